Context: an optimization exercise on an open-source flow, tuned for small area. The choices shown serve that exercise and are no tape-out recipe. Function was checked by simulation only, so behaviour that the tests miss may differ from the original. Runs are listed by start time; runs that overlapped did not see each other's results, and the first one shown may already differ from the original design. Not every run is shown, and edits may drop behaviour that the tests do not exercise. Power and IR drop assume default switching activity.

==> design/flow/design.v <==
`timescale 1ns / 1ps
`default_nettype none
module blk_mem_gen_inputMem(
	input	wire		clka,
	input	wire [7:0]	dina,
	input	wire [5:0]	addra,
	input	wire		wea,
	input	wire		clkb,
	input	wire [5:0]	addrb,
	output	reg  [7:0]	doutb
);
	reg [7:0] mem [0:63];
	reg [7:0] coreOut;
	always @(posedge clka) begin
		if(wea) mem[addra] <= dina;
		coreOut <= mem[addrb];
		doutb <= coreOut;
	end
endmodule
module blk_mem_gen_outputMem(
	input	wire		clka,
	input	wire [7:0]	dina,
	input	wire [5:0]	addra,
	input	wire [0:0]	wea,
	input	wire		clkb,
	input	wire [5:0]	addrb,
	output	reg  [7:0]	doutb
);
	reg [7:0] mem [0:63];
	always @(posedge clka) begin
		if(wea[0]) mem[addra] <= dina;
		doutb <= mem[addrb];
	end
endmodule
module blk_mem_gen_paramReg(
	input	wire		clka,
	input	wire [31:0]	dina,
	input	wire [7:0]	addra,
	input	wire		wea,
	output	reg  [31:0]	douta,
	input	wire		clkb,
	input	wire [31:0]	dinb,
	input	wire [7:0]	addrb,
	input	wire		web,
	output	reg  [31:0]	doutb
);
	reg [31:0] mem [0:15];
	always @(posedge clka) begin
		if(wea) mem[addra[3:0]] <= dina;
		if(web) mem[addrb[3:0]] <= dinb;
		douta <= wea ? dina : mem[addra[3:0]];
		doutb <= web ? dinb : mem[addrb[3:0]];
	end
endmodule
module fifo36Wrapper(
	input 	wire 			writeClk,
	input 	wire [35:0] writeData,
	input 	wire 			writeEnable,
	output 	wire 			full,
	input 	wire 			readClk,
	output 	wire [35:0] readData,
	input 	wire 			readEnable,
	output 	wire 			empty,
	input 	wire 			reset
);
	reg [35:0] mem [0:3];
	reg [1:0] wrPtr;
	reg [1:0] rdPtr;
	reg [2:0] count;
	wire doWrite = writeEnable && (count != 3'd4);
	wire doRead = readEnable && (count != 3'd0);
	assign full = (count == 3'd4);
	assign empty = (count == 3'd0);
	assign readData = mem[rdPtr];
	always @(posedge writeClk) begin
		if(reset) begin
			wrPtr <= 0;
			rdPtr <= 0;
			count <= 0;
		end
		else begin
			if(doWrite) begin
				mem[wrPtr] <= writeData;
				wrPtr <= wrPtr + 1'b1;
			end
			if(doRead) rdPtr <= rdPtr + 1'b1;
			count <= count + {2'b0, doWrite} - {2'b0, doRead};
		end
	end
endmodule
`timescale 1ns / 1ps
`default_nettype none
module ethernetController #(
	parameter INMEM_USER_BYTE_WIDTH = 1,
	parameter OUTMEM_USER_BYTE_WIDTH = 1,
	parameter INMEM_USER_ADDRESS_WIDTH = 6,
	parameter OUTMEM_USER_ADDRESS_WIDTH = 6,
	parameter INMEM_USER_REGISTER = 1,
	parameter MAC_ADDRESS = 48'hAAAAAAAAAAAA
)(
   input		wire clk,																	 
   input  	wire reset,																					 
   input		wire 		[7:0] 	rx_ll_data_in,														 
   input		wire 					rx_ll_sof_in,														 
   input		wire 					rx_ll_eof_in,														 
   input		wire 					rx_ll_src_rdy_in,													 
	output	reg 					rx_ll_dst_rdy_out,												 
   output 	wire 		[7:0] 	tx_ll_data_out,													 
   output 	reg					tx_ll_sof_out,														 
   output 	reg					tx_ll_eof_out,														 
	output 	reg					tx_ll_src_rdy_out,												 
   input  	wire 					tx_ll_dst_rdy_in,													 
	output	reg	[6:0]			sysACE_MPADD,														 
	input		wire 	[15:0]		sysACE_MPDATA_in,													 
	output	wire 	[15:0]		sysACE_MPDATA_out,													 
	output	wire 					sysACE_MPDATA_t,													 
	output	wire 					sysACE_MPCE,														 
	output	reg					sysACE_MPWE,														 
	output	reg					sysACE_MPOE,														 
	output	reg					userLogicReset,													 
	output 	wire 					userRunValue,														 
	input 	wire 					userRunClear,														 
	input 	wire 														register32CmdReq,				 
	output	wire 														register32CmdAck,				 
	input		wire 		[31:0] 										register32WriteData,			 
	input 	wire 		[7:0] 										register32Address,			 
	input 	wire 														register32WriteEn,			 
	output 	reg														register32ReadDataValid,	 
	output 	wire 		[31:0] 										register32ReadData,			 
	input 	wire 														inputMemoryReadReq,			 
	output	wire 														inputMemoryReadAck,			 
	input		wire [(INMEM_USER_ADDRESS_WIDTH - 1):0] 		inputMemoryReadAdd,			 
	output 	wire 														inputMemoryReadDataValid,	 
	output	wire [((INMEM_USER_BYTE_WIDTH * 8) - 1):0] 	inputMemoryReadData,			 
	input 	wire 														outputMemoryWriteReq,		 
	output 	wire 														outputMemoryWriteAck,		 
	input		wire [(OUTMEM_USER_ADDRESS_WIDTH - 1):0] 		outputMemoryWriteAdd,		 
	input		wire [((OUTMEM_USER_BYTE_WIDTH * 8) - 1):0] 	outputMemoryWriteData,		 
	input 	wire [(OUTMEM_USER_BYTE_WIDTH - 1):0]			outputMemoryWriteByteMask	 
);
	function integer logb2;
		input integer val;
		begin
			val = val >> 1;
			for(logb2 = 0; val > 0; logb2 = logb2+1)	begin
				val = val >> 1;
			end
		end
	endfunction
	localparam OUTMEM_LOG_USER_BYTE_WIDTH = logb2(OUTMEM_USER_BYTE_WIDTH);
	localparam INMEM_CONTROLLER_ADDR_WIDTH = INMEM_USER_ADDRESS_WIDTH + logb2(INMEM_USER_BYTE_WIDTH);
	localparam OUTMEM_CONTROLLER_ADDR_WIDTH = OUTMEM_USER_ADDRESS_WIDTH + logb2(OUTMEM_USER_BYTE_WIDTH);
	localparam	IDLE = 0;								 
	localparam	RECEIVING_REQ = 1;					 
	localparam	PROCESS_REQ = 2;						 
	localparam	RECEIVE_OUTPUT_MEM_READ = 3;		 
	localparam	PROCESS_OUTPUT_MEM_READ = 4;		 
	localparam	RECEIVE_INPUT_MEM_WRITE = 5;		 
	localparam	PROCESS_INPUT_MEM_WRITE = 6;		 
	localparam	SEND_INPUT_MEM_WRITE_ACK = 7;	 
	localparam	RECEIVE_REG32_READ = 8;			 
	localparam	RECEIVE_REG32_WRITE = 9;			 
	localparam	REG32_TRANSACTION = 10;			 
	localparam	SEND_REG32_ACK = 11;				 
	localparam	RECEIVE_CONFIG_CF = 12;			 
	localparam	SEND_CONFIG_CF_ACK = 13;			 
	localparam	SEND_SA_COMMAND = 14;				 
	localparam	RECEIVE_SA_REG_WRITE = 15;		 
	localparam	SEND_SA_REG_WRITE_ACK = 16;		 
	localparam	RECEIVE_SA_REG_READ = 17;			 
	localparam	SEND_SA_REG_READ = 18;				 
	localparam	SEND_SA_REG_READ_DATA = 19;		 
	localparam	SEND_RESET_ACK = 20;				 
	localparam	RECEIVE_ERROR = 21;					 
	localparam	RECEIVE_EMPTY_PACKET = 22;		 
	localparam	RECEIVE_ERROR_PACKET_LENGTH = 0;				 
	localparam	RECEIVE_ERROR_COMMAND = 1;						 
	localparam	RECEIVE_ERROR_READ_LENGTH = 2;					 
	localparam	RECEIVE_ERROR_READ_RUNNING = 3;					 
	localparam	RECEIVE_ERROR_WRITE_LENGTH = 4;					 
	localparam	RECEIVE_ERROR_WRITE_RUNNING = 5;				 
	localparam	RECEIVE_ERROR_WRITE_AND_EXECUTE_RUNNING = 6; 
	localparam	RECEIVE_ERROR_WRITE_AND_EXECUTE_LENGTH = 7;	 
	localparam	RECEIVE_ERROR_REG32_READ_LENGTH = 8;			 
	localparam	RECEIVE_ERROR_REG32_READ_RUNNING = 9;			 
	localparam	RECEIVE_ERROR_REG32_WRITE_LENGTH = 10;		 
	localparam	RECEIVE_ERROR_REG32_WRITE_RUNNING = 11;		 
	localparam	RECEIVE_ERROR_SYSACE_CONFIG_LENGTH = 12;		 
	localparam	RECEIVE_ERROR_SYSACE_CONFIG_RUNNING = 13;	 
	localparam	RECEIVE_ERROR_SYSACE_CONFIG_ADDRESS = 14;	 
	localparam	RECEIVE_ERROR_SA_REG_WRITE_LENGTH = 15;		 
	localparam	RECEIVE_ERROR_SA_REG_WRITE_RUNNING = 16;		 
	localparam	RECEIVE_ERROR_SA_REG_WRITE_ADDRESS = 17;		 
	localparam	RECEIVE_ERROR_SA_REG_READ_LENGTH = 18;		 
	localparam	RECEIVE_ERROR_SA_REG_READ_RUNNING = 19;		 
	localparam	RECEIVE_ERROR_SA_REG_READ_ADDRESS = 20;		 
	localparam	RECEIVE_ERROR_RESET_LENGTH = 21;				 
	localparam	PROCESS_READ_SEND_HEADER = 1;		 
	localparam	PROCESS_READ_SEND_DATA = 2;			 
	localparam	PROCESS_SEND_TERM_HEADER = 3;		 
	localparam	INIT_WAIT_FOR_DONE = 4;				 
	localparam	WAIT_FOR_DONE = 5;						 
	localparam CONFIGFROMCF = 0;
	localparam WRITE_SA_REG = 2;
	localparam READ_SA_REG = 3;
	localparam	MAX_PACKET_LENGTH = 1486;				 
	reg [4:0] rx_state;
	reg [3:0] rx_header_counter;
	reg [2:0] rx_command_counter;
	reg [6:0] rx_error_status;							 
	reg [39:0] rx_header_buffer_dest_add;			 
	reg [47:0] rx_header_buffer_src_add;
	reg [15:0] rx_header_buffer_len;
	reg [31:0] rx_mem_address;
	reg [31:0] rx_mem_length;
	reg [7:0] rx_reg_address;
	reg [31:0] rx_reg_value;
	reg [15:0] rx_SA_reg_value;
	reg [31:0] rx_mem_start_address;
	reg [31:0] rx_mem_start_length;
	reg [2:0] tx_state;
	reg [4:0] tx_header_counter;
	reg [31:0] tx_curr_mem_address;	 
	reg [31:0] tx_curr_bytes_left;		 
	reg [15:0] tx_read_len;				 
	reg [(OUTMEM_USER_ADDRESS_WIDTH - 1):0] tx_max_output_address;	
	reg resetMaxOutputAddress;
	reg tx_readback_after_execute;
	reg [47:0] tx_header_buffer_dest_add;
	reg [47:0] tx_header_buffer_src_add;
	reg [15:0] tx_header_buffer_len;
	reg [71:0] tx_packet_payload;
	reg [47:0] tx_save_dest_add;
	reg [(OUTMEM_CONTROLLER_ADDR_WIDTH - 1):0] oldReadAddress;
	wire [(OUTMEM_CONTROLLER_ADDR_WIDTH - 1):0] outputMemReadAddressIn;
	wire [7:0] outputMemReadDataOut;
	reg executeAfterReceive;
	reg userRunRegisterControllerSide;
	reg userRunRegisterUserSide;
	assign userRunValue = userRunRegisterUserSide;
	wire userRunRegisterSet;
	reg softReset;
	reg resetUserClockDomain;
	reg resetControllerClockDomain;
	wire [((INMEM_USER_BYTE_WIDTH * 8) - 1):0] inputMemoryExternalReadData;
	wire [7:0] outputMemoryInternalReadData;
	wire [31:0] register32ExternalReadData;
	reg register32InternalWriteEnable;
	wire [31:0] register32InternalReadData;
	reg [1:0] ethToFifoCommand;
	reg [6:0] ethToFifoAddress;
	reg [15:0] ethToFifoData;
	reg ethToFifoWrite;
	wire toSysACEFifoFull;
	wire [6:0] fifoToEthAddress;
	wire [15:0] fifoToEthData;
	reg fifoToEthRead;
	wire fromSysACEFifoEmpty;		
	always @(posedge clk) begin
		if(resetControllerClockDomain == 1) begin
			rx_state <= IDLE;
			rx_ll_dst_rdy_out <= 0;
			tx_state <= IDLE;
			tx_ll_sof_out <= 1;
			tx_ll_eof_out <= 1;
			tx_ll_src_rdy_out <= 1;
			register32InternalWriteEnable <= 0;
			executeAfterReceive <= 0;
			tx_readback_after_execute <= 0;
			ethToFifoWrite <= 0;
			fifoToEthRead <= 0;
			softReset <= 0;
			resetMaxOutputAddress <= 0;
		end
		else begin
			case(rx_state)
				IDLE: begin
					ethToFifoWrite <= 0;
					fifoToEthRead <= 0;
					softReset <= 0;
					register32InternalWriteEnable <= 0;
					resetMaxOutputAddress <= 0;
					if(rx_ll_src_rdy_in == 0 && rx_ll_sof_in == 0) begin
						rx_state <= RECEIVING_REQ;
						rx_header_buffer_len[7:0] <= rx_ll_data_in;
						rx_header_counter <= 12;
					end
				end
				RECEIVING_REQ: begin
					if(rx_ll_src_rdy_in == 0) begin
						rx_header_buffer_dest_add <= {rx_header_buffer_dest_add[31:0], rx_header_buffer_src_add[47:40]};	 
						rx_header_buffer_src_add <= {rx_header_buffer_src_add[39:0], rx_header_buffer_len[15:8]};
						rx_header_buffer_len <= {rx_header_buffer_len[7:0], rx_ll_data_in};
						rx_header_counter <= rx_header_counter - 1;
						if(rx_header_counter == 0) begin
							if({rx_header_buffer_dest_add[39:0], rx_header_buffer_src_add[47:40]} == MAC_ADDRESS) begin
								if({rx_header_buffer_len[7:0], rx_ll_data_in} >= 1) begin
									rx_state <= PROCESS_REQ;
								end
								else begin
									rx_state <= RECEIVE_ERROR;
									rx_error_status <= RECEIVE_ERROR_PACKET_LENGTH;
									rx_ll_dst_rdy_out <= 1;
								end
							end
							else begin
								rx_state <= RECEIVE_EMPTY_PACKET;
							end
						end
					end
				end
				PROCESS_REQ: begin
					if(rx_ll_src_rdy_in == 0) begin
						if(rx_ll_data_in == 8'h72) begin  
							if(rx_header_buffer_len != 9) begin
								rx_state <= RECEIVE_ERROR;
								rx_error_status <= RECEIVE_ERROR_READ_LENGTH;
								rx_ll_dst_rdy_out <= 1;
							end
							else if(userRunRegisterControllerSide == 1) begin
								rx_state <= RECEIVE_ERROR;
								rx_error_status <= RECEIVE_ERROR_READ_RUNNING;
								rx_ll_dst_rdy_out <= 1;			
							end
							else begin
								rx_state <= RECEIVE_OUTPUT_MEM_READ;
								rx_command_counter <= 7;
							end
						end
						else if(rx_ll_data_in == 8'h77) begin  
							if(userRunRegisterControllerSide == 1) begin
								rx_state <= RECEIVE_ERROR;
								rx_error_status <= RECEIVE_ERROR_WRITE_RUNNING;
								rx_ll_dst_rdy_out <= 1;			
							end
							else begin
								rx_state <= RECEIVE_INPUT_MEM_WRITE;
								rx_command_counter <= 7;
								executeAfterReceive <= 0;
							end
						end
						else if(rx_ll_data_in == 8'h79) begin  
							if(rx_header_buffer_len != 2) begin
								rx_state <= RECEIVE_ERROR;
								rx_error_status <= RECEIVE_ERROR_REG32_READ_LENGTH;
								rx_ll_dst_rdy_out <= 1;
							end
							else begin
								rx_state <= RECEIVE_REG32_READ;
								rx_error_status <= 7'h79;				 
							end
						end
						else if(rx_ll_data_in == 8'h6B) begin  
							if(rx_header_buffer_len != 6) begin
								rx_state <= RECEIVE_ERROR;
								rx_error_status <= RECEIVE_ERROR_REG32_WRITE_LENGTH;
								rx_ll_dst_rdy_out <= 1;
							end
							else if(userRunRegisterControllerSide == 1) begin
								rx_state <= RECEIVE_ERROR;
								rx_error_status <= RECEIVE_ERROR_REG32_WRITE_RUNNING;
								rx_ll_dst_rdy_out <= 1;			
							end
							else begin
								rx_state <= RECEIVE_REG32_WRITE;
								rx_command_counter <= 4;
								rx_error_status <= 7'h6B;				 
							end
						end
						else if(rx_ll_data_in == 8'h67) begin  
							if(userRunRegisterControllerSide == 1) begin
								rx_state <= RECEIVE_ERROR;
								rx_error_status <= RECEIVE_ERROR_WRITE_AND_EXECUTE_RUNNING;
								rx_ll_dst_rdy_out <= 1;
							end
							else begin
								rx_state <= RECEIVE_INPUT_MEM_WRITE;
								rx_command_counter <= 7;
								executeAfterReceive <= 1;
							end
						end
						else if(rx_ll_data_in == 8'h63) begin  
							if(rx_header_buffer_len != 2) begin
								rx_state <= RECEIVE_ERROR;
								rx_error_status <= RECEIVE_ERROR_SYSACE_CONFIG_LENGTH;
								rx_ll_dst_rdy_out <= 1;
							end
							else if(userRunRegisterControllerSide == 1) begin
								rx_state <= RECEIVE_ERROR;
								rx_error_status <= RECEIVE_ERROR_SYSACE_CONFIG_RUNNING;
								rx_ll_dst_rdy_out <= 1;			
							end
							else begin
								rx_state <= RECEIVE_CONFIG_CF;
							end
						end
						else if(rx_ll_data_in == 8'h73) begin  
							if(rx_header_buffer_len != 4) begin
								rx_state <= RECEIVE_ERROR;
								rx_error_status <= RECEIVE_ERROR_SA_REG_WRITE_LENGTH;
								rx_ll_dst_rdy_out <= 1;
							end
							else if(userRunRegisterControllerSide == 1) begin
								rx_state <= RECEIVE_ERROR;
								rx_error_status <= RECEIVE_ERROR_SA_REG_WRITE_RUNNING;
								rx_ll_dst_rdy_out <= 1;			
							end
							else begin
								rx_state <= RECEIVE_SA_REG_WRITE;
								rx_command_counter <= 2;
							end
						end
						else if(rx_ll_data_in == 8'h61) begin  
							if(rx_header_buffer_len != 2) begin
								rx_state <= RECEIVE_ERROR;
								rx_error_status <= RECEIVE_ERROR_SA_REG_READ_LENGTH;
								rx_ll_dst_rdy_out <= 1;
							end
							else if(userRunRegisterControllerSide == 1) begin
								rx_state <= RECEIVE_ERROR;
								rx_error_status <= RECEIVE_ERROR_SA_REG_READ_RUNNING;
								rx_ll_dst_rdy_out <= 1;			
							end
							else begin
								rx_state <= RECEIVE_SA_REG_READ;
							end
						end
						else if(rx_ll_data_in == 8'h6d) begin  
							if(rx_header_buffer_len != 1) begin
								rx_state <= RECEIVE_ERROR;
								rx_error_status <= RECEIVE_ERROR_RESET_LENGTH;
								rx_ll_dst_rdy_out <= 1;
							end
							else begin
								softReset <= 1;
								if(tx_state == IDLE) begin
									tx_ll_sof_out <= 0;
									tx_ll_src_rdy_out <= 0;
									tx_state <= PROCESS_SEND_TERM_HEADER;
									tx_header_counter <= 14;
									tx_header_buffer_dest_add <= rx_header_buffer_src_add;
									tx_header_buffer_src_add <= MAC_ADDRESS;
									tx_header_buffer_len <= 1;
									tx_packet_payload[71:64] <= 8'h6d;
									rx_state <= IDLE;	
								end
								else begin
									rx_ll_dst_rdy_out <= 1;
									rx_state <= SEND_RESET_ACK;
								end
							end
						end
						else begin
							rx_state <= RECEIVE_ERROR;
							rx_error_status <= RECEIVE_ERROR_COMMAND;
							rx_ll_dst_rdy_out <= 1;
						end
					end
				end
				RECEIVE_OUTPUT_MEM_READ: begin	
					if(rx_ll_src_rdy_in == 0) begin
						rx_command_counter <= rx_command_counter - 1;
						rx_mem_address <= {rx_mem_address[23:0], rx_mem_length[31:24]};
						rx_mem_length <= {rx_mem_length[23:0], rx_ll_data_in}; 
						if(rx_command_counter == 0) begin
							if(tx_state == IDLE) begin
								tx_ll_sof_out <= 0;
								tx_ll_src_rdy_out <= 0;
								tx_curr_mem_address <= {rx_mem_address[23:0], rx_mem_length[31:24]};
								tx_curr_bytes_left <= {rx_mem_length[23:0], rx_ll_data_in};
								tx_state <= PROCESS_READ_SEND_HEADER;
								tx_header_counter <= 18;
								tx_header_buffer_dest_add <= rx_header_buffer_src_add;
								tx_header_buffer_src_add <= MAC_ADDRESS;
								tx_readback_after_execute <= 0;
								if({rx_mem_length[23:0], rx_ll_data_in} > (MAX_PACKET_LENGTH - 5)) begin
									tx_header_buffer_len <= MAX_PACKET_LENGTH;
									tx_read_len <= (MAX_PACKET_LENGTH - 5);
									tx_save_dest_add <= rx_header_buffer_src_add;
								end
								else begin
									tx_header_buffer_len <= {rx_mem_length[7:0], rx_ll_data_in} + 5;
									tx_read_len <= {rx_mem_length[7:0], rx_ll_data_in};
								end
								tx_packet_payload[71:64] <= 8'h72;
								tx_packet_payload[63:32] <= {rx_mem_address[23:0], rx_mem_length[31:24]};
								rx_state <= IDLE;
							end
							else begin
								rx_ll_dst_rdy_out <= 1;
								rx_state <= PROCESS_OUTPUT_MEM_READ;
							end
						end
					end
				end
				PROCESS_OUTPUT_MEM_READ: begin
					if(tx_state == IDLE) begin
						tx_ll_sof_out <= 0;
						tx_ll_src_rdy_out <= 0;
						tx_curr_mem_address <= rx_mem_address;
						tx_curr_bytes_left <= rx_mem_length;
						tx_state <= PROCESS_READ_SEND_HEADER;
						tx_header_counter <= 18;
						tx_header_buffer_dest_add <= rx_header_buffer_src_add;
						tx_header_buffer_src_add <= MAC_ADDRESS;
						tx_readback_after_execute <= 0;
						if(rx_mem_length > MAX_PACKET_LENGTH) begin
							tx_header_buffer_len <= MAX_PACKET_LENGTH;
							tx_read_len <= (MAX_PACKET_LENGTH - 5);
							tx_save_dest_add <= rx_header_buffer_src_add;
						end
						else begin
							tx_header_buffer_len <= rx_mem_length[15:0] + 5;
							tx_read_len <= rx_mem_length[15:0];							
						end
						tx_packet_payload[71:64] <= 8'h72;
						tx_packet_payload[63:32] <= rx_mem_address;
						rx_state <= IDLE;
						rx_ll_dst_rdy_out <= 0;
					end
				end
				RECEIVE_INPUT_MEM_WRITE: begin
					if(rx_ll_src_rdy_in == 0) begin
						rx_command_counter <= rx_command_counter - 1;
						rx_mem_address <= {rx_mem_address[23:0], rx_mem_length[31:24]};
						rx_mem_length <= {rx_mem_length[23:0], rx_ll_data_in}; 
						rx_mem_start_address <= {rx_mem_address[23:0], rx_mem_length[31:24]};
						rx_mem_start_length <= {rx_mem_length[23:0], rx_ll_data_in}; 
						if(rx_command_counter == 0) begin
							if({rx_mem_length[7:0], rx_ll_data_in} != rx_header_buffer_len - 9) begin
								rx_state <= RECEIVE_ERROR;
								if(executeAfterReceive == 1) begin
									rx_error_status <= RECEIVE_ERROR_WRITE_AND_EXECUTE_LENGTH;
								end
								else begin
									rx_error_status <= RECEIVE_ERROR_WRITE_LENGTH;
								end
								rx_ll_dst_rdy_out <= 1;
							end
							else begin
								rx_state <= PROCESS_INPUT_MEM_WRITE;
							end
						end
					end				
				end
				PROCESS_INPUT_MEM_WRITE: begin
					if(rx_ll_src_rdy_in == 0) begin
						rx_mem_length <= rx_mem_length - 1;
						rx_mem_address  <= rx_mem_address + 1;
						if(rx_mem_length == 1) begin
							if(tx_state == IDLE) begin
								if(executeAfterReceive == 0)begin
									tx_ll_sof_out <= 0;
									tx_ll_src_rdy_out <= 0;
									tx_state <= PROCESS_SEND_TERM_HEADER;
									tx_header_counter <= 22;
									tx_header_buffer_dest_add <= rx_header_buffer_src_add;
									tx_header_buffer_src_add <= MAC_ADDRESS;
									tx_header_buffer_len <= 9;
									tx_packet_payload[71:64] <= 8'h77;
									tx_packet_payload[63:32] <= rx_mem_start_address;
									tx_packet_payload[31:0] <= rx_mem_start_length;
								end
								else begin
									register32InternalWriteEnable <= 1;
									rx_reg_address <= 8'hFF;
									rx_reg_value <= 32'h00000001;
									tx_state <= INIT_WAIT_FOR_DONE;
									tx_curr_mem_address <= 0;
									resetMaxOutputAddress <= 1;
									tx_header_counter <= 22;
									tx_header_buffer_dest_add <= rx_header_buffer_src_add;
									tx_header_buffer_src_add <= MAC_ADDRESS;
									tx_save_dest_add <= rx_header_buffer_src_add;
									tx_packet_payload[71:64] <= 8'h67;
									tx_packet_payload[63:32] <= 0;
								end																							
								rx_state <= IDLE;
							end
							else begin
								rx_ll_dst_rdy_out <= 1;
								rx_state <= SEND_INPUT_MEM_WRITE_ACK;
							end
						end
					end
				end
				SEND_INPUT_MEM_WRITE_ACK: begin
					if(tx_state == IDLE) begin
						if(executeAfterReceive == 0)begin
							tx_ll_sof_out <= 0;
							tx_ll_src_rdy_out <= 0;
							tx_state <= PROCESS_SEND_TERM_HEADER;
							tx_header_counter <= 22;
							tx_header_buffer_dest_add <= rx_header_buffer_src_add;
							tx_header_buffer_src_add <= MAC_ADDRESS;
							tx_header_buffer_len <= 9;
							tx_packet_payload[71:64] <= 8'h77;
							tx_packet_payload[63:32] <= rx_mem_start_address;
							tx_packet_payload[31:0] <= rx_mem_start_length;
						end
						else begin
							register32InternalWriteEnable <= 1;
							rx_reg_address <= 8'hFF;
							rx_reg_value <= 32'h00000001;
							tx_state <= INIT_WAIT_FOR_DONE;
							tx_curr_mem_address <= 0;
							resetMaxOutputAddress <= 1;
							tx_header_counter <= 22;
							tx_header_buffer_dest_add <= rx_header_buffer_src_add;
							tx_header_buffer_src_add <= MAC_ADDRESS;
							tx_save_dest_add <= rx_header_buffer_src_add;
							tx_packet_payload[71:64] <= 8'h67;
							tx_packet_payload[63:32] <= 0;
						end	
						rx_ll_dst_rdy_out <= 0;						
						rx_state <= IDLE;
					end
				end
				RECEIVE_REG32_READ: begin
					if(rx_ll_src_rdy_in == 0) begin						
						rx_reg_address <= rx_ll_data_in;
						if(userRunRegisterControllerSide == 1 && rx_ll_data_in != 8'hFF) begin
							rx_state <= RECEIVE_ERROR;
							rx_error_status <= RECEIVE_ERROR_REG32_READ_RUNNING;
						end
						else begin
							rx_state <= REG32_TRANSACTION;		
							rx_command_counter <= 1;							
						end
						rx_ll_dst_rdy_out <= 1;
					end								
				end
				RECEIVE_REG32_WRITE: begin
					if(rx_ll_src_rdy_in == 0) begin
						rx_command_counter <= rx_command_counter - 1;
						rx_reg_address <= rx_reg_value[31:24];
						rx_reg_value <= {rx_reg_value[23:0], rx_ll_data_in};
						if(rx_command_counter == 0) begin
							rx_state <= REG32_TRANSACTION;		
							register32InternalWriteEnable <= 1;
							rx_command_counter <= 1;
							rx_ll_dst_rdy_out <= 1;
						end
					end
				end
				REG32_TRANSACTION: begin
					rx_command_counter <= rx_command_counter - 1;
					register32InternalWriteEnable <= 0;
					if(rx_command_counter == 0) begin
						if(tx_state == IDLE) begin
							tx_ll_sof_out <= 0;
							tx_ll_src_rdy_out <= 0;
							tx_state <= PROCESS_SEND_TERM_HEADER;
							tx_header_counter <= 19;
							tx_header_buffer_dest_add <= rx_header_buffer_src_add;
							tx_header_buffer_src_add <= MAC_ADDRESS;
							tx_header_buffer_len <= 6;
							tx_packet_payload[71:64] <= {1'b0, rx_error_status};		 
							tx_packet_payload[63:56] <= rx_reg_address;
							if(rx_reg_address == 8'hFF) begin
								tx_packet_payload[55:24] <= {31'd0, userRunRegisterControllerSide};
							end
							else begin
								tx_packet_payload[55:24] <= register32InternalReadData;
							end
							rx_ll_dst_rdy_out <= 0;
							rx_state <= IDLE;	
						end
						else begin
							rx_state <= SEND_REG32_ACK;
						end
					end
				end
				SEND_REG32_ACK: begin
					if(tx_state == IDLE) begin
						tx_ll_sof_out <= 0;
						tx_ll_src_rdy_out <= 0;
						tx_state <= PROCESS_SEND_TERM_HEADER;
						tx_header_counter <= 19;
						tx_header_buffer_dest_add <= rx_header_buffer_src_add;
						tx_header_buffer_src_add <= MAC_ADDRESS;
						tx_header_buffer_len <= 6;
						tx_packet_payload[71:64] <= {1'b0, rx_error_status};		 
						tx_packet_payload[63:56] <= rx_reg_address;						
						if(rx_reg_address == 8'hFF) begin
							tx_packet_payload[55:24] <= {31'd0, userRunRegisterControllerSide};
						end
						else begin
							tx_packet_payload[55:24] <= register32InternalReadData;
						end
						rx_ll_dst_rdy_out <= 0;
						rx_state <= IDLE;	
					end				
				end
				RECEIVE_CONFIG_CF: begin
					if(rx_ll_src_rdy_in == 0) begin
						if(rx_ll_data_in > 8'd7)begin
							rx_state <= RECEIVE_ERROR;
							rx_error_status <= RECEIVE_ERROR_SYSACE_CONFIG_ADDRESS;
							rx_ll_dst_rdy_out <= 1;
						end
						else begin
							ethToFifoCommand <= CONFIGFROMCF;
							ethToFifoData <= {8'd0, rx_ll_data_in};
							if(tx_state == IDLE && toSysACEFifoFull == 0) begin
								ethToFifoWrite <= 1;
								tx_ll_sof_out <= 0;
								tx_ll_src_rdy_out <= 0;
								tx_state <= PROCESS_SEND_TERM_HEADER;
								tx_header_counter <= 15;
								tx_header_buffer_dest_add <= rx_header_buffer_src_add;
								tx_header_buffer_src_add <= MAC_ADDRESS;
								tx_header_buffer_len <= 2;
								tx_packet_payload[71:64] <= 8'h63;
								tx_packet_payload[63:56] <= rx_ll_data_in;
								rx_state <= IDLE;
							end
							else if(tx_state == IDLE) begin
								tx_ll_sof_out <= 0;
								tx_ll_src_rdy_out <= 0;
								tx_state <= PROCESS_SEND_TERM_HEADER;
								tx_header_counter <= 15;
								tx_header_buffer_dest_add <= rx_header_buffer_src_add;
								tx_header_buffer_src_add <= MAC_ADDRESS;
								tx_header_buffer_len <= 2;
								tx_packet_payload[71:64] <= 8'h63;
								tx_packet_payload[63:56] <= rx_ll_data_in;
								rx_ll_dst_rdy_out <= 1;
								rx_state <= SEND_SA_COMMAND;
							end
							else begin
								rx_ll_dst_rdy_out <= 1;
								rx_state <= SEND_CONFIG_CF_ACK;						
							end
						end
					end								
				end
				SEND_CONFIG_CF_ACK: begin
					if(tx_state == IDLE && toSysACEFifoFull == 0) begin
						ethToFifoWrite <= 1;
						tx_ll_sof_out <= 0;
						tx_ll_src_rdy_out <= 0;
						tx_state <= PROCESS_SEND_TERM_HEADER;
						tx_header_counter <= 15;
						tx_header_buffer_dest_add <= rx_header_buffer_src_add;
						tx_header_buffer_src_add <= MAC_ADDRESS;
						tx_header_buffer_len <= 2;
						tx_packet_payload[71:64] <= 8'h63;
						tx_packet_payload[63:56] <= ethToFifoData[7:0];
						rx_ll_dst_rdy_out <= 0;						
						rx_state <= IDLE;
					end
					else if(tx_state == IDLE) begin
						tx_ll_sof_out <= 0;
						tx_ll_src_rdy_out <= 0;
						tx_state <= PROCESS_SEND_TERM_HEADER;
						tx_header_counter <= 15;
						tx_header_buffer_dest_add <= rx_header_buffer_src_add;
						tx_header_buffer_src_add <= MAC_ADDRESS;
						tx_header_buffer_len <= 2;
						tx_packet_payload[71:64] <= 8'h63;
						tx_packet_payload[63:56] <= ethToFifoData[7:0];
						rx_state <= SEND_SA_COMMAND;
					end					
				end
				SEND_SA_COMMAND: begin
					if(toSysACEFifoFull == 0) begin
						ethToFifoWrite <= 1;
						rx_ll_dst_rdy_out <= 0;
						rx_state <= IDLE;
					end
				end		
				RECEIVE_SA_REG_WRITE: begin
					if(rx_ll_src_rdy_in == 0) begin
						rx_command_counter <= rx_command_counter - 1;
						rx_SA_reg_value <= {rx_SA_reg_value[7:0], rx_ll_data_in};
						if(rx_command_counter == 0) begin
							if(rx_SA_reg_value[15:8] > 8'd47) begin
								rx_state <= RECEIVE_ERROR;
								rx_error_status <= RECEIVE_ERROR_SA_REG_WRITE_ADDRESS;
								rx_ll_dst_rdy_out <= 1;
							end		
							else begin
								ethToFifoCommand <= WRITE_SA_REG;
								ethToFifoAddress <= rx_SA_reg_value[15:8];
								ethToFifoData <= {rx_SA_reg_value[7:0], rx_ll_data_in};
								if(tx_state == IDLE && toSysACEFifoFull == 0) begin
									ethToFifoWrite <= 1;
									tx_ll_sof_out <= 0;
									tx_ll_src_rdy_out <= 0;
									tx_state <= PROCESS_SEND_TERM_HEADER;
									tx_header_counter <= 17;
									tx_header_buffer_dest_add <= rx_header_buffer_src_add;
									tx_header_buffer_src_add <= MAC_ADDRESS;
									tx_header_buffer_len <= 4;
									tx_packet_payload[71:64] <= 8'h73;
									tx_packet_payload[63:40] <= {rx_SA_reg_value, rx_ll_data_in};
									rx_state <= IDLE;
								end
								else if(tx_state == IDLE) begin
									tx_ll_sof_out <= 0;
									tx_ll_src_rdy_out <= 0;
									tx_state <= PROCESS_SEND_TERM_HEADER;
									tx_header_counter <= 17;
									tx_header_buffer_dest_add <= rx_header_buffer_src_add;
									tx_header_buffer_src_add <= MAC_ADDRESS;
									tx_header_buffer_len <= 4;
									tx_packet_payload[71:64] <= 8'h73;
									tx_packet_payload[63:40] <= {rx_SA_reg_value, rx_ll_data_in};
									rx_ll_dst_rdy_out <= 1;
									rx_state <= SEND_SA_COMMAND;
								end
								else begin
									rx_ll_dst_rdy_out <= 1;
									rx_state <= SEND_SA_REG_WRITE_ACK;						
								end
							end
						end								
					end
				end
				SEND_SA_REG_WRITE_ACK: begin
					if(tx_state == IDLE && toSysACEFifoFull == 0) begin
						ethToFifoWrite <= 1;
						tx_ll_sof_out <= 0;
						tx_ll_src_rdy_out <= 0;
						tx_state <= PROCESS_SEND_TERM_HEADER;
						tx_header_counter <= 17;
						tx_header_buffer_dest_add <= rx_header_buffer_src_add;
						tx_header_buffer_src_add <= MAC_ADDRESS;
						tx_header_buffer_len <= 4;
						tx_packet_payload[71:64] <= 8'h73;
						tx_packet_payload[63:40] <= {rx_SA_reg_value, rx_ll_data_in};
						rx_ll_dst_rdy_out <= 0;						
						rx_state <= IDLE;
					end
					else if(tx_state == IDLE) begin
						tx_ll_sof_out <= 0;
						tx_ll_src_rdy_out <= 0;
						tx_state <= PROCESS_SEND_TERM_HEADER;
						tx_header_counter <= 17;
						tx_header_buffer_dest_add <= rx_header_buffer_src_add;
						tx_header_buffer_src_add <= MAC_ADDRESS;
						tx_header_buffer_len <= 4;
						tx_packet_payload[71:64] <= 8'h73;
						tx_packet_payload[63:40] <= {rx_SA_reg_value, rx_ll_data_in};
						rx_state <= SEND_SA_COMMAND;
					end					
				end
				RECEIVE_SA_REG_READ: begin
					if(rx_ll_src_rdy_in == 0) begin
						rx_ll_dst_rdy_out <= 1;
						if(rx_ll_data_in > 8'd47)begin
							rx_state <= RECEIVE_ERROR;
							rx_error_status <= RECEIVE_ERROR_SA_REG_READ_ADDRESS;
						end
						else begin
							ethToFifoCommand <= READ_SA_REG;
							ethToFifoAddress <= rx_ll_data_in[6:0];
							if(toSysACEFifoFull == 0) begin
								ethToFifoWrite <= 1;
								rx_state <= SEND_SA_REG_READ_DATA;
							end
							else begin
								rx_state <= SEND_SA_REG_READ;						
							end
						end
					end								
				end
				SEND_SA_REG_READ: begin
					if(toSysACEFifoFull == 0) begin
						ethToFifoWrite <= 1;
						rx_state <= SEND_SA_REG_READ_DATA;
					end
				end
				SEND_SA_REG_READ_DATA: begin
					ethToFifoWrite <= 0;
					if(tx_state == IDLE && fromSysACEFifoEmpty == 0) begin
						fifoToEthRead <= 1;
						tx_ll_sof_out <= 0;
						tx_ll_src_rdy_out <= 0;
						tx_state <= PROCESS_SEND_TERM_HEADER;
						tx_header_counter <= 17;
						tx_header_buffer_dest_add <= rx_header_buffer_src_add;
						tx_header_buffer_src_add <= MAC_ADDRESS;
						tx_header_buffer_len <= 4;
						tx_packet_payload[71:64] <= 8'h61;
						tx_packet_payload[63:40] <= {1'b0, fifoToEthAddress, fifoToEthData};
						rx_ll_dst_rdy_out <= 0;
						rx_state <= IDLE;
					end
				end
				SEND_RESET_ACK: begin
					if(tx_state == IDLE) begin
						tx_ll_sof_out <= 0;
						tx_ll_src_rdy_out <= 0;
						tx_state <= PROCESS_SEND_TERM_HEADER;
						tx_header_counter <= 14;
						tx_header_buffer_dest_add <= rx_header_buffer_src_add;
						tx_header_buffer_src_add <= MAC_ADDRESS;
						tx_header_buffer_len <= 1;
						tx_packet_payload[71:64] <= 8'h6d;
						rx_ll_dst_rdy_out <= 0;
						rx_state <= IDLE;	
					end				
				end
				RECEIVE_ERROR: begin
					if(tx_state == IDLE) begin
						tx_ll_sof_out <= 0;
						tx_ll_src_rdy_out <= 0;
						tx_state <= PROCESS_SEND_TERM_HEADER;
						tx_header_counter <= 15;
						tx_header_buffer_dest_add <= rx_header_buffer_src_add;
						tx_header_buffer_src_add <= MAC_ADDRESS;
						tx_header_buffer_len <= 2;
						tx_packet_payload[71:64] <= 8'h65;
						tx_packet_payload[63:56] <= {1'b0, rx_error_status};		 
						rx_state <= RECEIVE_EMPTY_PACKET;
						rx_ll_dst_rdy_out <= 0;
					end
				end
				RECEIVE_EMPTY_PACKET: begin
					if(rx_ll_src_rdy_in == 0) begin
						if(rx_ll_eof_in == 0) begin
							rx_state <= IDLE;
						end
					end
				end
				default: begin
					rx_state <= IDLE;
					rx_ll_dst_rdy_out <= 0;
					rx_header_counter <= 12;
				end
			endcase
			case(tx_state)
				IDLE: begin
				end
				PROCESS_READ_SEND_HEADER: begin
					if(tx_ll_dst_rdy_in == 0) begin
						tx_header_counter <= tx_header_counter - 1;
						tx_header_buffer_dest_add <= {tx_header_buffer_dest_add[39:0], tx_header_buffer_src_add[47:40]};
						tx_header_buffer_src_add <= {tx_header_buffer_src_add[39:0], tx_header_buffer_len[15:8]};
						tx_header_buffer_len <= {tx_header_buffer_len[7:0], tx_packet_payload[71:64]};
						tx_packet_payload[71:8] <= tx_packet_payload[63:0];
						if(tx_ll_sof_out == 0) begin
							tx_ll_sof_out <= 1;
						end					
						if(tx_header_counter == 0) begin
							tx_state <= PROCESS_READ_SEND_DATA;
							tx_curr_mem_address <= tx_curr_mem_address + 1;
							oldReadAddress <= tx_curr_mem_address[(OUTMEM_CONTROLLER_ADDR_WIDTH - 1):0];
							if(tx_curr_bytes_left == 1) begin
								tx_ll_eof_out <= 0;
							end
						end
					end
				end
				PROCESS_SEND_TERM_HEADER: begin
					if(tx_ll_dst_rdy_in == 0) begin
						tx_header_counter <= tx_header_counter - 1;
						tx_header_buffer_dest_add <= {tx_header_buffer_dest_add[39:0], tx_header_buffer_src_add[47:40]};
						tx_header_buffer_src_add <= {tx_header_buffer_src_add[39:0], tx_header_buffer_len[15:8]};
						tx_header_buffer_len <= {tx_header_buffer_len[7:0], tx_packet_payload[71:64]};
						tx_packet_payload[71:8] <= tx_packet_payload[63:0];
						if(tx_ll_sof_out == 0) begin
							tx_ll_sof_out <= 1;
						end					
						else if(tx_header_counter == 1) begin
							tx_ll_eof_out <= 0;
						end
						else if(tx_header_counter == 0) begin
							tx_ll_eof_out <= 1;
							tx_ll_src_rdy_out <= 1;
							tx_state <= IDLE;
						end
					end
				end
				PROCESS_READ_SEND_DATA: begin
					if(tx_ll_dst_rdy_in == 0) begin
						tx_read_len <= tx_read_len - 1;
						tx_curr_bytes_left <= tx_curr_bytes_left - 1;
						if(tx_read_len != 1) begin
							tx_curr_mem_address <= tx_curr_mem_address + 1;
							oldReadAddress <= tx_curr_mem_address;
						end
						if(tx_read_len == 2) begin
							tx_ll_eof_out <= 0;
						end
						else if(tx_read_len == 1) begin
							tx_ll_eof_out <= 1;
							if(tx_curr_bytes_left == 1) begin
								tx_ll_src_rdy_out <= 1;
								tx_state <= IDLE;
							end
							else begin
								if(tx_readback_after_execute == 0) begin
									tx_state <= PROCESS_READ_SEND_HEADER;
									tx_header_counter <= 18;
									tx_header_buffer_dest_add <= tx_save_dest_add;
									tx_header_buffer_src_add <= MAC_ADDRESS;
									if(tx_curr_bytes_left - 1 > (MAX_PACKET_LENGTH - 5)) begin
										tx_header_buffer_len <= MAX_PACKET_LENGTH;
										tx_read_len <= (MAX_PACKET_LENGTH - 5);
									end
									else begin
										tx_header_buffer_len <= tx_curr_bytes_left + 4;
										tx_read_len <= tx_curr_bytes_left - 1;
									end
									tx_packet_payload[71:64] <= 8'h72;
									tx_packet_payload[63:32] <= tx_curr_mem_address;
									tx_ll_sof_out <= 0;
								end
								else begin
									tx_state <= PROCESS_READ_SEND_HEADER;
									tx_header_counter <= 22;
									tx_header_buffer_dest_add <= tx_save_dest_add;
									tx_header_buffer_src_add <= MAC_ADDRESS;
									if(tx_curr_bytes_left - 1 > (MAX_PACKET_LENGTH - 9)) begin
										tx_header_buffer_len <= MAX_PACKET_LENGTH;
										tx_read_len <= (MAX_PACKET_LENGTH - 9);
									end
									else begin
										tx_header_buffer_len <= tx_curr_bytes_left + 8;
										tx_read_len <= tx_curr_bytes_left - 1;
									end
									tx_packet_payload[71:64] <= 8'h67;
									tx_packet_payload[63:32] <= tx_curr_mem_address;
									tx_packet_payload[31:0] <= tx_curr_bytes_left - 1;
									tx_ll_sof_out <= 0;
								end
							end
						end
					end
				end
				INIT_WAIT_FOR_DONE: begin
					tx_state <= WAIT_FOR_DONE;
				end
				WAIT_FOR_DONE: begin
					if(softReset == 1)begin
						tx_state <= IDLE;
					end
					if(userRunRegisterControllerSide == 0)begin
						tx_state <= PROCESS_READ_SEND_HEADER;
						tx_readback_after_execute <= 1;
						tx_ll_sof_out <= 0;
						tx_ll_src_rdy_out <= 0;
						tx_curr_bytes_left <= (tx_max_output_address + 1) << OUTMEM_LOG_USER_BYTE_WIDTH;
						if(((tx_max_output_address + 1) << OUTMEM_LOG_USER_BYTE_WIDTH) > (MAX_PACKET_LENGTH - 9)) begin
							tx_header_buffer_len <= MAX_PACKET_LENGTH;
							tx_read_len <= (MAX_PACKET_LENGTH - 9);
						end
						else begin
							tx_header_buffer_len <= ((tx_max_output_address + 1) << OUTMEM_LOG_USER_BYTE_WIDTH) + 9;
							tx_read_len <= (tx_max_output_address + 1) << OUTMEM_LOG_USER_BYTE_WIDTH;
						end		
						tx_packet_payload[31:0] <= (tx_max_output_address + 1) << OUTMEM_LOG_USER_BYTE_WIDTH;
					end
				end
				default: begin
					tx_state <= IDLE;
					tx_ll_sof_out <= 1;
					tx_ll_eof_out <= 1;
					tx_ll_src_rdy_out <= 1;
				end
			endcase
		end
	end
	always @(posedge clk)begin
		if(resetMaxOutputAddress == 1 || reset == 1) begin
			tx_max_output_address <= {OUTMEM_USER_ADDRESS_WIDTH{1'b0}};
		end
		else if(outputMemoryWriteReq == 1 && userRunRegisterUserSide == 1 && (outputMemoryWriteAdd > tx_max_output_address))begin
				tx_max_output_address <= outputMemoryWriteAdd;
		end
	end
	always @(posedge clk) begin
		if(reset) begin
			resetUserClockDomain <= 1;
		end
		else begin
			resetUserClockDomain <= 0;
		end
	end
	always @(posedge clk) begin
		if(reset) begin
			resetControllerClockDomain <= 1;
		end
		else begin
			resetControllerClockDomain <= 0;
		end
	end
	reg userRunClearHistory;
	reg userRunClearToggle;
	reg [1:0] userRunClearToggleControllerSide;
	always @(posedge clk)begin
		if(reset) begin
			userRunClearHistory <= 0;
			userRunClearToggle <= 0;
		end
		else begin
			userRunClearHistory <= userRunClear;
			if(userRunClear == 1 && userRunClearHistory == 0)begin
				userRunClearToggle <= ~userRunClearToggle;
			end
		end
	end
	always @(posedge clk) begin
		if(reset) userRunClearToggleControllerSide <= 2'd0;
		else userRunClearToggleControllerSide <= {userRunClearToggleControllerSide[0], userRunClearToggle};
	end
	always @(posedge clk) begin
		if(softReset == 1 || resetControllerClockDomain == 1) begin
			userRunRegisterControllerSide <= 0;
		end
		else if(userRunClearToggleControllerSide[1] ^ userRunClearToggleControllerSide[0]) begin
			userRunRegisterControllerSide <= 0;
		end
		else if(userRunRegisterSet == 1) begin
			userRunRegisterControllerSide <= 1;
		end
	end
	assign userRunRegisterSet = (register32InternalWriteEnable == 1 && rx_reg_address == 8'hFF) ? rx_reg_value[0] : 0;
	reg userRunRegisterSetHistory;
	reg userRunRegisterSetToggle;
	reg [1:0] userRunRegisterSetToggleUserSide;
	reg softResetHistory;
	reg softResetToggle;
	reg [1:0] softResetToggleUserSide;
	always @(posedge clk)begin
		if(reset) begin
			userRunRegisterSetHistory <= 0;
			userRunRegisterSetToggle <= 0;
			softResetHistory <= 0;
			softResetToggle <= 0;
		end
		else begin
			userRunRegisterSetHistory <= userRunRegisterSet;
			if(userRunRegisterSet == 1 && userRunRegisterSetHistory == 0)begin
				userRunRegisterSetToggle <= ~userRunRegisterSetToggle;
			end
			softResetHistory <= softReset;
			if(softReset == 1 && softResetHistory == 0)begin
				softResetToggle <= ~softResetToggle;
			end
		end
	end
	always @(posedge clk) begin
		if(reset) userRunRegisterSetToggleUserSide <= 2'd0;
		else userRunRegisterSetToggleUserSide <= {userRunRegisterSetToggleUserSide[0], userRunRegisterSetToggle};
		if(reset) softResetToggleUserSide <= 2'd0;
		else softResetToggleUserSide <= {softResetToggleUserSide[0], softResetToggle};
	end
	always @(posedge clk) begin
		if(resetUserClockDomain == 1 || (softResetToggleUserSide[1] ^ softResetToggleUserSide[0])) begin
			userRunRegisterUserSide <= 0;
			userLogicReset <= 1;
		end
		else if(userRunClear) begin
			userRunRegisterUserSide <= 0;
		end
		else if(userRunRegisterSetToggleUserSide[1] ^ userRunRegisterSetToggleUserSide[0]) begin
			userRunRegisterUserSide <= 1;
		end
		else begin
			userLogicReset <= 0;
		end
	end	
	blk_mem_gen_inputMem memInputData(
		.clka(clk),
		.dina(rx_ll_data_in),
		.addra(rx_mem_address[(INMEM_CONTROLLER_ADDR_WIDTH - 1):0]),
		.wea((rx_state == PROCESS_INPUT_MEM_WRITE && rx_ll_src_rdy_in == 0 && userRunRegisterControllerSide == 0) ? 1'b1 : 1'b0),
		.clkb(clk),
		.addrb(inputMemoryReadAdd),
		.doutb(inputMemoryExternalReadData)
	);
	assign inputMemoryReadData = (userRunRegisterUserSide == 1 && inputMemoryReadDataValid == 1) ? 
											inputMemoryExternalReadData : {(INMEM_USER_BYTE_WIDTH * 8){1'b0}};
	assign inputMemoryReadAck = userRunRegisterUserSide;
	reg	[INMEM_USER_REGISTER:0] inputMemoryReadDataValidPipeline;
	always @(posedge clk) begin
		if(reset) inputMemoryReadDataValidPipeline = {(INMEM_USER_REGISTER + 1){1'b0}};
		else begin
			inputMemoryReadDataValidPipeline = inputMemoryReadDataValidPipeline << 1;
			inputMemoryReadDataValidPipeline[0] = (inputMemoryReadReq == 1) && (userRunRegisterUserSide == 1);
		end
	end
	assign inputMemoryReadDataValid = inputMemoryReadDataValidPipeline[INMEM_USER_REGISTER];
	blk_mem_gen_outputMem memOutputData(
		.clka(clk),
		.dina(outputMemoryWriteData),
		.addra(outputMemoryWriteAdd),
		.wea((userRunRegisterUserSide == 1 && outputMemoryWriteReq == 1) ? outputMemoryWriteByteMask : {OUTMEM_USER_BYTE_WIDTH{1'b0}}),
		.clkb(clk),
		.addrb(outputMemReadAddressIn),
		.doutb(outputMemoryInternalReadData)
	);
	assign outputMemReadDataOut = (userRunRegisterControllerSide == 0) ? outputMemoryInternalReadData : 8'd0;
	assign outputMemReadAddressIn = (tx_ll_dst_rdy_in == 0) ? tx_curr_mem_address[(OUTMEM_CONTROLLER_ADDR_WIDTH - 1):0] : oldReadAddress;
	assign outputMemoryWriteAck = userRunRegisterUserSide;
	assign tx_ll_data_out = (tx_state == PROCESS_READ_SEND_DATA)? outputMemReadDataOut: tx_header_buffer_dest_add[47:40];
	blk_mem_gen_paramReg register32File(
		.clka(clk),
		.dina(rx_reg_value),
		.addra(rx_reg_address),
		.wea((userRunRegisterControllerSide == 0) ? register32InternalWriteEnable : 1'b0),
		.douta(register32InternalReadData),
		.clkb(clk),
		.dinb(register32WriteData),
		.addrb(register32Address),
		.web((userRunRegisterUserSide == 1 && register32CmdReq == 1) ? register32WriteEn : 1'b0),
		.doutb(register32ExternalReadData)
	);
	assign register32ReadData = (userRunRegisterUserSide == 1 && register32ReadDataValid ==1) ? register32ExternalReadData : 32'd0;
	assign register32CmdAck = userRunRegisterUserSide;
	always @(posedge clk) begin
		if(reset) register32ReadDataValid <= 0;
		else register32ReadDataValid <= (userRunRegisterUserSide == 1) && (register32CmdReq == 1) && (register32WriteEn == 0);
	end
	reg [15:0] sysACE_MPDATA_In;
	wire [15:0] sysACE_MPDATA_Out;
	assign sysACE_MPDATA_out = sysACE_MPDATA_In;
	assign sysACE_MPDATA_Out = sysACE_MPDATA_in;
	assign sysACE_MPDATA_t = (~sysACE_MPOE && ~sysACE_MPCE);	 
	wire sysACE_clk_o;
	wire sysACEreset;
	assign sysACE_clk_o = clk;
	assign sysACEreset = reset;
	wire toSysACEFifoEmpty;
	wire [1:0] fifoToSysACECommand;
	wire [6:0] fifoToSysACEAddress;
	wire [15:0] fifoToSysACEData;
	reg fifoToSysACERead;
	wire fromSysACEFifoFull;
	reg sysACEToFifoWrite;
	fifo36Wrapper EthToSysACEFifo(
		.writeClk(clk),
		.writeData({ethToFifoCommand, ethToFifoAddress, ethToFifoData}),
		.writeEnable(ethToFifoWrite),
		.full(toSysACEFifoFull),
		.readClk(sysACE_clk_o),
		.readData({fifoToSysACECommand, fifoToSysACEAddress, fifoToSysACEData}),
		.readEnable(fifoToSysACERead),
		.empty(toSysACEFifoEmpty),
		.reset(sysACEreset)
	);
	fifo36Wrapper SysACEToEthFifo(
		.writeClk(sysACE_clk_o),
		.writeData({sysACE_MPADD ,sysACE_MPDATA_Out}),
		.writeEnable(sysACEToFifoWrite),
		.full(fromSysACEFifoFull),
		.readClk(clk),
		.readData({fifoToEthAddress, fifoToEthData}),
		.readEnable(fifoToEthRead),
		.empty(fromSysACEFifoEmpty),
		.reset(sysACEreset)
	);
	localparam	PROCESS_CONFIGFROMCF = 1;		 
	localparam	PROCESS_SA_WRITE = 2;			 
	localparam	PROCESS_SA_READ = 3;				 
	localparam FORCECFRESET = 13'b0000010111111;
	localparam FORCECFUNRESET = 13'b0000000111100;
	reg [2:0] sysACE_state;
	reg [2:0] sysACECounter;
	assign sysACE_MPCE = 0;		 
	always @(posedge sysACE_clk_o) begin
		if(sysACEreset == 1) begin
			sysACE_MPADD <= 0;
			sysACE_MPWE <= 0;		 
			sysACE_MPDATA_In <= 16'd1;
			sysACE_MPOE <= 1;
			sysACE_state <= IDLE;
			fifoToSysACERead <= 0;
			sysACEToFifoWrite <= 0;
		end
		else begin
			case(sysACE_state)
				IDLE: begin
					sysACE_MPWE <= 1;
					sysACE_MPOE <= 1;
					sysACEToFifoWrite	<= 0;
					if(toSysACEFifoEmpty == 0) begin
						fifoToSysACERead <= 1;
						if(fifoToSysACECommand == CONFIGFROMCF) begin
							sysACE_MPADD <= 6'h18;
							sysACE_MPDATA_In <= {fifoToSysACEData[2:0], 13'h00BF};
							sysACE_MPWE <= 0;
							sysACECounter <= 2;
							sysACE_state <= PROCESS_CONFIGFROMCF;
						end
						else if(fifoToSysACECommand == WRITE_SA_REG) begin
							sysACE_MPADD <= fifoToSysACEAddress;
							sysACE_MPDATA_In <= fifoToSysACEData;
							sysACE_MPWE <= 0;
							sysACE_state <= PROCESS_SA_WRITE;
						end
						else if(fifoToSysACECommand == READ_SA_REG) begin
							sysACE_MPADD <= fifoToSysACEAddress;
							sysACE_MPOE <= 0;
							sysACE_state <= PROCESS_SA_READ;
						end
					end
				end
				PROCESS_CONFIGFROMCF: begin
					fifoToSysACERead <= 0;
					sysACECounter <= sysACECounter - 1;
					sysACE_MPWE <= ~sysACE_MPWE;
					if(sysACECounter == 2) begin
						sysACE_MPDATA_In <= {fifoToSysACEData[2:0], 13'h003C};
					end
					if(sysACECounter == 0) begin
						sysACE_state <= IDLE;
					end
				end
				PROCESS_SA_WRITE: begin
					fifoToSysACERead <= 0;
					sysACE_state <= IDLE;
					sysACE_MPWE <= 1;
				end
				PROCESS_SA_READ: begin
					fifoToSysACERead <= 0;
					if(fromSysACEFifoFull == 0) begin
						sysACEToFifoWrite	<= 1;
						sysACE_state <= IDLE;
					end
				end
			endcase
		end
	end
endmodule
==> design/flow/run.sh <==
#!/bin/bash
# synth_recipe.tcl (not shown) runs the flow's synth.tcl, then flattens the netlist and writes it again
# the make line also repeats each setting of config.mk as NAME=value (left out here)
make -C /OpenROAD-flow-scripts/flow DESIGN_CONFIG=/design/flow/config.mk WORK_HOME=/design/flow/orfs CLKGATE_MAP_FILE= SYNTH_SCRIPT=/design/flow/synth_recipe.tcl finish
==> design/flow/config.mk <==
export PLATFORM = sky130hd
export DESIGN_NAME = ethernetController
export DESIGN_NICKNAME = ethernetController
export VERILOG_FILES = /design/flow/design.v
export SDC_FILE = /design/flow/constraint.sdc
export NUM_CORES = 4
export LEC_CHECK = 0
export CAP_MARGIN = 20
export CORE_MARGIN = 2
export CORE_UTILIZATION = 40
export SLEW_MARGIN = 20
==> design/flow/constraint.sdc <==
create_clock -name core_clock -period 8.0 [get_ports {clk}]
set_input_delay 1.6000 -clock core_clock [delete_from_list [all_inputs] [get_ports {clk}]]
set_output_delay 1.6000 -clock core_clock [all_outputs]
set_load 0.01 [all_outputs]
==> results of run 1 <==
cell type report:
| type | count | area (um2) |
|---|---|---|
| diodes | 9 | 22.5 |
| clock buffers | 376 | 7800 |
| clock inverters | 143 | 1650 |
| fillers | 26500 | 165000 |
| inverters | 94 | 365 |
| multi-input cells | 5075 | 44300 |
| flip-flops and latches | 2559 | 75100 |
| well taps | 3978 | 4980 |
| repair buffers | 391 | 3390 |
cells by family (layout without fill, tap and decap cells):
family	count (synthesis)	in the layout	synth area share
muxes	1296	1296	0.180
and+or+nand+nor	2093	2093	0.0817
DFF	2559	2559	0.615
xor gates and xnor gates	165	165	0.0119
AOI/OAI and AO/OA	1459	1459	0.0794
other	1	10	0.0000308
buffers and inverters	788	1004	0.0250
adders and majority gates	61	61	0.00638
layer usage:
layer / GRT usage / up-vias
li1: - / 33400
met1: 0.336 / 41400
met2: 0.395 / 4353
met3: 0.0481 / 989
met4: 0.116 / 20
met5: 0 / -
report_power, final:
| group | leakage, nW | switching, mW | total, mW | internal (mW) |
|---|---|---|---|---|
| combinational | 16.4 | 5.01 | 7.94 | 2.93 |
| clock | 4.56 | 5.72 | 13.3 | 7.54 |
| sequential | 23.0 | 1.12 | 17.0 | 15.8 |
| total | 43.9 | 11.9 | 38.2 | 26.3 |
worst min-delay path by stage:
| stage | end | slack [ps] |
|---|---|---|
| 6_report | memInputData.doutb[4]$_DFF_P_ | 330 |
| 4_1_cts | memInputData.doutb[4]$_DFF_P_ | 330 |
| 5_1_grt | memInputData.doutb[4]$_DFF_P_ | 330 |
| 2_1_floorplan | memInputData.doutb[0]$_DFF_P_ | 310 |
| 3_3_place_gp | memInputData.doutb[2]$_DFF_P_ | 310 |
| 3_5_place_dp | memInputData.doutb[4]$_DFF_P_ | 310 |
worst max-delay path: cells and delay by family (launching register included):
kind                   cells  cell delay, ps
DFF                        1             780
buffers and inverters      2             700
and+or+nand+nor            4            2560
AOI/OAI and AO/OA          4             940
cell usage after synthesis, types with 14 or more instances:
master     number  area (um2)
or3_1          29         181
o31ai_1        14         105
xnor2_1       106         928
o311ai_0       16         140
or2_2          16         100
nor2_1        490        1840
and2_1         70         438
a22oi_1       107         803
inv_1          88         330
edfxtp_1     2380       71500
mux4_2        664       15000
nor2b_1        67         419
o21bai_1       15         113
o211ai_1       41         308
buf_1         109         409
clkbuf_1      542        2030
nand4_1        54         338
a211oi_1       70         526
a21o_1         17         128
a22o_1         41         359
a31oi_1        61         382
o32ai_1        16         140
a311oi_1       22         193
o221ai_1       45         394
buf_2          33         165
a221o_1        63         631
nand2b_1       31         194
nor3_1        125         626
and3_1        121         757
nor4_1         46         288
mux2i_1        80         801
o2111ai_1      24         210
nand2_1       732        2750
nand3_1       187         936
o21ai_0       381        1910
mux2_2        552        6220
o22ai_1        65         407
a222oi_1       21         210
nor3b_1        22         165
a221oi_1       27         236
ha_1           59         738
xor2_1         59         517
a21oi_1       303        1520
dfxtp_1       179        3580
stage by stage:
step	worst slack, ps	util	hold WS, ps
2_1_floorplan	656	-	310
3_5_place_dp	2250	0.423	312
4_1_cts	2920	0.454	325
3_3_place_gp	2320	0.423	311
6_report	2700	0.454	326
5_1_grt	2600	0.454	327
state kept, by name, indices dropped and copies added (netlist names), 40 cells and up, named ones only:
| name | cells |
|---|---|
| tx_header_buffer_src_add | 48 |
| EthToSysACEFifo.mem | 100 |
| tx_save_dest_add | 48 |
| memInputData.mem | 512 |
| SysACEToEthFifo.mem | 92 |
| register32File.mem | 512 |
| tx_header_buffer_dest_add | 48 |
| tx_packet_payload | 72 |
| rx_header_buffer_src_add | 48 |
| rx_header_buffer_dest_add | 40 |
| memOutputData.mem | 512 |
==> results.cfg, run 1 <==
[logic_synthesis]
ys_seq_area_frac = 0.615
ys_seq_elements = 2559
synth_nets = 8579
synth-main-ff-cell = edfxtp_1
synth_edf_count = 2380
synthCells = 8422
synthArstFlopShare = 0
syn_area_mm2 = 0.122
synth.distinct_cells = 98
syn_avg_cell_area_um2 = 14.5
synth_warnings = 9

[place]
place_inst = 12100
placed_cell_area_mm2 = 0.128
port_buffers = 176
gp_congestion = 0.985
place_hpwl_mm = 249

[setup_path]
crit_arrival_ps = 5910
r2r-start = rx_state[0]$_SDFFE_PP0P_
end_kind = flip-flop
slowest_delay_ps = 840
cp.required_ps = 8610
path_cells = buf_4, nor2b_1, nand2_1, nor2_1, o21ai_2, buf_4, nor2b_1, o21ai_0, o21ai_0, a221o_1
r2r_slack_ps = 2700
crit_type = reg -> reg
worstPathMaxFanout = 23
cp-start-kind = flip-flop
slowest_stage = nor2_1
regToRegEndpoint = tx_curr_bytes_left[21]$_DFFE_PN_
endpoint = tx_curr_bytes_left[21]$_DFFE_PN_
startpoint = rx_state[0]$_SDFFE_PP0P_
rr_worst_depth = 10

[floorplanning]
fp.coreArea_mm2 = 0.303
initial_utilization = 0.402
die_width_um = 556
fp.dieH_um = 556
row_count = 202
die_area_mm2 = 0.309
ios = 182

[cells_and_area]
final_common_cell = edfxtp_1
area_delta_synth_final_pct = 12.8
final_cell_mix = edfxtp_1, nand2_1, mux4_2
fin_nets = 8566
drive_gt1_frac = 0.233
final_area_mm2 = 0.138
layout.cells.non_filler = 12600

[global_route]
antenna_found_initial = 33
grt_max_degree = 157
overflow = 0
grt_pass1_vias = 78700
grt_usage = 0.251
grt_pass1_wl_mm = 567

[sta]
final_hold_viol_count = 0
drv_slew = 0
slew_headroom = 0.168
rsz0062_at_grt = false
fmax_mhz = 189
fin_crit_sh = 0.663
fin_setup_tns_ps = 0
tightestPinTransition_ps = 1240
fin_skew_ps = 71.7
fin_crit_ps = 5300
finalSetupViolCount = 0

[cts]
worstSkewPairLatency_ps = 920
cts.root.buffer_cell = clkbuf_16
cts_hold_buf = 0
cts-buffers-inserted = 288
cts.clk_slew.worst_paths_ps = 70
post_cts_buffers = 0
htree_levels = 5
cts_resized = 0
clockBufferDepth = 4
clock_sinks = 2559
cts_tree = done

[route]
ant_nets = 0
dr_wl_met3_mm = 36.5
routed_wl_mm = 398
drt_iter0_drc = 10600
avgViaCountPerCell = 6.35
vias = 80100
met1Wirelength_mm = 156
wl_met2_mm = 184
drc = 0
top_layer = met5
wl_per_cell_um = 31.5
dr.pass1.iters = 10

[job]
cap_violations = 0

[power_and_ir_drop]
ir_drop_mv = 0.180
p_per_area_mw_per_mm2 = 277
leakage_nw = 43.9
power_mw = 38.2

[min_path]
worstHoldStart = memInputData.coreOut[4]$_DFF_P_
hold_depth = 0
hp-class = reg -> reg

[outcome]
outcome = timing/DRC/antenna clean
==> inputs of run 2 (changes only) <==
==> design/flow/design.v (replaced) <==
`timescale 1ns / 1ps
`default_nettype none
module blk_mem_gen_inputMem(
	input	wire		clka,
	input	wire [7:0]	dina,
	input	wire [5:0]	addra,
	input	wire		wea,
	input	wire		clkb,
	input	wire [5:0]	addrb,
	output	reg  [7:0]	doutb
);
	reg [7:0] mem [0:63];
	reg [7:0] coreOut;
	always @(posedge clka) begin
		if(wea) mem[addra] <= dina;
		coreOut <= mem[addrb];
		doutb <= coreOut;
	end
endmodule
module blk_mem_gen_outputMem(
	input	wire		clka,
	input	wire [7:0]	dina,
	input	wire [5:0]	addra,
	input	wire [0:0]	wea,
	input	wire		clkb,
	input	wire [5:0]	addrb,
	output	reg  [7:0]	doutb
);
	reg [7:0] mem [0:63];
	always @(posedge clka) begin
		if(wea[0]) mem[addra] <= dina;
		doutb <= mem[addrb];
	end
endmodule
module blk_mem_gen_paramReg(
	input	wire		clka,
	input	wire [31:0]	dina,
	input	wire [7:0]	addra,
	input	wire		wea,
	output	reg  [31:0]	douta,
	input	wire		clkb,
	input	wire [31:0]	dinb,
	input	wire [7:0]	addrb,
	input	wire		web,
	output	reg  [31:0]	doutb
);
	reg [31:0] mem [0:15];
	always @(posedge clka) begin
		if(wea) mem[addra[3:0]] <= dina;
		if(web) mem[addrb[3:0]] <= dinb;
		douta <= wea ? dina : mem[addra[3:0]];
		doutb <= web ? dinb : mem[addrb[3:0]];
	end
endmodule
module fifo36Wrapper(
	input 	wire 			writeClk,
	input 	wire [35:0] writeData,
	input 	wire 			writeEnable,
	output 	wire 			full,
	input 	wire 			readClk,
	output 	wire [35:0] readData,
	input 	wire 			readEnable,
	output 	wire 			empty,
	input 	wire 			reset
);
	reg [35:0] mem [0:3];
	reg [1:0] wrPtr;
	reg [1:0] rdPtr;
	reg [2:0] count;
	wire doWrite = writeEnable && (count != 3'd4);
	wire doRead = readEnable && (count != 3'd0);
	assign full = (count == 3'd4);
	assign empty = (count == 3'd0);
	assign readData = mem[rdPtr];
	always @(posedge writeClk) begin
		if(reset) begin
			wrPtr <= 0;
			rdPtr <= 0;
			count <= 0;
		end
		else begin
			if(doWrite) begin
				mem[wrPtr] <= writeData;
				wrPtr <= wrPtr + 1'b1;
			end
			if(doRead) rdPtr <= rdPtr + 1'b1;
			count <= count + {2'b0, doWrite} - {2'b0, doRead};
		end
	end
endmodule
`timescale 1ns / 1ps
`default_nettype none
module ethernetController #(
	parameter INMEM_USER_BYTE_WIDTH = 1,
	parameter OUTMEM_USER_BYTE_WIDTH = 1,
	parameter INMEM_USER_ADDRESS_WIDTH = 6,
	parameter OUTMEM_USER_ADDRESS_WIDTH = 6,
	parameter INMEM_USER_REGISTER = 1,
	parameter MAC_ADDRESS = 48'hAAAAAAAAAAAA
)(
	input	wire clk,
	input	wire reset,
	input	wire	[7:0]	rx_ll_data_in,
	input	wire			rx_ll_sof_in,
	input	wire			rx_ll_eof_in,
	input	wire			rx_ll_src_rdy_in,
	output	reg				rx_ll_dst_rdy_out,
	output	wire	[7:0]	tx_ll_data_out,
	output	reg				tx_ll_sof_out,
	output	reg				tx_ll_eof_out,
	output	reg				tx_ll_src_rdy_out,
	input	wire			tx_ll_dst_rdy_in,
	output	reg		[6:0]	sysACE_MPADD,
	input	wire	[15:0]	sysACE_MPDATA_in,
	output	wire	[15:0]	sysACE_MPDATA_out,
	output	wire			sysACE_MPDATA_t,
	output	wire			sysACE_MPCE,
	output	reg				sysACE_MPWE,
	output	reg				sysACE_MPOE,
	output	reg				userLogicReset,
	output	wire			userRunValue,
	input	wire			userRunClear,
	input	wire			register32CmdReq,
	output	wire			register32CmdAck,
	input	wire	[31:0]	register32WriteData,
	input	wire	[7:0]	register32Address,
	input	wire			register32WriteEn,
	output	reg				register32ReadDataValid,
	output	wire	[31:0]	register32ReadData,
	input	wire			inputMemoryReadReq,
	output	wire			inputMemoryReadAck,
	input	wire	[(INMEM_USER_ADDRESS_WIDTH - 1):0]		inputMemoryReadAdd,
	output	wire			inputMemoryReadDataValid,
	output	wire	[((INMEM_USER_BYTE_WIDTH * 8) - 1):0]	inputMemoryReadData,
	input	wire			outputMemoryWriteReq,
	output	wire			outputMemoryWriteAck,
	input	wire	[(OUTMEM_USER_ADDRESS_WIDTH - 1):0]		outputMemoryWriteAdd,
	input	wire	[((OUTMEM_USER_BYTE_WIDTH * 8) - 1):0]	outputMemoryWriteData,
	input	wire	[(OUTMEM_USER_BYTE_WIDTH - 1):0]		outputMemoryWriteByteMask
);
	localparam [15:0] MAX_PACKET_LENGTH = 16'd1486;
	localparam [4:0]
		R_IDLE = 5'd0, R_HDR = 5'd1, R_CMD = 5'd2,
		R_RD_ARGS = 5'd3, R_RD_WAIT = 5'd4,
		R_WR_ARGS = 5'd5, R_WR_DATA = 5'd6, R_WR_WAIT = 5'd7,
		R_Y_ARG = 5'd8, R_K_ARGS = 5'd9, R_REG_TX = 5'd10, R_REG_WAIT = 5'd11,
		R_C_ARG = 5'd12, R_C_WAIT = 5'd13,
		R_S_ARGS = 5'd14, R_S_WAIT = 5'd15,
		R_A_ARG = 5'd16, R_A_WAIT = 5'd17,
		R_M_WAIT = 5'd18, R_ERR = 5'd19, R_EMPTY = 5'd20;
	localparam [2:0]
		T_IDLE = 3'd0, T_RSH = 3'd1, T_RSD = 3'd2, T_TERM = 3'd3, T_INIT = 3'd4, T_WAIT = 3'd5;
	localparam [3:0]
		TY_R = 4'd0, TY_G = 4'd1, TY_W = 4'd2, TY_Y = 4'd3, TY_K = 4'd4,
		TY_C = 4'd5, TY_E = 4'd6, TY_S = 4'd7, TY_A = 4'd8, TY_M = 4'd9;
	localparam [1:0] SA_CONFIG = 2'd0, SA_WRITE = 2'd2, SA_READ = 2'd3;
	reg [4:0]	rx_state;
	reg [3:0]	rx_cnt;
	reg			rx_macok;
	reg [63:0]	rx_sl;			 
	wire [47:0]	rx_src = rx_sl[63:16];
	wire [15:0]	rx_len = rx_sl[15:0];
	reg [63:0]	rx_arg;			 
	reg [15:0]	rx_wr_hi;		 
	reg [5:0]	rx_wp;			 
	reg [4:0]	rx_err;
	reg			executeAfterReceive;
	reg			register32InternalWriteEnable;
	reg			softReset;
	reg [1:0]	ethToFifoCommand;
	reg			ethToFifoWrite;
	reg [2:0]	tx_state;
	reg [4:0]	tx_i;
	reg [3:0]	tx_type;
	reg [47:0]	tx_dest;
	reg [47:0]	tx_save_dest;
	reg [31:0]	tx_a;			 
	reg [31:0]	tx_b;			 
	reg [15:0]	tx_read_len;
	reg [5:0]	tx_max_output_address;
	reg			resetControllerClockDomain;
	reg			userRunRegisterControllerSide;
	reg			userRunRegisterUserSide;
	assign userRunValue = userRunRegisterUserSide;
	wire ctrlRun = userRunRegisterControllerSide;
	wire rxv = ~rx_ll_src_rdy_in;
	wire txIdle = (tx_state == T_IDLE);
	wire [15:0] lenMinus9 = rx_len - 16'd9;
	wire [7:0]	regAddrA = rx_arg[39:32];
	wire [31:0]	regDataA = rx_arg[31:0];
	wire [31:0]	register32InternalReadData;
	wire [31:0]	regAckValue = (regAddrA == 8'hFF) ? {31'd0, ctrlRun} : register32InternalReadData;
	wire [6:0]	retAddr;
	wire [15:0]	retData;
	wire		retEmpty;
	wire [31:0] rdDirectLen = {rx_arg[23:0], rx_ll_data_in};
	wire rdDirectSplit = rdDirectLen > (MAX_PACKET_LENGTH - 16'd5);
	wire rdWaitSplit = rx_arg[31:0] > MAX_PACKET_LENGTH;
	wire [31:0] txBytesLeftM1 = tx_b - 32'd1;
	reg txStartTerm, txStartRead, txStartG;
	reg [3:0] txStartType;
	reg [4:0] termLast;
	reg [7:0] cmdChar;
	reg [15:0] lenField;
	wire [7:0] outputMemoryInternalReadData;
	always @(posedge clk) begin
		if(resetControllerClockDomain) begin
			rx_state <= R_IDLE;
			rx_ll_dst_rdy_out <= 0;
			tx_state <= T_IDLE;
			tx_ll_sof_out <= 1;
			tx_ll_eof_out <= 1;
			tx_ll_src_rdy_out <= 1;
			register32InternalWriteEnable <= 0;
			executeAfterReceive <= 0;
			ethToFifoWrite <= 0;
			softReset <= 0;
		end
		else begin
			case(rx_state)
				R_IDLE: begin
					ethToFifoWrite <= 0;
					softReset <= 0;
					register32InternalWriteEnable <= 0;
					if(rxv && !rx_ll_sof_in) begin
						rx_state <= R_HDR;
						rx_macok <= (rx_ll_data_in == MAC_ADDRESS[47:40]);
						rx_cnt <= 12;
					end
				end
				R_HDR: begin
					if(rxv) begin
						rx_sl <= {rx_sl[55:0], rx_ll_data_in};
						rx_cnt <= rx_cnt - 1'b1;
						if(rx_cnt[3] && rx_ll_data_in != MAC_ADDRESS[47:40]) rx_macok <= 0;
						if(rx_cnt == 0) begin
							if(rx_macok) begin
								if({rx_sl[7:0], rx_ll_data_in} != 16'd0) rx_state <= R_CMD;
								else begin
									rx_state <= R_ERR;
									rx_err <= 0;
									rx_ll_dst_rdy_out <= 1;
								end
							end
							else rx_state <= R_EMPTY;
						end
					end
				end
				R_CMD: begin
					if(rxv) begin
						case(rx_ll_data_in)
							8'h72: begin	 
								if(rx_len != 9) begin rx_state <= R_ERR; rx_err <= 2; rx_ll_dst_rdy_out <= 1; end
								else if(ctrlRun) begin rx_state <= R_ERR; rx_err <= 3; rx_ll_dst_rdy_out <= 1; end
								else begin rx_state <= R_RD_ARGS; rx_cnt <= 7; end
							end
							8'h77: begin	 
								if(ctrlRun) begin rx_state <= R_ERR; rx_err <= 5; rx_ll_dst_rdy_out <= 1; end
								else begin rx_state <= R_WR_ARGS; rx_cnt <= 7; executeAfterReceive <= 0; end
							end
							8'h79: begin	 
								if(rx_len != 2) begin rx_state <= R_ERR; rx_err <= 8; rx_ll_dst_rdy_out <= 1; end
								else begin rx_state <= R_Y_ARG; rx_err <= 0; end
							end
							8'h6B: begin	 
								if(rx_len != 6) begin rx_state <= R_ERR; rx_err <= 10; rx_ll_dst_rdy_out <= 1; end
								else if(ctrlRun) begin rx_state <= R_ERR; rx_err <= 11; rx_ll_dst_rdy_out <= 1; end
								else begin rx_state <= R_K_ARGS; rx_cnt <= 4; rx_err <= 1; end
							end
							8'h67: begin	 
								if(ctrlRun) begin rx_state <= R_ERR; rx_err <= 6; rx_ll_dst_rdy_out <= 1; end
								else begin rx_state <= R_WR_ARGS; rx_cnt <= 7; executeAfterReceive <= 1; end
							end
							8'h63: begin	 
								if(rx_len != 2) begin rx_state <= R_ERR; rx_err <= 12; rx_ll_dst_rdy_out <= 1; end
								else if(ctrlRun) begin rx_state <= R_ERR; rx_err <= 13; rx_ll_dst_rdy_out <= 1; end
								else rx_state <= R_C_ARG;
							end
							8'h73: begin	 
								if(rx_len != 4) begin rx_state <= R_ERR; rx_err <= 15; rx_ll_dst_rdy_out <= 1; end
								else if(ctrlRun) begin rx_state <= R_ERR; rx_err <= 16; rx_ll_dst_rdy_out <= 1; end
								else begin rx_state <= R_S_ARGS; rx_cnt <= 2; end
							end
							8'h61: begin	 
								if(rx_len != 2) begin rx_state <= R_ERR; rx_err <= 18; rx_ll_dst_rdy_out <= 1; end
								else if(ctrlRun) begin rx_state <= R_ERR; rx_err <= 19; rx_ll_dst_rdy_out <= 1; end
								else rx_state <= R_A_ARG;
							end
							8'h6D: begin	 
								if(rx_len != 1) begin rx_state <= R_ERR; rx_err <= 21; rx_ll_dst_rdy_out <= 1; end
								else begin
									softReset <= 1;
									if(txIdle) rx_state <= R_IDLE;
									else begin rx_ll_dst_rdy_out <= 1; rx_state <= R_M_WAIT; end
								end
							end
							default: begin rx_state <= R_ERR; rx_err <= 1; rx_ll_dst_rdy_out <= 1; end
						endcase
					end
				end
				R_RD_ARGS: begin
					if(rxv) begin
						rx_cnt <= rx_cnt - 1'b1;
						rx_arg <= {rx_arg[55:0], rx_ll_data_in};
						if(rx_cnt == 0) begin
							if(txIdle) rx_state <= R_IDLE;
							else begin rx_ll_dst_rdy_out <= 1; rx_state <= R_RD_WAIT; end
						end
					end
				end
				R_RD_WAIT: begin
					if(txIdle) begin rx_state <= R_IDLE; rx_ll_dst_rdy_out <= 0; end
				end
				R_WR_ARGS: begin
					if(rxv) begin
						rx_cnt <= rx_cnt - 1'b1;
						rx_arg <= {rx_arg[55:0], rx_ll_data_in};
						rx_wr_hi <= rx_arg[23:8];
						rx_wp <= rx_arg[29:24];
						if(rx_cnt == 0) begin
							if({rx_arg[7:0], rx_ll_data_in} != lenMinus9) begin
								rx_state <= R_ERR;
								rx_err <= executeAfterReceive ? 5'd7 : 5'd4;
								rx_ll_dst_rdy_out <= 1;
							end
							else rx_state <= R_WR_DATA;
						end
					end
				end
				R_WR_DATA: begin
					if(rxv) begin
						rx_arg[31:0] <= rx_arg[31:0] - 1'b1;
						rx_wp <= rx_wp + 1'b1;
						if(rx_arg[31:0] == 32'd1) begin
							if(txIdle) begin
								if(executeAfterReceive) begin
									register32InternalWriteEnable <= 1;
									rx_arg[39:0] <= {8'hFF, 32'd1};
								end
								rx_state <= R_IDLE;
							end
							else begin rx_ll_dst_rdy_out <= 1; rx_state <= R_WR_WAIT; end
						end
					end
				end
				R_WR_WAIT: begin
					if(txIdle) begin
						if(executeAfterReceive) begin
							register32InternalWriteEnable <= 1;
							rx_arg[39:0] <= {8'hFF, 32'd1};
						end
						rx_ll_dst_rdy_out <= 0;
						rx_state <= R_IDLE;
					end
				end
				R_Y_ARG: begin
					if(rxv) begin
						rx_arg[39:32] <= rx_ll_data_in;
						if(ctrlRun && rx_ll_data_in != 8'hFF) begin rx_state <= R_ERR; rx_err <= 9; end
						else begin rx_state <= R_REG_TX; rx_cnt <= 1; end
						rx_ll_dst_rdy_out <= 1;
					end
				end
				R_K_ARGS: begin
					if(rxv) begin
						rx_cnt <= rx_cnt - 1'b1;
						rx_arg <= {rx_arg[55:0], rx_ll_data_in};
						if(rx_cnt == 0) begin
							rx_state <= R_REG_TX;
							register32InternalWriteEnable <= 1;
							rx_cnt <= 1;
							rx_ll_dst_rdy_out <= 1;
						end
					end
				end
				R_REG_TX: begin
					rx_cnt <= rx_cnt - 1'b1;
					register32InternalWriteEnable <= 0;
					if(rx_cnt == 0) begin
						if(txIdle) begin rx_ll_dst_rdy_out <= 0; rx_state <= R_IDLE; end
						else rx_state <= R_REG_WAIT;
					end
				end
				R_REG_WAIT: begin
					if(txIdle) begin rx_ll_dst_rdy_out <= 0; rx_state <= R_IDLE; end
				end
				R_C_ARG: begin
					if(rxv) begin
						if(rx_ll_data_in > 8'd7) begin rx_state <= R_ERR; rx_err <= 14; rx_ll_dst_rdy_out <= 1; end
						else begin
							ethToFifoCommand <= SA_CONFIG;
							rx_arg <= {rx_arg[55:0], rx_ll_data_in};
							if(txIdle) begin ethToFifoWrite <= 1; rx_state <= R_IDLE; end
							else begin rx_ll_dst_rdy_out <= 1; rx_state <= R_C_WAIT; end
						end
					end
				end
				R_C_WAIT: begin
					if(txIdle) begin ethToFifoWrite <= 1; rx_ll_dst_rdy_out <= 0; rx_state <= R_IDLE; end
				end
				R_S_ARGS: begin
					if(rxv) begin
						rx_cnt <= rx_cnt - 1'b1;
						rx_arg <= {rx_arg[55:0], rx_ll_data_in};
						if(rx_cnt == 0) begin
							if(rx_arg[15:8] > 8'd47) begin rx_state <= R_ERR; rx_err <= 17; rx_ll_dst_rdy_out <= 1; end
							else begin
								ethToFifoCommand <= SA_WRITE;
								if(txIdle) begin ethToFifoWrite <= 1; rx_state <= R_IDLE; end
								else begin rx_ll_dst_rdy_out <= 1; rx_state <= R_S_WAIT; end
							end
						end
					end
				end
				R_S_WAIT: begin
					if(txIdle) begin ethToFifoWrite <= 1; rx_ll_dst_rdy_out <= 0; rx_state <= R_IDLE; end
				end
				R_A_ARG: begin
					if(rxv) begin
						rx_ll_dst_rdy_out <= 1;
						if(rx_ll_data_in > 8'd47) begin rx_state <= R_ERR; rx_err <= 20; end
						else begin
							ethToFifoCommand <= SA_READ;
							rx_arg <= {rx_arg[55:0], rx_ll_data_in};
							ethToFifoWrite <= 1;
							rx_state <= R_A_WAIT;
						end
					end
				end
				R_A_WAIT: begin
					ethToFifoWrite <= 0;
					if(txIdle && !retEmpty) begin rx_ll_dst_rdy_out <= 0; rx_state <= R_IDLE; end
				end
				R_M_WAIT: begin
					if(txIdle) begin rx_ll_dst_rdy_out <= 0; rx_state <= R_IDLE; end
				end
				R_ERR: begin
					if(txIdle) begin rx_state <= R_EMPTY; rx_ll_dst_rdy_out <= 0; end
				end
				R_EMPTY: begin
					if(rxv && !rx_ll_eof_in) rx_state <= R_IDLE;
				end
				default: begin
					rx_state <= R_IDLE;
					rx_ll_dst_rdy_out <= 0;
				end
			endcase
			case(tx_state)
				T_RSH: begin
					if(!tx_ll_dst_rdy_in) begin
						tx_i <= tx_i + 1'b1;
						if(!tx_ll_sof_out) tx_ll_sof_out <= 1;
						if(tx_i == ((tx_type == TY_G) ? 5'd22 : 5'd18)) begin
							tx_state <= T_RSD;
							tx_a <= tx_a + 1'b1;
							if(tx_b == 32'd1) tx_ll_eof_out <= 0;
						end
					end
				end
				T_TERM: begin
					if(!tx_ll_dst_rdy_in) begin
						tx_i <= tx_i + 1'b1;
						if(!tx_ll_sof_out) tx_ll_sof_out <= 1;
						else if(tx_i == termLast - 1'b1) tx_ll_eof_out <= 0;
						else if(tx_i == termLast) begin
							tx_ll_eof_out <= 1;
							tx_ll_src_rdy_out <= 1;
							tx_state <= T_IDLE;
						end
					end
				end
				T_RSD: begin
					if(!tx_ll_dst_rdy_in) begin
						tx_read_len <= tx_read_len - 1'b1;
						tx_b <= txBytesLeftM1;
						if(tx_read_len != 16'd1) tx_a <= tx_a + 1'b1;
						if(tx_read_len == 16'd2) tx_ll_eof_out <= 0;
						else if(tx_read_len == 16'd1) begin
							tx_ll_eof_out <= 1;
							if(tx_b == 32'd1) begin
								tx_ll_src_rdy_out <= 1;
								tx_state <= T_IDLE;
							end
							else begin
								tx_state <= T_RSH;
								tx_i <= 0;
								tx_type <= TY_R;
								tx_dest <= tx_save_dest;
								tx_read_len <= (txBytesLeftM1 > (MAX_PACKET_LENGTH - 16'd5)) ? (MAX_PACKET_LENGTH - 16'd5) : txBytesLeftM1[15:0];
								tx_ll_sof_out <= 0;
							end
						end
					end
				end
				T_INIT: tx_state <= T_WAIT;
				T_WAIT: begin
					if(softReset) tx_state <= T_IDLE;
					if(!ctrlRun) begin
						tx_state <= T_RSH;
						tx_ll_sof_out <= 0;
						tx_ll_src_rdy_out <= 0;
						tx_b <= {25'd0, {1'b0, tx_max_output_address} + 7'd1};
						tx_read_len <= {9'd0, {1'b0, tx_max_output_address} + 7'd1};
					end
				end
				T_IDLE: ;
				default: begin
					tx_state <= T_IDLE;
					tx_ll_sof_out <= 1;
					tx_ll_eof_out <= 1;
					tx_ll_src_rdy_out <= 1;
				end
			endcase
			if(txStartTerm || txStartRead) begin
				tx_ll_sof_out <= 0;
				tx_ll_src_rdy_out <= 0;
				tx_i <= 0;
				tx_dest <= rx_src;
				tx_state <= txStartRead ? T_RSH : T_TERM;
				tx_type <= txStartType;
			end
			if(txStartG) begin
				tx_state <= T_INIT;
				tx_i <= 0;
				tx_dest <= rx_src;
				tx_save_dest <= rx_src;
				tx_type <= TY_G;
				tx_a <= 0;
			end
			if(txStartRead) begin
				if(rx_state == R_RD_ARGS) begin
					tx_a <= rx_arg[55:24];
					tx_b <= rdDirectLen;
					tx_read_len <= rdDirectSplit ? (MAX_PACKET_LENGTH - 16'd5) : rdDirectLen[15:0];
					if(rdDirectSplit) tx_save_dest <= rx_src;
				end
				else begin
					tx_a <= rx_arg[63:32];
					tx_b <= rx_arg[31:0];
					tx_read_len <= rdWaitSplit ? (MAX_PACKET_LENGTH - 16'd5) : rx_arg[15:0];
					if(rdWaitSplit) tx_save_dest <= rx_src;
				end
			end
			if(txStartTerm) begin
				case(txStartType)
					TY_W: begin tx_a <= rx_arg[63:32]; tx_b <= {rx_wr_hi, lenMinus9}; end
					TY_Y, TY_K: begin tx_a <= {regAddrA, regAckValue[31:8]}; tx_b[31:24] <= regAckValue[7:0]; end
					TY_C: tx_a[31:24] <= {5'd0, (rx_state == R_C_ARG) ? rx_ll_data_in[2:0] : rx_arg[2:0]};
					TY_S: tx_a[31:8] <= {rx_arg[15:0], rx_ll_data_in};
					TY_A: tx_a[31:8] <= {1'b0, retAddr, retData};
					TY_E: tx_a[31:24] <= {3'd0, rx_err};
					default: ;
				endcase
			end
		end
	end
	always @(*) begin
		txStartTerm = 0;
		txStartRead = 0;
		txStartG = 0;
		txStartType = TY_R;
		if(txIdle) begin
			case(rx_state)
				R_CMD: if(rxv && rx_ll_data_in == 8'h6D && rx_len == 1) begin txStartTerm = 1; txStartType = TY_M; end
				R_M_WAIT: begin txStartTerm = 1; txStartType = TY_M; end
				R_RD_ARGS: if(rxv && rx_cnt == 0) txStartRead = 1;
				R_RD_WAIT: txStartRead = 1;
				R_WR_DATA: if(rxv && rx_arg[31:0] == 32'd1) begin
					if(executeAfterReceive) txStartG = 1;
					else begin txStartTerm = 1; txStartType = TY_W; end
				end
				R_WR_WAIT: begin
					if(executeAfterReceive) txStartG = 1;
					else begin txStartTerm = 1; txStartType = TY_W; end
				end
				R_REG_TX: if(rx_cnt == 0) begin txStartTerm = 1; txStartType = rx_err[0] ? TY_K : TY_Y; end
				R_REG_WAIT: begin txStartTerm = 1; txStartType = rx_err[0] ? TY_K : TY_Y; end
				R_C_ARG: if(rxv && rx_ll_data_in <= 8'd7) begin txStartTerm = 1; txStartType = TY_C; end
				R_C_WAIT: begin txStartTerm = 1; txStartType = TY_C; end
				R_S_ARGS: if(rxv && rx_cnt == 0 && rx_arg[15:8] <= 8'd47) begin txStartTerm = 1; txStartType = TY_S; end
				R_S_WAIT: begin txStartTerm = 1; txStartType = TY_S; end
				R_A_WAIT: if(!retEmpty) begin txStartTerm = 1; txStartType = TY_A; end
				R_ERR: begin txStartTerm = 1; txStartType = TY_E; end
				default: ;
			endcase
		end
	end
	wire [15:0] readLenField = tx_read_len + ((tx_type == TY_G) ? 16'd9 : 16'd5);
	always @(*) begin
		case(tx_type)
			TY_R: begin termLast = 5'd18; cmdChar = 8'h72; lenField = readLenField; end
			TY_G: begin termLast = 5'd22; cmdChar = 8'h67; lenField = readLenField; end
			TY_W: begin termLast = 5'd22; cmdChar = 8'h77; lenField = 16'd9; end
			TY_Y: begin termLast = 5'd19; cmdChar = 8'h79; lenField = 16'd6; end
			TY_K: begin termLast = 5'd19; cmdChar = 8'h6B; lenField = 16'd6; end
			TY_C: begin termLast = 5'd15; cmdChar = 8'h63; lenField = 16'd2; end
			TY_E: begin termLast = 5'd15; cmdChar = 8'h65; lenField = 16'd2; end
			TY_S: begin termLast = 5'd17; cmdChar = 8'h73; lenField = 16'd4; end
			TY_A: begin termLast = 5'd17; cmdChar = 8'h61; lenField = 16'd4; end
			default: begin termLast = 5'd14; cmdChar = 8'h6D; lenField = 16'd1; end
		endcase
	end
	reg [7:0] hdrByte;
	always @(*) begin
		case(tx_i)
			5'd0: hdrByte = tx_dest[47:40];
			5'd1: hdrByte = tx_dest[39:32];
			5'd2: hdrByte = tx_dest[31:24];
			5'd3: hdrByte = tx_dest[23:16];
			5'd4: hdrByte = tx_dest[15:8];
			5'd5: hdrByte = tx_dest[7:0];
			5'd12: hdrByte = lenField[15:8];
			5'd13: hdrByte = lenField[7:0];
			5'd14: hdrByte = cmdChar;
			5'd15: hdrByte = tx_a[31:24];
			5'd16: hdrByte = tx_a[23:16];
			5'd17: hdrByte = tx_a[15:8];
			5'd18: hdrByte = tx_a[7:0];
			5'd19: hdrByte = tx_b[31:24];
			5'd20: hdrByte = tx_b[23:16];
			5'd21: hdrByte = tx_b[15:8];
			5'd22: hdrByte = tx_b[7:0];
			default: hdrByte = MAC_ADDRESS[7:0];
		endcase
	end
	assign tx_ll_data_out = (tx_state == T_RSD) ? (ctrlRun ? 8'd0 : outputMemoryInternalReadData) : hdrByte;
	always @(posedge clk) begin
		if((register32InternalWriteEnable && rx_state == R_IDLE) || reset)
			tx_max_output_address <= 0;
		else if(outputMemoryWriteReq && userRunRegisterUserSide && (outputMemoryWriteAdd > tx_max_output_address))
			tx_max_output_address <= outputMemoryWriteAdd;
	end
	always @(posedge clk) resetControllerClockDomain <= reset;
	reg clrHist, clrP1, clrP2;
	reg setHist, setP1, setP2;
	reg srHist, srP1, srP2;
	wire userRunRegisterSet = register32InternalWriteEnable && (regAddrA == 8'hFF) && regDataA[0];
	always @(posedge clk) begin
		if(reset) begin
			clrHist <= 0; clrP1 <= 0; clrP2 <= 0;
			setHist <= 0; setP1 <= 0; setP2 <= 0;
			srHist <= 0; srP1 <= 0; srP2 <= 0;
		end
		else begin
			clrHist <= userRunClear;
			clrP1 <= userRunClear && !clrHist;
			clrP2 <= clrP1;
			setHist <= userRunRegisterSet;
			setP1 <= userRunRegisterSet && !setHist;
			setP2 <= setP1;
			srHist <= softReset;
			srP1 <= softReset && !srHist;
			srP2 <= srP1;
		end
	end
	always @(posedge clk) begin
		if(softReset || resetControllerClockDomain) userRunRegisterControllerSide <= 0;
		else if(clrP2) userRunRegisterControllerSide <= 0;
		else if(userRunRegisterSet) userRunRegisterControllerSide <= 1;
	end
	always @(posedge clk) begin
		if(resetControllerClockDomain || srP2) begin
			userRunRegisterUserSide <= 0;
			userLogicReset <= 1;
		end
		else if(userRunClear) userRunRegisterUserSide <= 0;
		else if(setP2) userRunRegisterUserSide <= 1;
		else userLogicReset <= 0;
	end
	wire [7:0] inputMemoryExternalReadData;
	blk_mem_gen_inputMem memInputData(
		.clka(clk),
		.dina(rx_ll_data_in),
		.addra(rx_wp),
		.wea(rx_state == R_WR_DATA && rxv && !ctrlRun),
		.clkb(clk),
		.addrb(inputMemoryReadAdd),
		.doutb(inputMemoryExternalReadData)
	);
	reg [1:0] inputMemoryReadDataValidPipeline;
	always @(posedge clk) begin
		if(reset) inputMemoryReadDataValidPipeline <= 2'b00;
		else inputMemoryReadDataValidPipeline <= {inputMemoryReadDataValidPipeline[0], inputMemoryReadReq && userRunRegisterUserSide};
	end
	assign inputMemoryReadDataValid = inputMemoryReadDataValidPipeline[1];
	assign inputMemoryReadData = (userRunRegisterUserSide && inputMemoryReadDataValid) ? inputMemoryExternalReadData : 8'd0;
	assign inputMemoryReadAck = userRunRegisterUserSide;
	wire [5:0] txAddrM1 = tx_a[5:0] - 1'b1;
	blk_mem_gen_outputMem memOutputData(
		.clka(clk),
		.dina(outputMemoryWriteData),
		.addra(outputMemoryWriteAdd),
		.wea(userRunRegisterUserSide && outputMemoryWriteReq && outputMemoryWriteByteMask[0]),
		.clkb(clk),
		.addrb(tx_ll_dst_rdy_in ? txAddrM1 : tx_a[5:0]),
		.doutb(outputMemoryInternalReadData)
	);
	assign outputMemoryWriteAck = userRunRegisterUserSide;
	wire [31:0] register32ExternalReadData;
	blk_mem_gen_paramReg register32File(
		.clka(clk),
		.dina(regDataA),
		.addra(regAddrA),
		.wea(!ctrlRun && register32InternalWriteEnable),
		.douta(register32InternalReadData),
		.clkb(clk),
		.dinb(register32WriteData),
		.addrb(register32Address),
		.web(userRunRegisterUserSide && register32CmdReq && register32WriteEn),
		.doutb(register32ExternalReadData)
	);
	assign register32ReadData = (userRunRegisterUserSide && register32ReadDataValid) ? register32ExternalReadData : 32'd0;
	assign register32CmdAck = userRunRegisterUserSide;
	always @(posedge clk) begin
		if(reset) register32ReadDataValid <= 0;
		else register32ReadDataValid <= userRunRegisterUserSide && register32CmdReq && !register32WriteEn;
	end
	reg [15:0] sysACE_MPDATA_In;
	assign sysACE_MPDATA_out = sysACE_MPDATA_In;
	assign sysACE_MPCE = 0;
	assign sysACE_MPDATA_t = ~sysACE_MPOE;
	reg cmdValid;
	always @(posedge clk) cmdValid <= !reset && ethToFifoWrite;
	wire [1:0] fifoCmd = ethToFifoCommand;
	reg [22:0] ret0, ret1;
	reg [1:0] retCount;
	reg sysACEToFifoWrite;
	wire retPop = (rx_state == R_A_WAIT) && txIdle && !retEmpty;
	assign retEmpty = (retCount == 2'd0);
	assign retAddr = ret0[22:16];
	assign retData = ret0[15:0];
	always @(posedge clk) begin
		if(reset) retCount <= 0;
		else begin
			if(retPop) ret0 <= ret1;
			if(sysACEToFifoWrite) begin
				if(retCount == 2'd0 || (retCount == 2'd1 && retPop)) ret0 <= {sysACE_MPADD, sysACE_MPDATA_in};
				else ret1 <= {sysACE_MPADD, sysACE_MPDATA_in};
			end
			retCount <= retCount + {1'b0, sysACEToFifoWrite} - {1'b0, retPop};
		end
	end
	localparam [1:0] SA_IDLE = 2'd0, SA_PCF = 2'd1, SA_PWR = 2'd2, SA_PRD = 2'd3;
	reg [1:0] sysACE_state;
	reg [1:0] sysACECounter;
	always @(posedge clk) begin
		if(reset) begin
			sysACE_MPADD <= 0;
			sysACE_MPWE <= 0;
			sysACE_MPDATA_In <= 16'd1;
			sysACE_MPOE <= 1;
			sysACE_state <= SA_IDLE;
			sysACEToFifoWrite <= 0;
		end
		else begin
			case(sysACE_state)
				SA_IDLE: begin
					sysACE_MPWE <= 1;
					sysACE_MPOE <= 1;
					sysACEToFifoWrite <= 0;
					if(cmdValid) begin
						if(fifoCmd == SA_CONFIG) begin
							sysACE_MPADD <= 7'h18;
							sysACE_MPDATA_In <= {rx_arg[2:0], 13'h00BF};
							sysACE_MPWE <= 0;
							sysACECounter <= 2;
							sysACE_state <= SA_PCF;
						end
						else if(fifoCmd == SA_WRITE) begin
							sysACE_MPADD <= rx_arg[22:16];
							sysACE_MPDATA_In <= rx_arg[15:0];
							sysACE_MPWE <= 0;
							sysACE_state <= SA_PWR;
						end
						else if(fifoCmd == SA_READ) begin
							sysACE_MPADD <= rx_arg[6:0];
							sysACE_MPOE <= 0;
							sysACE_state <= SA_PRD;
						end
					end
				end
				SA_PCF: begin
					sysACECounter <= sysACECounter - 1'b1;
					sysACE_MPWE <= ~sysACE_MPWE;
					if(sysACECounter == 2) sysACE_MPDATA_In <= {rx_arg[2:0], 13'h003C};
					if(sysACECounter == 0) sysACE_state <= SA_IDLE;
				end
				SA_PWR: begin
					sysACE_state <= SA_IDLE;
					sysACE_MPWE <= 1;
				end
				SA_PRD: begin
					sysACEToFifoWrite <= 1;
					sysACE_state <= SA_IDLE;
				end
			endcase
		end
	end
endmodule
==> run 2 against run 1 <==
Net effect: via count decreased by 21%; setup slack got worse by 1000 ps; still clean on timing, DRC and antenna; hold slack got worse by 1.6 ps; first-iteration DRC count decreased by 24%; clock skew decreased by 7.3 ps; clock-buffer cell count decreased by 81; cell count decreased by 19%; critical endpoint is now tx_ll_data_out[6]; core utilization decreased by 0.071 points; sequential share of layout area decreased by 0.81 points; power decreased by 25%; register-to-register slack improved by 350 ps; clock power decreased by about 20%; highest routed layer unchanged.
==> results.cfg, run 2 <==
[power_and_ir_drop]
pwr-share-clk = 0.371
p_int_mw = 20.6
seqPwrFrac = 0.457
switching_power_mw = 7.93
combPwrFrac = 0.172
switching_share = 0.278
ir_drop_mv = 0.237
p_per_area_mw_per_mm2 = 251
leakage_nw = 36.0

[floorplanning]
fp.dieH_um = 506
die_area_mm2 = 0.256
die_width_um = 506
initial_utilization = 0.401
fp.coreArea_mm2 = 0.251
ios = 182
row_count = 184

[cts]
cts_hold_buf = 0
clock_sinks = 2088
worstSkewPairLatency_ps = 910
cts_resized = 0
cts_tree = done
post_cts_buffers = 0
clockBufferDepth = 3
cts-buffers-inserted = 223
cts.clk_slew.worst_paths_ps = 60
htree_levels = 4
cts.root.buffer_cell = clkbuf_16

[logic_synthesis]
ys_seq_area_frac = 0.607
synthCells = 6610
synth-main-ff-cell = edfxtp_1
synth_most_common_cell = edfxtp_1
synth_warnings = 4
synth_top_area_share = 0.576
syn_area_mm2 = 0.101
synth.distinct_cells = 102
synth_nets = 6751
synth_top_cell_by_area = edfxtp_1
syn_avg_cell_area_um2 = 15.2
synthArstFlopShare = 0
synth_area_leaders = edfxtp_1, mux4_2, mux2_2, dfxtp_1, nand2_1
synth_edf_count = 1931
synthTopCellsByCount = edfxtp_1, mux4_2, mux2_2
ys_seq_elements = 2088

[cells_and_area]
area_delta_synth_final_pct = 13.0
drive_gt1_frac = 0.282
utilization = 0.453
final_common_cell = edfxtp_1
top_regs = memInputData.mem (512), memOutputData.mem (512), register32File.mem (512)
fin_nets = 6756
fillers = 22000
final_cell_mix = edfxtp_1, mux4_2, mux2_2

[global_route]
grt_pass1_vias = 62100
grt_usage = 0.244
overflow = 0
grt_max_degree = 129
antenna_found_initial = 42
grt_pass1_wl_mm = 455

[sta]
fmax_mhz = 158
fin_skew_ps = 64.4
fin_crit_ps = 6340
final_hold_viol_count = 0
worst_slack_ps = 1660
rsz0062_at_grt = false
tightestPinTransition_ps = 1180
slew_headroom = 0.212
fin_crit_sh = 0.792
holdWs_ps = 325
fin_setup_tns_ps = 0
finalSetupViolCount = 0
drv_slew = 0

[place]
port_buffers = 176
gp_congestion = 0.977
place_hpwl_mm = 201
pre_cts_slack_ps = 1900

[route]
dr.pass1.iters = 6
drc = 0
vias = 63000
ant_nets = 0
drt_iter0_drc = 8074
wl_per_cell_um = 31.3
avgViaCountPerCell = 6.19
routed_wl_mm = 318

[setup_path]
worstPathMaxFanout = 21
r2r-start = rx_state[3]$_SDFFE_PP0P_
crit_type = reg -> out
startpoint = tx_type[2]$_SDFFCE_PP0P_
cp-start-kind = flip-flop
end_kind = output pin
crit_arrival_ps = 4740
cp.required_ps = 6400

[outcome]
outcome = timing/DRC/antenna clean

[job]
cap_violations = 0

[min_path]
worstHoldStart = memInputData.coreOut[5]$_DFF_P_
hp-class = reg -> reg
==> run 2: critical path: stages, from the launching register on <==
cell and delay [ps]:
edfxtp_1 670, nor3_2 360, nand2_1 120, ha_1 350, a21oi_1 150, nor2_1 50
nor2_1 440, nor3_1 150, xnor2_1 220, nor2_1 60, nor4_1 560, a21oi_1 190
clkdlybuf4s50_1 540
==> run 2: layer usage <==
layer / global-route usage / up-vias / routed length [um] / part of all wire
met5: 0 / - / 195 / 0.00061
met4: 0.0879 / 28 / 12500 / 0.039
met3: 0.0492 / 601 / 27200 / 0.085
met2: 0.388 / 3027 / 150000 / 0.47
met1: 0.333 / 33000 / 129000 / 0.40
li1: - / 26400 / - / -
==> run 2: final timing paths <==
kind,end,slack (ps),cells past startpoint
setup / recovery,tx_ll_data_out[6],1660,12
setup reg to reg,tx_dest[42]$_DFFE_PP_,3050,10
hold reg to reg,memInputData.doutb[5]$_DFF_P_,320,0
hold / removal,memInputData.doutb[5]$_DFF_P_,320,0
==> run 2: area by class of cell <==
type	count	area (um2)	area share
diodes	15	37.5	0.000330
repair buffers	343	3030	0.0266
inverters	60	228	0.00200
clock buffers	295	6200	0.0545
multi-input cells	3899	37500	0.330
well taps	3348	4190	0.0368
clock inverters	130	1380	0.0122
flip-flops and latches	2088	61100	0.537
==> run 2: cell families after synthesis <==
logic type / count (synthesis) / synth area share
adder cells (fa/ha/maj): 46 / 0.00569
buffers and inverters: 623 / 0.0242
flip-flops: 2088 / 0.607
XOR/XNOR: 153 / 0.0137
other: 1 / 0.0000372
multiplexers: 1334 / 0.222
AO/OA/AOI/OAI: 842 / 0.0550
AND/OR/NAND/NOR: 1523 / 0.0725
==> run 2: power by group through the flow <==
stage	Sequential [mW]	Clock [mW]	Combinational, mW
5_1_grt	13.0	11.2	5.22
6_report	13.0	10.6	4.92
3_5_place_dp	13.3	0	4.87
2_1_floorplan	12.9	0	3.31
4_1_cts	13.0	10.7	4.89
3_3_place_gp	13.3	0	4.81
==> run 2: through the flow <==
stage / std cells / cell area [um2] / power (mW)
2_1_floorplan: 6610 / 101000 / 16.2
3_3_place_gp: 9736 / 106000 / 18.1
3_5_place_dp: 9736 / 106000 / 18.1
4_1_cts: 10200 / 114000 / 28.7
5_1_grt: 10200 / 114000 / 29.4
6_report: 10200 / 114000 / 28.5
==> inputs of run 3 (changes only) <==
--- a/design/flow/design.v
+++ b/design/flow/design.v
@@ -1,92 +1,53 @@
 `timescale 1ns / 1ps
 `default_nettype none
-module blk_mem_gen_inputMem(
-	input	wire		clka,
-	input	wire [7:0]	dina,
-	input	wire [5:0]	addra,
-	input	wire		wea,
-	input	wire		clkb,
-	input	wire [5:0]	addrb,
-	output	reg  [7:0]	doutb
-);
-	reg [7:0] mem [0:63];
-	reg [7:0] coreOut;
-	always @(posedge clka) begin
-		if(wea) mem[addra] <= dina;
-		coreOut <= mem[addrb];
-		doutb <= coreOut;
-	end
+module g_aoi222(input wire a0, input wire s0, input wire a1, input wire s1, input wire a2, input wire s2, output wire y);
+	assign y = ~((a0 & s0) | (a1 & s1) | (a2 & s2));
 endmodule
-module blk_mem_gen_outputMem(
-	input	wire		clka,
-	input	wire [7:0]	dina,
-	input	wire [5:0]	addra,
-	input	wire [0:0]	wea,
-	input	wire		clkb,
-	input	wire [5:0]	addrb,
-	output	reg  [7:0]	doutb
-);
-	reg [7:0] mem [0:63];
-	always @(posedge clka) begin
-		if(wea[0]) mem[addra] <= dina;
-		doutb <= mem[addrb];
-	end
+module g_a22o(input wire a1, input wire a2, input wire b1, input wire b2, output wire y);
+	assign y = (a1 & a2) | (b1 & b2);
 endmodule
-module blk_mem_gen_paramReg(
-	input	wire		clka,
-	input	wire [31:0]	dina,
-	input	wire [7:0]	addra,
-	input	wire		wea,
-	output	reg  [31:0]	douta,
-	input	wire		clkb,
-	input	wire [31:0]	dinb,
-	input	wire [7:0]	addrb,
-	input	wire		web,
-	output	reg  [31:0]	doutb
-);
-	reg [31:0] mem [0:15];
-	always @(posedge clka) begin
-		if(wea) mem[addra[3:0]] <= dina;
-		if(web) mem[addrb[3:0]] <= dinb;
-		douta <= wea ? dina : mem[addra[3:0]];
-		doutb <= web ? dinb : mem[addrb[3:0]];
-	end
+module g_nand2(input wire a, input wire b, output wire y);
+	assign y = ~(a & b);
 endmodule
-module fifo36Wrapper(
-	input 	wire 			writeClk,
-	input 	wire [35:0] writeData,
-	input 	wire 			writeEnable,
-	output 	wire 			full,
-	input 	wire 			readClk,
-	output 	wire [35:0] readData,
-	input 	wire 			readEnable,
-	output 	wire 			empty,
-	input 	wire 			reset
-);
-	reg [35:0] mem [0:3];
-	reg [1:0] wrPtr;
-	reg [1:0] rdPtr;
-	reg [2:0] count;
-	wire doWrite = writeEnable && (count != 3'd4);
-	wire doRead = readEnable && (count != 3'd0);
-	assign full = (count == 3'd4);
-	assign empty = (count == 3'd0);
-	assign readData = mem[rdPtr];
-	always @(posedge writeClk) begin
-		if(reset) begin
-			wrPtr <= 0;
-			rdPtr <= 0;
-			count <= 0;
-		end
-		else begin
-			if(doWrite) begin
-				mem[wrPtr] <= writeData;
-				wrPtr <= wrPtr + 1'b1;
-			end
-			if(doRead) rdPtr <= rdPtr + 1'b1;
-			count <= count + {2'b0, doWrite} - {2'b0, doRead};
-		end
-	end
+module g_nand4(input wire a, input wire b, input wire c, input wire d, output wire y);
+	assign y = ~(a & b & c & d);
+endmodule
+module g_nor3(input wire a, input wire b, input wire c, output wire y);
+	assign y = ~(a | b | c);
+endmodule
+module g_or2(input wire a, input wire b, output wire y);
+	assign y = a | b;
+endmodule
+module sel64(input wire [63:0] d, input wire [63:0] s, output wire y);
+	wire [21:0] l;
+	genvar k;
+	generate for(k = 0; k < 21; k = k + 1) begin : g
+		g_aoi222 u(.a0(d[3*k]), .s0(s[3*k]), .a1(d[3*k+1]), .s1(s[3*k+1]), .a2(d[3*k+2]), .s2(s[3*k+2]), .y(l[k]));
+	end endgenerate
+	g_nand2 u63(.a(d[63]), .b(s[63]), .y(l[21]));
+	wire [5:0] p;
+	g_nand4 n0(.a(l[0]), .b(l[1]), .c(l[2]), .d(l[3]), .y(p[0]));
+	g_nand4 n1(.a(l[4]), .b(l[5]), .c(l[6]), .d(l[7]), .y(p[1]));
+	g_nand4 n2(.a(l[8]), .b(l[9]), .c(l[10]), .d(l[11]), .y(p[2]));
+	g_nand4 n3(.a(l[12]), .b(l[13]), .c(l[14]), .d(l[15]), .y(p[3]));
+	g_nand4 n4(.a(l[16]), .b(l[17]), .c(l[18]), .d(l[19]), .y(p[4]));
+	g_nand2 n5(.a(l[20]), .b(l[21]), .y(p[5]));
+	wire q0, q1;
+	g_nor3 m0(.a(p[0]), .b(p[1]), .c(p[2]), .y(q0));
+	g_nor3 m1(.a(p[3]), .b(p[4]), .c(p[5]), .y(q1));
+	g_nand2 f(.a(q0), .b(q1), .y(y));
+endmodule
+module sel16(input wire [15:0] d, input wire [15:0] s, output wire y);
+	wire [5:0] l;
+	genvar k;
+	generate for(k = 0; k < 5; k = k + 1) begin : g
+		g_aoi222 u(.a0(d[3*k]), .s0(s[3*k]), .a1(d[3*k+1]), .s1(s[3*k+1]), .a2(d[3*k+2]), .s2(s[3*k+2]), .y(l[k]));
+	end endgenerate
+	g_nand2 u15(.a(d[15]), .b(s[15]), .y(l[5]));
+	wire p0, p1;
+	g_nand4 n0(.a(l[0]), .b(l[1]), .c(l[2]), .d(l[3]), .y(p0));
+	g_nand2 n1(.a(l[4]), .b(l[5]), .y(p1));
+	g_or2 f(.a(p0), .b(p1), .y(y));
 endmodule
 `timescale 1ns / 1ps
 `default_nettype none
@@ -188,7 +149,7 @@
 	wire [15:0] lenMinus9 = rx_len - 16'd9;
 	wire [7:0]	regAddrA = rx_arg[39:32];
 	wire [31:0]	regDataA = rx_arg[31:0];
-	wire [31:0]	register32InternalReadData;
+	reg [31:0]	register32InternalReadData;
 	wire [31:0]	regAckValue = (regAddrA == 8'hFF) ? {31'd0, ctrlRun} : register32InternalReadData;
 	wire [6:0]	retAddr;
 	wire [15:0]	retData;
@@ -667,16 +628,34 @@
 		else if(setP2) userRunRegisterUserSide <= 1;
 		else userLogicReset <= 0;
 	end
-	wire [7:0] inputMemoryExternalReadData;
-	blk_mem_gen_inputMem memInputData(
-		.clka(clk),
-		.dina(rx_ll_data_in),
-		.addra(rx_wp),
-		.wea(rx_state == R_WR_DATA && rxv && !ctrlRun),
-		.clkb(clk),
-		.addrb(inputMemoryReadAdd),
-		.doutb(inputMemoryExternalReadData)
-	);
+	integer w;
+	genvar gb, gw;
+	reg [511:0] inMem;
+	reg [7:0] inMemCoreOut;
+	reg [7:0] inputMemoryExternalReadData;
+	wire inMemWe = (rx_state == R_WR_DATA) && rxv && !ctrlRun;
+	wire [63:0] inMemSel = 64'd1 << inputMemoryReadAdd;
+	wire [7:0] inMemRd;
+	generate for(gb = 0; gb < 8; gb = gb + 1) begin : inRd
+		wire [63:0] col;
+		for(gw = 0; gw < 64; gw = gw + 1) begin : c
+			assign col[gw] = inMem[gw*8 + gb];
+		end
+		sel64 u(.d(col), .s(inMemSel), .y(inMemRd[gb]));
+	end endgenerate
+	wire [63:0] inMemWr = {64{inMemWe}} & (64'd1 << rx_wp);
+	wire [63:0] inMemHold = ~inMemWr;
+	wire [511:0] inMemNext;
+	generate for(gw = 0; gw < 64; gw = gw + 1) begin : inWr
+		for(gb = 0; gb < 8; gb = gb + 1) begin : b
+			g_a22o u(.a1(inMem[gw*8 + gb]), .a2(inMemHold[gw]), .b1(rx_ll_data_in[gb]), .b2(inMemWr[gw]), .y(inMemNext[gw*8 + gb]));
+		end
+	end endgenerate
+	always @(posedge clk) begin
+		inMem <= inMemNext;
+		inMemCoreOut <= inMemRd;
+		inputMemoryExternalReadData <= inMemCoreOut;
+	end
 	reg [1:0] inputMemoryReadDataValidPipeline;
 	always @(posedge clk) begin
 		if(reset) inputMemoryReadDataValidPipeline <= 2'b00;
@@ -685,30 +664,60 @@
 	assign inputMemoryReadDataValid = inputMemoryReadDataValidPipeline[1];
 	assign inputMemoryReadData = (userRunRegisterUserSide && inputMemoryReadDataValid) ? inputMemoryExternalReadData : 8'd0;
 	assign inputMemoryReadAck = userRunRegisterUserSide;
+	reg [511:0] outMem;
+	reg [7:0] outMemDout;
+	wire outMemWe = userRunRegisterUserSide && outputMemoryWriteReq && outputMemoryWriteByteMask[0];
 	wire [5:0] txAddrM1 = tx_a[5:0] - 1'b1;
-	blk_mem_gen_outputMem memOutputData(
-		.clka(clk),
-		.dina(outputMemoryWriteData),
-		.addra(outputMemoryWriteAdd),
-		.wea(userRunRegisterUserSide && outputMemoryWriteReq && outputMemoryWriteByteMask[0]),
-		.clkb(clk),
-		.addrb(tx_ll_dst_rdy_in ? txAddrM1 : tx_a[5:0]),
-		.doutb(outputMemoryInternalReadData)
-	);
+	wire [63:0] outMemSel = 64'd1 << (tx_ll_dst_rdy_in ? txAddrM1 : tx_a[5:0]);
+	wire [7:0] outMemRd;
+	generate for(gb = 0; gb < 8; gb = gb + 1) begin : outRd
+		wire [63:0] col;
+		for(gw = 0; gw < 64; gw = gw + 1) begin : c
+			assign col[gw] = outMem[gw*8 + gb];
+		end
+		sel64 u(.d(col), .s(outMemSel), .y(outMemRd[gb]));
+	end endgenerate
+	wire [63:0] outMemWr = {64{outMemWe}} & (64'd1 << outputMemoryWriteAdd);
+	wire [63:0] outMemHold = ~outMemWr;
+	wire [511:0] outMemNext;
+	generate for(gw = 0; gw < 64; gw = gw + 1) begin : outWr
+		for(gb = 0; gb < 8; gb = gb + 1) begin : b
+			g_a22o u(.a1(outMem[gw*8 + gb]), .a2(outMemHold[gw]), .b1(outputMemoryWriteData[gb]), .b2(outMemWr[gw]), .y(outMemNext[gw*8 + gb]));
+		end
+	end endgenerate
+	always @(posedge clk) begin
+		outMem <= outMemNext;
+		outMemDout <= outMemRd;
+	end
+	assign outputMemoryInternalReadData = outMemDout;
 	assign outputMemoryWriteAck = userRunRegisterUserSide;
-	wire [31:0] register32ExternalReadData;
-	blk_mem_gen_paramReg register32File(
-		.clka(clk),
-		.dina(regDataA),
-		.addra(regAddrA),
-		.wea(!ctrlRun && register32InternalWriteEnable),
-		.douta(register32InternalReadData),
-		.clkb(clk),
-		.dinb(register32WriteData),
-		.addrb(register32Address),
-		.web(userRunRegisterUserSide && register32CmdReq && register32WriteEn),
-		.doutb(register32ExternalReadData)
-	);
+	reg [511:0] regMemN;
+	wire [511:0] regMem = ~regMemN;
+	wire [511:0] regMemNext;
+	reg [31:0] register32ExternalReadData;
+	wire regWeA = !ctrlRun && register32InternalWriteEnable;
+	wire regWeB = userRunRegisterUserSide && register32CmdReq && register32WriteEn;
+	wire [15:0] regSelA = 16'd1 << regAddrA[3:0];
+	wire [15:0] regSelB = 16'd1 << register32Address[3:0];
+	wire [15:0] regWrB = {16{regWeB}} & regSelB;
+	wire [15:0] regWrA = {16{regWeA}} & regSelA & ~regWrB;
+	wire [15:0] regHold = ~(regWrA | regWrB);
+	wire [31:0] regRdA, regRdB;
+	generate for(gb = 0; gb < 32; gb = gb + 1) begin : regRd
+		wire [15:0] col;
+		for(gw = 0; gw < 16; gw = gw + 1) begin : c
+			assign col[gw] = regMem[gw*32 + gb];
+			g_aoi222 nx(.a0(regMem[gw*32 + gb]), .s0(regHold[gw]), .a1(regDataA[gb]), .s1(regWrA[gw]),
+				.a2(register32WriteData[gb]), .s2(regWrB[gw]), .y(regMemNext[gw*32 + gb]));
+		end
+		sel16 ua(.d(col), .s(regSelA), .y(regRdA[gb]));
+		sel16 ub(.d(col), .s(regSelB), .y(regRdB[gb]));
+	end endgenerate
+	always @(posedge clk) begin
+		regMemN <= regMemNext;
+		register32InternalReadData <= regWeA ? regDataA : regRdA;
+		register32ExternalReadData <= regRdB;
+	end
 	assign register32ReadData = (userRunRegisterUserSide && register32ReadDataValid) ? register32ExternalReadData : 32'd0;
 	assign register32CmdAck = userRunRegisterUserSide;
 	always @(posedge clk) begin
==> design/flow/flow/run.sh (new file) <==
#!/bin/bash
# Layout flow: the standard flow (standard synthesis unchanged), with
#  - the port buffers made of sky130_fd_sc_hd__buf_1 instead of clkdlybuf4s50_1,
#  - a clock tree of clkbuf_8 leaf clusters of up to 12 sinks, without dummy loads.
# All tool output goes to logs in this folder (standard.log and ORFS's own logs).
export BUFFER_PORTS_ARGS="-buffer_cell sky130_fd_sc_hd__buf_1"
export CTS_ARGS="-sink_clustering_enable -repair_clock_nets -sink_clustering_size 12 -sink_clustering_max_diameter 50 -buf_list sky130_fd_sc_hd__clkbuf_8 -dont_use_dummy_load"
bash standard.sh > standard.log 2>&1
==> design/flow/standard.sh (new file) <==
#!/bin/bash
# synth_recipe.tcl (not shown) runs the flow's synth.tcl, then flattens the netlist and writes it again
# the make line also repeats each setting of config.mk as NAME=value (left out here)
make -C /OpenROAD-flow-scripts/flow DESIGN_CONFIG=/design/flow/config.mk WORK_HOME=/design/flow/orfs CLKGATE_MAP_FILE= SYNTH_SCRIPT=/design/flow/synth_recipe.tcl "${@:-finish}"
--- a/design/flow/config.mk
+++ b/design/flow/config.mk
@@ -6,6 +6,12 @@
 export NUM_CORES = 4
 export LEC_CHECK = 0
 export CAP_MARGIN = 20
+export CELL_PAD_IN_SITES_DETAIL_PLACEMENT = 1
+export CELL_PAD_IN_SITES_GLOBAL_PLACEMENT = 2
 export CORE_MARGIN = 2
 export CORE_UTILIZATION = 40
+export CTS_BUF_LIST = sky130_fd_sc_hd__clkbuf_8
+export CTS_CLUSTER_DIAMETER = 50
+export CTS_CLUSTER_SIZE = 12
 export SLEW_MARGIN = 20
+export SYNTH_HIERARCHICAL = 1
removed: design/flow/run.sh
==> run 3 against run 2 <==
Net effect: cell count is 17% higher; die area fell by 11%; core utilization down 0.73 points; synthesized cell count grew 29%; still clean; flip-flop and latch count stayed put; maximum frequency down 1.1%; final area down 13%; critical endpoint unchanged; critical path depth is 4 lower; largest cell class unchanged; sequential share of layout area is 7.7 points lower; highest routed layer unchanged; via count up 32%; hold slack better by 11 ps; area after synthesis shrank 11%.
==> results.cfg, run 3 <==
[outcome]
outcome = timing/DRC/antenna clean

[setup_path]
crit_type = reg -> out
slowest_delay_ps = 880
worstPathMaxFanout = 19
regToRegEndpoint = tx_i[2]$_SDFFCE_PP0P_
rr_worst_depth = 9
end_kind = output pin
r2r-start = rx_arg[18]$_DFFE_PP_
path_cells = inv_1, ha_1, a221o_1, a2111oi_0, o2111ai_1, a21oi_1, o21ai_0, buf_1
slowest_stage = edfxtp_1
crit_arrival_ps = 4810
r2r_slack_ps = 2540
cp-start-kind = flip-flop
cp.required_ps = 6400

[sta]
tightestPinTransition_ps = 1200
finalSetupViolCount = 0
fin_crit_sh = 0.801
fin_crit_ps = 6410
worst_slack_ps = 1590
slew_headroom = 0.194
fmax_mhz = 156
rsz0062_at_grt = false
final_hold_viol_count = 0
drv_slew = 0
fin_skew_ps = 111
fin_setup_tns_ps = 0
holdWs_ps = 336

[floorplanning]
die_width_um = 478
fp.dieH_um = 478
die_area_mm2 = 0.228
ios = 182
initial_utilization = 0.403
row_count = 173
fp.coreArea_mm2 = 0.223

[cells_and_area]
drive_gt1_frac = 0.0937
final_common_cell = dfxtp_1
seq_area_mm2 = 0.0458
fillers = 24300
layout.cells.non_filler = 11900
multi_input_area_mm2 = 0.0409
utilization = 0.446
final_cell_mix = dfxtp_1, a222oi_1, a22o_1
fin_nets = 9070
final_area_mm2 = 0.0993
top_regs = inMem (512), outMem (512), regMemN (512)
area_delta_synth_final_pct = 10.6

[power_and_ir_drop]
p_int_mw = 15.3
ir_drop_mv = 0.168
seqPwrFrac = 0.521
pwr-share-clk = 0.317
switching_power_mw = 6.98
power_mw = 22.2
p_per_area_mw_per_mm2 = 224
combPwrFrac = 0.162
leakage_nw = 39.7
switching_share = 0.314

[cts]
clockBufferDepth = 4
cts-buffers-inserted = 283
htree_levels = 5
cts_tree = done
cts_resized = 0
cts_hold_buf = 0
cts.root.buffer_cell = clkbuf_8
clock_sinks = 2088
worstSkewPairLatency_ps = 1070
cts.clk_slew.worst_paths_ps = 80
post_cts_buffers = 0

[logic_synthesis]
synth-main-ff-cell = dfxtp_1
synth_area_leaders = dfxtp_1, edfxtp_1, a222oi_1, a22o_1, nand2_1
syn_avg_cell_area_um2 = 10.5
synth_top_cell_by_area = dfxtp_1
synthTopCellsByCount = dfxtp_1, a222oi_1, a22o_1
ys_seq_elements = 2088
ys_seq_area_frac = 0.510
synthArstFlopShare = 0
synthCells = 8547
synth.distinct_cells = 94
synth_edf_count = 395
synth_top_area_share = 0.378
syn_area_mm2 = 0.0898
synth_nets = 8693
synth_most_common_cell = dfxtp_1
synth_warnings = 7

[route]
wl_per_cell_um = 34.9
routed_wl_mm = 416
ant_nets = 0
drc = 0
dr.pass1.iters = 13
drt_iter0_drc = 14000
vias = 83300
avgViaCountPerCell = 6.99

[place]
gp_congestion = 0.898
pre_cts_slack_ps = 2190
placed_cell_area_mm2 = 0.0954
place_hpwl_mm = 264
port_buffers = 176
place_inst = 11600

[min_path]
worstHoldStart = inMemCoreOut[6]$_DFF_P_
hold_depth = 0
hp-class = reg -> reg
whs_endpoint = inputMemoryExternalReadData[6]$_DFF_P_

[global_route]
grt_max_degree = 67
antenna_found_initial = 28
grt_pass1_wl_mm = 589
overflow = 0
grt_pass1_vias = 81600
grt_usage = 0.347

[job]
cap_violations = 0
## run 3: cell count changes after synthesis, sizes merged, moves of 61 or more
cell	before	now
dfxtp	157	1693
edfxtp	1931	395
a222oi	8	1173
a22o	20	1048
mux4	656	0
inv	58	701
mux2	615	132
nand2	512	728
clkbuf	439	244
nand4	47	177
buf	124	54
nor3	108	169
## run 3: power groups by stage
stage / Clock (mW) / Sequential (mW) / Combinational (mW)
floorplan: 0 / 11.6 / 1.98
global placement: 0 / 11.8 / 3.45
detailed placement: 0 / 11.8 / 3.51
CTS: 7.22 / 11.6 / 3.52
global route: 7.57 / 11.6 / 3.79
finish: 7.06 / 11.6 / 3.60
## run 3: how the worst max path moves through the flow
stage / startpoint / endpoint / slack [ps] / cells past startpoint
global placement: tx_ll_dst_rdy_in / outMemDout[5]$_DFF_P_ / 2230 / 10
floorplan: rx_ll_src_rdy_in / rx_sl[0]$_DFFE_PP_ / 1040 / 3
global route: tx_type[0]$_SDFFCE_PP1P_ / tx_ll_data_out[1] / 1400 / 13
detailed placement: tx_ll_dst_rdy_in / outMemDout[5]$_DFF_P_ / 2190 / 10
CTS: tx_i[4]$_SDFFCE_PP0P_ / tx_ll_data_out[6] / 1530 / 8
finish: tx_i[4]$_SDFFCE_PP0P_ / tx_ll_data_out[6] / 1590 / 8
## run 3: cells by family after synthesis
group / synth area share
AOI/OAI and AO/OA: 0.288
xor gates and xnor gates: 0.0156
adders and majority gates: 0.00719
buffers and inverters: 0.0429
DFF: 0.510
muxes: 0.0249
other: 0.0000418
and+or+nand+nor: 0.112
## run 3: routing by layer
metal | share of wire | GRT usage
met1 | 0.41 | 0.463
met2 | 0.45 | 0.544
met3 | 0.091 | 0.0661
met4 | 0.047 | 0.152
met5 | 0.00026 | 0
## run 3: layout make-up
class / instances / area share
sequential: 2088 / 0.461
antenna: 18 / 0.000453
tap: 2975 / 0.0375
inverter: 705 / 0.0267
timing repair buffer: 390 / 0.0234
multi-input combinational: 5456 / 0.412
clock buffer: 283 / 0.0392
## run 3: worst max-delay path: cells and delay by family, from the launching register on
kind                     cells  cell delay, ps
adder cells (fa/ha/maj)      1             420
buffers and inverters        2             360
AO/OA/AOI/OAI                5            2110
flip-flops                   1             880
## run 3: Yosys stat by module (local to each module, per instance), excerpt
module	area, um2	flops+latches	times used	cells
g_aoi222	10.0	0	1168	1
g_a22o	8.76	0	1024	1
g_nor3	10.0	0	32	1
g_nand4	6.26	0	144	1
g_nand2	3.75	0	176	1
g_or2	6.26	0	64	1
ethernetController	66800	2088	1	5939
==> inputs of run 4 (changes only) <==
==> design/flow/flow/run.sh (replaced) <==
#!/bin/bash
# Layout flow: the standard flow (standard synthesis unchanged), with
#  - the port buffers made of sky130_fd_sc_hd__buf_1 instead of clkdlybuf4s50_1,
#  - a clock tree of clkbuf_8 leaf clusters of up to 12 sinks within 80 um, without dummy loads.
# All tool output goes to logs in this folder (standard.log and ORFS's own logs).
export BUFFER_PORTS_ARGS="-buffer_cell sky130_fd_sc_hd__buf_1"
export CTS_ARGS="-sink_clustering_enable -repair_clock_nets -sink_clustering_size 12 -sink_clustering_max_diameter 80 -buf_list sky130_fd_sc_hd__clkbuf_8 -dont_use_dummy_load"
bash standard.sh > standard.log 2>&1
--- a/design/flow/config.mk
+++ b/design/flow/config.mk
@@ -11,7 +11,7 @@
 export CORE_MARGIN = 2
 export CORE_UTILIZATION = 40
 export CTS_BUF_LIST = sky130_fd_sc_hd__clkbuf_8
-export CTS_CLUSTER_DIAMETER = 50
+export CTS_CLUSTER_DIAMETER = 80
 export CTS_CLUSTER_SIZE = 12
 export SLEW_MARGIN = 20
 export SYNTH_HIERARCHICAL = 1
==> run 4 against run 3 <==
Net effect: sequential share of layout area grew 0.56 points; via count fell by 0.78%; critical path type unchanged; first-iteration DRC count shrank 1.7%; combinational power is essentially flat; maximum frequency rose by 0.73%; final area is 1.2% lower; cell count is 0.70% lower; global-route usage fell by 0.11 points; clock-buffer cell count decreased by 88.
==> results.cfg, run 4 <==
[outcome]
outcome = timing/DRC/antenna clean

[cts]
cts_resized = 0
htree_levels = 4
cts.clk_slew.worst_paths_ps = 80
post_cts_buffers = 0
cts_tree = done
worstSkewPairLatency_ps = 1040
clock_sinks = 2088
clockBufferDepth = 3
cts_hold_buf = 0
cts-buffers-inserted = 195
cts.root.buffer_cell = clkbuf_8

[floorplanning]
fp.coreArea_mm2 = 0.223
row_count = 173
die_width_um = 478
fp.dieH_um = 478
initial_utilization = 0.403
die_area_mm2 = 0.228
ios = 182

[place]
place_hpwl_mm = 264
port_buffers = 176
gp_congestion = 0.898
placed_cell_area_mm2 = 0.0954

[setup_path]
crit_type = reg -> out
slowest_delay_ps = 900
rr_worst_depth = 9
cp-start-kind = flip-flop
end_kind = output pin
slowest_stage = edfxtp_1
worstPathMaxFanout = 19
cp.required_ps = 6400
crit_arrival_ps = 4760
crit_family = compound AO/OA/AOI/OAI gates
path_cells = inv_1, ha_1, a221o_1, a2111oi_0, o2111ai_1, a21oi_1, o21ai_0, buf_1
cp_num_buf_inv = 2
critical_path_depth = 8

[logic_synthesis]
synth-main-ff-cell = dfxtp_1
synth_warnings = 7
synth_edf_count = 395
synth_top_cell_by_area = dfxtp_1
synth_most_common_cell = dfxtp_1
synth_top_area_share = 0.378
syn_area_mm2 = 0.0898
ys_seq_elements = 2088
synth_nets = 8693
synthTopCellsByCount = dfxtp_1, a222oi_1, a22o_1
synthCells = 8547
syn_avg_cell_area_um2 = 10.5
ys_seq_area_frac = 0.510
synth_area_leaders = dfxtp_1, edfxtp_1, a222oi_1, a22o_1, nand2_1
synth.distinct_cells = 94
synthArstFlopShare = 0

[cells_and_area]
fillers = 24400
seq_area_mm2 = 0.0458
area_delta_synth_final_pct = 9.31
final_area_mm2 = 0.0981
drive_gt1_frac = 0.0847
top_regs = inMem (512), outMem (512), regMemN (512)
final_cell_mix = dfxtp_1, a222oi_1, a22o_1
multi_input_area_mm2 = 0.0409
final_common_cell = dfxtp_1
fin_nets = 8982

[power_and_ir_drop]
switching_share = 0.322
p_per_area_mw_per_mm2 = 214
pwr-share-clk = 0.278
ir_drop_mv = 0.166
seqPwrFrac = 0.550
combPwrFrac = 0.171
p_int_mw = 14.3
switching_power_mw = 6.76
leakage_nw = 39.1
power_mw = 21.0

[global_route]
antenna_found_initial = 31
grtUsageMet1 = 0.461
grt_max_degree = 67
grt_pass1_vias = 80800
overflow = 0
grt_use_met2 = 0.542
use_met3 = 0.0695
grt_pass1_wl_mm = 587
grt_usage = 0.346
grt-busiest-layer = met2

[sta]
fin_setup_tns_ps = 0
rsz0062_at_grt = false
tightestPinTransition_ps = 1200
fin_crit_sh = 0.795
slew_headroom = 0.197
final_hold_viol_count = 0
drv_slew = 0
fmax_mhz = 157
finalSetupViolCount = 0
fin_crit_ps = 6360
fin_skew_ps = 105

[job]
cap_violations = 0

[min_path]
hp-class = reg -> reg
hold_depth = 0

[route]
wl_per_cell_um = 35.0
ant_nets = 0
drc = 0
drt_iter0_drc = 13800
routed_wl_mm = 415
avgViaCountPerCell = 6.98
dr.pass1.iters = 13
vias = 82600
-- run 4: changes by cell type in the layout (fill, tap and decap cells not counted) --
| cell | delta |
|---|---|
| clkbuf_8 | -88 |
| diode_2 | +4 |
-- run 4: power groups by stage --
stage / clock [mW] / sequential, mW / combinational (mW)
after detailed placement: 0 / 11.8 / 3.51
after floorplan: 0 / 11.6 / 1.98
after global routing: 6.34 / 11.6 / 3.79
final: 5.86 / 11.6 / 3.60
after global placement: 0 / 11.8 / 3.45
after CTS: 5.99 / 11.5 / 3.52
-- run 4: worst paths after layout --
| check | endpoint | startpoint | slack (ps) |
|---|---|---|---|
| setup / recovery | tx_ll_data_out[6] | tx_i[4]$_SDFFCE_PP0P_ | 1640 |
| hold / removal | inputMemoryExternalReadData[3]$_DFF_P_ | inMemCoreOut[3]$_DFF_P_ | 340 |
| setup reg to reg | tx_dest[23]$_DFFE_PP_ | rx_arg[18]$_DFFE_PP_ | 2510 |
| hold reg to reg | inputMemoryExternalReadData[3]$_DFF_P_ | inMemCoreOut[3]$_DFF_P_ | 340 |
-- run 4: per-layer routing --
metal | part of all wire | wire length, um
met5 | 0.00033 | 138
met3 | 0.089 | 36900
met4 | 0.045 | 18500
met2 | 0.45 | 186000
met1 | 0.42 | 173000
-- run 4: final cells by class --
cell class,count,area share
inverters,705,0.0270
diodes,22,0.000561
repair buffers,390,0.0237
multi-input cells,5456,0.417
flip-flops and latches,2088,0.466
well taps,2975,0.0379
clock buffers,195,0.0273
-- run 4: per-stage QoR --
stage	util	hold WS (ps)	setup slack [ps]	std cells
floorplan	-	310	1040	8547
global placement	0.428	319	2230	11600
detailed placement	0.428	320	2190	11600
CTS	0.440	341	1620	11800
global route	0.440	350	1470	11800
finish	0.441	337	1640	11800
-- run 4: worst reg2reg max path, delay by kind of cell (launching register included) --
kind            cells  cell delay (ps)
flops               1              850
simple gates        5             2730
mux                 1              530
compound gates      2              500
buf+inv             1              640
-- run 4: modules after synthesis (local to each module, per instance), a selection --
module              flip-flops and latches  cell area (um2)  copies in the design
g_aoi222                                 0             10.0                  1168
ethernetController                    2088            66800                     1
g_nand4                                  0             6.26                   144
g_nand2                                  0             3.75                   176
g_nor3                                   0             10.0                    32
g_or2                                    0             6.26                    64
g_a22o                                   0             8.76                  1024
-- run 4: cells by family (layout without fill, tap and decap cells) --
family | after synthesis | after routing | share of synthesized area
AO/OA/AOI/OAI | 2973 | 2973 | 0.288
flip-flops | 2088 | 2088 | 0.510
AND/OR/NAND/NOR | 2068 | 2068 | 0.112
buffers and inverters | 1003 | 1290 | 0.0429
multiplexers | 207 | 207 | 0.0249
XOR/XNOR | 155 | 155 | 0.0156
adder cells (fa/ha/maj) | 52 | 52 | 0.00719
other | 1 | 23 | 0.0000418
==> inputs of run 5 (changes only) <==
==> design/flow/flow/run.sh (replaced) <==
#!/bin/bash
# Layout flow: the standard flow (standard synthesis unchanged), with
#  - the port buffers made of sky130_fd_sc_hd__buf_1 instead of clkdlybuf4s50_1,
#  - a clock tree of clkbuf_8 leaf clusters of up to 16 sinks within 70 um, without dummy loads.
# All tool output goes to logs in this folder (standard.log and ORFS's own logs).
export BUFFER_PORTS_ARGS="-buffer_cell sky130_fd_sc_hd__buf_1"
export CTS_ARGS="-sink_clustering_enable -repair_clock_nets -sink_clustering_size 16 -sink_clustering_max_diameter 70 -buf_list sky130_fd_sc_hd__clkbuf_8 -dont_use_dummy_load"
bash standard.sh > standard.log 2>&1
--- a/design/flow/config.mk
+++ b/design/flow/config.mk
@@ -11,7 +11,7 @@
 export CORE_MARGIN = 2
 export CORE_UTILIZATION = 40
 export CTS_BUF_LIST = sky130_fd_sc_hd__clkbuf_8
-export CTS_CLUSTER_DIAMETER = 80
-export CTS_CLUSTER_SIZE = 12
+export CTS_CLUSTER_DIAMETER = 70
+export CTS_CLUSTER_SIZE = 16
 export SLEW_MARGIN = 20
 export SYNTH_HIERARCHICAL = 1
==> run 5 against run 4 <==
Net effect: register-to-register slack improved by 40 ps; combinational power about the same; routed wire length decreased by 0.29%; synthesized cell count unchanged; area after synthesis unchanged; final area decreased by 0.38%; sequential share of layout area increased by 0.18 points; clock power decreased by 6.7%; clock skew increased by 14 ps; cell count decreased by 0.24%; hold slack improved by 6.2 ps; maximum frequency decreased by 0.64%; largest cell class unchanged.
==> results.cfg, run 5 <==
[floorplanning]
initial_utilization = 0.403
row_count = 173
ios = 182
fp.coreArea_mm2 = 0.223
fp.dieH_um = 478
die_area_mm2 = 0.228
die_width_um = 478

[power_and_ir_drop]
seqPwrFrac = 0.561
p_int_mw = 14.0
p_per_area_mw_per_mm2 = 211
switching_share = 0.323
pwr-share-clk = 0.265
power_mw = 20.6
switching_power_mw = 6.66
combPwrFrac = 0.174
ir_drop_mv = 0.196
leakage_nw = 38.9

[logic_synthesis]
syn_area_mm2 = 0.0898
synth-main-ff-cell = dfxtp_1
synth_top_cell_by_area = dfxtp_1
syn_avg_cell_area_um2 = 10.5
ys_seq_elements = 2088
synthCells = 8547
synth_warnings = 7
ys_seq_area_frac = 0.510
synth_top_area_share = 0.378
synth_edf_count = 395
synth_area_leaders = dfxtp_1, edfxtp_1, a222oi_1, a22o_1, nand2_1
synth.distinct_cells = 94
synth_most_common_cell = dfxtp_1
synthArstFlopShare = 0
synth_nets = 8693
synthTopCellsByCount = dfxtp_1, a222oi_1, a22o_1

[sta]
final_hold_viol_count = 0
fmax_mhz = 156
fin_setup_tns_ps = 0
rsz0062_at_grt = false
tightestPinTransition_ps = 1200
drv_slew = 0
holdWs_ps = 343
finalSetupViolCount = 0
fin_crit_ps = 6400
fin_crit_sh = 0.800
slew_headroom = 0.179
fin_skew_ps = 119

[setup_path]
r2r_slack_ps = 2550
startpoint = tx_i[4]$_SDFFCE_PP0P_
cp-start-kind = flip-flop
crit_arrival_ps = 4800
worstPathMaxFanout = 19
end_kind = output pin
crit_type = reg -> out
slowest_delay_ps = 910
crit_family = compound AO/OA/AOI/OAI gates
critical_path_depth = 8
endpoint = tx_ll_data_out[6]
regToRegEndpoint = tx_i[2]$_SDFFCE_PP0P_
slowest_stage = edfxtp_1
cp_num_buf_inv = 2
r2r-start = rx_arg[18]$_DFFE_PP_
rr_worst_depth = 9
path_cells = inv_1, ha_1, a221o_1, a2111oi_0, o2111ai_1, a21oi_1, o21ai_0, buf_1
cp.required_ps = 6400

[cells_and_area]
final_common_cell = dfxtp_1
fin_nets = 8955
final_cell_mix = dfxtp_1, a222oi_1, a22o_1
top_regs = inMem (512), outMem (512), regMemN (512)
final_area_mm2 = 0.0978
drive_gt1_frac = 0.0819
area_delta_synth_final_pct = 8.90

[route]
vias = 82400
drc = 0
avgViaCountPerCell = 6.98
dr.pass1.iters = 14
routed_wl_mm = 413
drt_iter0_drc = 14000
ant_nets = 0
wl_per_cell_um = 35.0

[cts]
cts_hold_buf = 0
post_cts_buffers = 0
cts_resized = 0
clock_sinks = 2088
cts.root.buffer_cell = clkbuf_8
clockBufferDepth = 3
htree_levels = 4
worstSkewPairLatency_ps = 1010
cts-buffers-inserted = 168
cts_tree = done
cts.clk_slew.worst_paths_ps = 100

[place]
port_buffers = 176
place_hpwl_mm = 264
gp_congestion = 0.898
placed_cell_area_mm2 = 0.0954

[global_route]
grt_usage = 0.345
overflow = 0
antenna_found_initial = 27
grt_pass1_wl_mm = 586
use_met3 = 0.0653
grt_pass1_vias = 80700
grt_use_met2 = 0.541
grt-busiest-layer = met2
grtUsageMet1 = 0.462
grt_max_degree = 67

[outcome]
outcome = timing/DRC/antenna clean

[job]
cap_violations = 0

[min_path]
hp-class = reg -> reg
-- run 5: cell counts after synthesis --
No cell type changed its count.
-- run 5: logic make-up after synthesis --
logic type                 after synthesis  synth area share
xor gates and xnor gates               155            0.0156
AOI/OAI and AO/OA                     2973             0.288
adders and majority gates               52           0.00719
muxes                                  207            0.0249
DFF                                   2088             0.510
other                                    1         0.0000418
buffers and inverters                 1003            0.0429
and+or+nand+nor                       2068             0.112
-- run 5: metrics by stage --
step                      setup WS, ps   util  cells
after floorplan                   1040      -   8547
after global placement            2230  0.428  11600
after detailed placement          2190  0.428  11600
after CTS                         1630  0.439  11800
after global routing              1440  0.439  11800
final                             1600  0.439  11800
-- run 5: worst min path at each step --
stage	startpoint	end	slack [ps]	cells past startpoint
detailed placement	inMemCoreOut[4]$_DFF_P_	inputMemoryExternalReadData[4]$_DFF_P_	320	0
CTS	inMemCoreOut[3]$_DFF_P_	inputMemoryExternalReadData[3]$_DFF_P_	350	0
floorplan	inMemCoreOut[0]$_DFF_P_	inputMemoryExternalReadData[0]$_DFF_P_	310	0
global route	inMemCoreOut[3]$_DFF_P_	inputMemoryExternalReadData[3]$_DFF_P_	350	0
finish	inMemCoreOut[6]$_DFF_P_	inputMemoryExternalReadData[6]$_DFF_P_	340	0
global placement	inMemCoreOut[1]$_DFF_P_	inputMemoryExternalReadData[1]$_DFF_P_	320	0
-- run 5: layout make-up --
| class | instances | area, um2 |
|---|---|---|
| multi-input combinational | 5456 | 40900 |
| inverter | 705 | 2650 |
| sequential | 2088 | 45800 |
| antenna | 21 | 52.6 |
| fill | 24400 | 125000 |
| timing repair buffer | 390 | 2330 |
| clock buffer | 168 | 2310 |
| tap | 2975 | 3720 |
-- run 5: routing by layer --
| metal | vias up | routed length [um] |
|---|---|---|
| li1 | 35000 | - |
| met3 | 933 | 36500 |
| met4 | 12 | 19000 |
| met2 | 4383 | 185000 |
| met1 | 42100 | 173000 |
| met5 | - | 76 |
-- run 5: Yosys stat by module (local to each module, per instance), excerpt --
module              area (um2)  copies in the design  cells inside
g_a22o                    8.76                  1024             1
g_nand4                   6.26                   144             1
g_or2                     6.26                    64             1
g_aoi222                  10.0                  1168             1
ethernetController       66800                     1          5939
g_nor3                    10.0                    32             1
g_nand2                   3.75                   176             1
-- run 5: power groups by stage --
stage          Combinational (mW)  Clock [mW]  Sequential, mW
2_1_floorplan                1.98           0            11.6
3_3_place_gp                 3.45           0            11.8
3_5_place_dp                 3.51           0            11.8
4_1_cts                      3.52        5.60            11.6
5_1_grt                      3.79        5.94            11.6
6_report                     3.60        5.47            11.6

## afterwards: timing with drivers on the ports
The flow's constraints put no driver on any port. The routed layouts listed below were extracted and timed again, unchanged, in two steps. Step 1 assumes that a clkbuf_16 drives the clock port and a buf_2 every other input. Step 2, shift: input delay + t, output delay - t, t = (earliest + latest rising clock arrival at the registers) / 2. This alone moves slack from input paths to output paths. a / b / c = ideal / step 1 / step 2; a / b = the first two.
run | t, ns | setup slack, ns | cell pins on the clock port's net
run 1 | 0.990 | 2.699 / 2.699 / 2.204 | 1
run 2 | 0.983 | 1.663 / 1.560 / 1.679 | 1
run 3 | 1.107 | 1.593 / 1.504 / 2.170 | 1
run 4 | 1.071 | 1.639 / 1.549 / 2.109 | 1
run 5 | 1.040 | 1.599 / 1.496 / 2.176 | 1
After both steps setup and hold are still met in every run listed. For run 1, which loses most, drivers alone change the setup slack by 0.000 ns; drivers and shift together by -0.495 ns.
